This design comes from an exercise in tuning for small area, a short achievable clock period and few clock cycles on the open sky130 flow, not from production work. In this exercise RTL edits were held to simulation tests only and were not proved equivalent to the original. Order is by start time. A run may have started before the one above it ended, and the first run may already hold edits. Some runs may be left out. An edit can pass the tests and still lose a function that they never use. Power and IR drop assume default switching activity.

==> flow/config.mk <==
export PLATFORM = sky130hd
export DESIGN_NAME = CPU
export DESIGN_NICKNAME = CPU
export VERILOG_FILES = /design/flow/design.v
export SDC_FILE = /design/flow/constraint.sdc
export NUM_CORES = 4
export LEC_CHECK = 0
export CAP_MARGIN = 20
export CORE_MARGIN = 2
export CORE_UTILIZATION = 40
export SLEW_MARGIN = 20
==> flow/constraint.sdc <==
create_clock -name core_clock -period 10.0 [get_ports {clk}]
set_input_delay 2.0000 -clock core_clock [delete_from_list [all_inputs] [get_ports {clk}]]
set_output_delay 2.0000 -clock core_clock [all_outputs]
set_load 0.01 [all_outputs]
==> flow/design.v <==
module ALU(A, B, op, zero, out);
	input signed[31:0] A, B;
	input[2:0] op;
	output zero;
	output[31:0] out;
	assign out = (op==3'b000) ? A + B:
			(op==3'b001) ? A - B:
			(op==3'b010) ? A & B:
			(op==3'b011) ? A | B:
			(op==3'b100) ? A ^ B:
			(op==3'b101) ? ((A < B)? 1 : 0) : 0;
	assign zero = ~|out;
endmodule
module adder32bit(A, B, out);
	input[31:0] A, B;
	output[31:0] out;
	assign out = A + B;
endmodule
module controller(op, func3, func7, regWrite, resultSrc, memWrite, jal, branch, jalr, ALUControl, ALUSrc, immSrc);
	input[6:0] op, func7;
	input[2:0] func3;
	output reg[2:0] ALUControl, immSrc;
	output reg[1:0] resultSrc;
	output reg memWrite, jal, branch, jalr, ALUSrc, regWrite;
	parameter[6:0] RTYPE = 7'b0110011, ITYPE = 7'b0010011, STYPE = 7'b0100011, JTYPE = 7'b1101111,
		 BTYPE = 7'b1100011, UTYPE = 7'b0110111, LWTYPE = 7'b0000011, JALRTYPE = 7'b1100111;
	parameter[9:0] ADD = 10'b0000000000, SUB = 10'b0100000000, AND = 10'b0000000111, OR = 10'b0000000110, SLT = 10'b0000000010;
	parameter[2:0] LW = 3'b010, ADDI = 3'b000, XORI = 3'b100, ORI = 3'b110, SLTI = 3'b010, JALR = 3'b000, 
			SW = 3'b010,
			BEQ = 3'b000, BNE = 3'b001, BLT = 3'b100, BGE = 3'b101; 
	always@(op, func3, func7)
	begin
		{regWrite, resultSrc, memWrite, jal, branch, jalr, ALUControl, ALUSrc, immSrc} = 14'b0;
		case(op)
			RTYPE:
			begin
				{regWrite, resultSrc, memWrite, jal, branch, jalr, ALUSrc} = 8'b1000_0000;
				case({func7, func3})
					ADD: ALUControl = 3'b000;
					SUB: ALUControl = 3'b001;
					AND: ALUControl = 3'b010;
					OR: ALUControl = 3'b011;
					SLT: ALUControl = 3'b101;
				endcase
			end
			ITYPE:
			begin
				{regWrite, resultSrc, memWrite, jal, branch, jalr, ALUSrc, immSrc} = 11'b1000_0001_000;
				case(func3)
					ADDI: ALUControl = 3'b000;
					XORI: ALUControl = 3'b100;
					ORI: ALUControl = 3'b011;
					SLTI: ALUControl = 3'b101;
				endcase
			end
			STYPE: {regWrite, memWrite, jal, branch, jalr, ALUControl, ALUSrc, immSrc} = 12'b0100_0000_1001;
			JTYPE: {regWrite, resultSrc, memWrite, jal, branch, jalr, immSrc} = 10'b1100_1000_10;
			BTYPE: 
			begin
				{regWrite, memWrite, jal, branch, jalr, ALUSrc, immSrc} = 9'b0001_0001_1;
				case(func3)
					BEQ:
					begin
						ALUControl <= 3'b001;
					end
					BNE:
					begin
						ALUControl <= 3'b001;
					end
					BLT:
					begin
						ALUControl <= 3'b101;
					end
					BGE:
					begin
						ALUControl <= 3'b101;
					end
				endcase
			end
			UTYPE: {regWrite, resultSrc, memWrite, jal, branch, jalr, immSrc} = 10'b1110_0001_00;
			LWTYPE: {regWrite, resultSrc, memWrite, jal, branch, jalr, ALUControl, ALUSrc, immSrc} = 14'b1010_0000_0010_00;
			JALRTYPE: {regWrite, resultSrc, memWrite, jal, branch, jalr, ALUControl, ALUSrc, immSrc} = 14'b1100_0010_0010_00;
		endcase
	end
endmodule
module decoder(jalr, jal, branch, zero, LSB, func3, PCSrc);
	input jalr, jal, branch, zero, LSB;
	input[2:0] func3;
	output reg[1:0] PCSrc;
	parameter[2:0] BEQ = 3'b000, BNE = 3'b001, BLT = 3'b100, BGE = 3'b101;
	always@(jalr, jal, branch, zero, LSB, func3)
	begin
		if(jal)
			PCSrc = 2'b01;
		else if(jalr)
			PCSrc = 2'b10;
		else if(branch)
		begin
			case(func3)
				BEQ: PCSrc = zero ? 2'b01 : 2'b00;
				BNE: PCSrc = zero ? 2'b00 : 2'b01;
				BLT: PCSrc = LSB ? 2'b01 : 2'b00;
				BGE: PCSrc = LSB ? 2'b00 : 2'b01;
				default: PCSrc = 2'b00;
			endcase
		end
		else
			PCSrc = 2'b00;
	end
endmodule
module FDReg(clk, en, clr, instRF, PCF, PCPlus4F, instRD, PCD, PCPlus4D);
	input clk, en, clr;
	input[31:0] instRF, PCF, PCPlus4F;
	output reg[31:0] instRD, PCD, PCPlus4D;
	always@(posedge clk)
	begin
		if(clr)
			{instRD, PCD, PCPlus4D} <= 96'b0;
		else if(~en) 
			{instRD, PCD, PCPlus4D} <= {instRF, PCF, PCPlus4F};
		else
			{instRD, PCD, PCPlus4D} <= {instRD, PCD, PCPlus4D};
	end
endmodule
module DEReg(clk, clr, regWriteD, resultSrcD, memWriteD, jalD, branchD, jalrD, ALUControlD, ALUSrcD,func3D ,RD1D, RD2D, PCD, RS1D, RS2D, RDD,
		immExtD, PCPlus4D, regWriteE, resultSrcE, memWriteE, jalE, branchE, jalrE, ALUControlE, ALUSrcE, func3E, RD1E, RD2E, PCE, RS1E,
		RS2E, RDE, immExtE, PCPlus4E);
	input clk, clr;
	input regWriteD;
	input[1:0] resultSrcD;
	input memWriteD, jalD, branchD, jalrD;
	input[2:0] ALUControlD;
	input ALUSrcD;
	input[2:0] func3D;
	input[31:0] RD1D, RD2D, PCD;
	input[4:0] RS1D, RS2D, RDD;
	input[31:0] immExtD, PCPlus4D;
	output reg regWriteE;
	output reg[1:0] resultSrcE;
	output reg memWriteE, jalE, branchE, jalrE;
	output reg[2:0] ALUControlE;
	output reg ALUSrcE;
	output reg[2:0] func3E;
	output reg[31:0] RD1E, RD2E, PCE;
	output reg[4:0] RS1E, RS2E, RDE;
	output reg[31:0] immExtE, PCPlus4E;
	always@(posedge clk)
	begin
		if(clr)
			{regWriteE, resultSrcE, memWriteE, jalE, branchE, jalrE, ALUControlE, ALUSrcE, func3E, RD1E, RD2E, PCE, RS1E, RS2E,
			RDE, immExtE, PCPlus4E} <= 0;
		else
			{regWriteE, resultSrcE, memWriteE, jalE, branchE, jalrE, ALUControlE, ALUSrcE, func3E, RD1E, RD2E, PCE, RS1E, RS2E, RDE,
			immExtE, PCPlus4E} <= {regWriteD, resultSrcD, memWriteD, jalD, branchD, jalrD, ALUControlD, ALUSrcD, func3D, RD1D, RD2D,
			PCD, RS1D, RS2D, RDD, immExtD, PCPlus4D};
	end
endmodule
module EMReg(clk, rst, regWriteE, resultSrcE, memWriteE, ALUResultE, writeDataE, RDE, immExtE, PCPlus4E, regWriteM, resultSrcM, memWriteM,
		ALUResultM, writeDataM, RDM, immExtM, PCPlus4M);
	input clk, rst;
	input regWriteE;
	input[1:0] resultSrcE;
	input memWriteE;
	input[31:0] ALUResultE, writeDataE;
	input[4:0] RDE;
	input[31:0] immExtE, PCPlus4E;
	output reg regWriteM;
	output reg[1:0] resultSrcM;
	output reg memWriteM;
	output reg[31:0] ALUResultM, writeDataM;
	output reg[4:0] RDM;
	output reg[31:0] immExtM, PCPlus4M;
	always@(posedge clk)
	begin
		if(rst)
			{regWriteM, resultSrcM, memWriteM} <= 0;
		else
		{regWriteM, resultSrcM, memWriteM, ALUResultM, writeDataM, RDM, immExtM, PCPlus4M} <= {regWriteE, resultSrcE, memWriteE,
		ALUResultE, writeDataE, RDE, immExtE, PCPlus4E};
	end
endmodule
module MWReg(clk, rst, regWriteM, resultSrcM, ALUResultM, readDataM, RDM, immExtM, PCPlus4M, regWriteW, resultSrcW, ALUResultW, readDataW, RDW,
		immExtW, PCPlus4W);
	input clk, rst;
	input regWriteM;
	input[1:0] resultSrcM;
	input[31:0] ALUResultM, readDataM;
	input[4:0] RDM;
	input[31:0] immExtM, PCPlus4M;
	output reg regWriteW;
	output reg[1:0] resultSrcW;
	output reg[31:0] ALUResultW, readDataW;
	output reg[4:0] RDW;
	output reg[31:0] immExtW, PCPlus4W;
	always@(posedge clk)
	begin
		if(rst)
			{regWriteW, resultSrcW} <= 0;
		else
		{regWriteW, resultSrcW, ALUResultW, readDataW, RDW, immExtW, PCPlus4W} <= {regWriteM, resultSrcM, ALUResultM, readDataM, RDM,
		immExtM, PCPlus4M};
	end
endmodule
module hazardUnit(RS1D, RS2D, RS1E, RS2E, RDE, PCSrcE, resultSrcE, RDM, regWriteM, RDW, regWriteW, resultSrcM, resultSrcW, stallF, stallD, flushD, flushE, forwardAE,
		forwardBE);
	input[4:0] RS1D, RS2D, RS1E, RS2E, RDE;
	input[1:0] PCSrcE, resultSrcE;
	input[4:0] RDM;
	input regWriteM;
	input[4:0] RDW;
	input regWriteW;
	input[1:0] resultSrcM, resultSrcW;
	output reg stallF, stallD, flushD, flushE;
	output reg[1:0] forwardAE, forwardBE;
	reg lwStall;
	always@(RS1D, RS2D, RS1E, RS2E, RDE, PCSrcE, resultSrcE, RDM, regWriteM, RDW, regWriteW, resultSrcM, resultSrcW)
	begin
		{stallF, stallD, flushD, flushE, forwardAE, forwardBE} = 0; 
		if(RS1E == RDM && resultSrcM==2'b11 && RS1E!=0)
			forwardAE = 2'b11;
		else if (((RS1E == RDM) && regWriteM) && RS1E!=0)
			forwardAE = 2'b10;
		else if ((RS1E == RDW && regWriteW && RS1E!=0) || (RS1E == RDW && resultSrcW==2'b11 && RS1E!=0))
			forwardAE = 2'b01;
		else
			forwardAE = 2'b00;
		if(RS2E == RDM && resultSrcM==2'b11 && RS2E!=0)
			forwardBE = 2'b11;
		else if (((RS2E == RDM) && regWriteM) && RS2E!=0)
			forwardBE = 2'b10;
		else if ((RS2E == RDW && regWriteW && RS2E!=0) || (RS2E == RDW && resultSrcW==2'b11 && RS2E!=0))
			forwardBE = 2'b01;
		else
			forwardBE = 2'b00;
		if(((RS1D == RDE) || (RS2D == RDE)) && (resultSrcE == 2'b01))
			lwStall = 1'b1;
		else
			lwStall = 1'b0;
		{stallF, stallD} = {lwStall, lwStall};
		if(PCSrcE != 2'b00)
			flushD = 1'b1;
		else
			flushD = 1'b0;
		if(PCSrcE != 2'b00 || lwStall == 1)
			flushE = 1'b1;
		else
			flushE = 1'b0;
	end
endmodule
module immExtend(in, immSrc, out);
	input[31:7] in;
	input[2:0] immSrc;
	output[31:0] out;
	assign out = (immSrc == 3'b000) ? {{20{in[31]}}, in[31:20]}:
		(immSrc == 3'b001) ? {{20{in[31]}}, in[31:25], in[11:7]}:
		(immSrc == 3'b010) ? {{12{in[31]}}, in[31], in[19:12], in[20], in[30:21], 1'b0}:
		(immSrc == 3'b011) ? {{19{in[31]}}, in[31], in[7], in[30:25], in[11:8], 1'b0}:
		(immSrc == 3'b100) ? {in[31:12], 12'b0}:
		32'b0;
endmodule
module mux2to1(i0, i1, sel, out);
	input[31:0] i0, i1;
	input sel;
	output[31:0] out;
	assign out = (sel==1'b0) ? i0:
			(sel==1'b1) ? i1 : 0;
endmodule
module mux3to1(i0, i1, i2, sel, out);
	input[31:0] i0, i1, i2;
	input[1:0] sel;
	output[31:0] out;
	assign out = (sel==2'b00) ? i0:
			(sel==2'b01) ? i1:
			(sel==2'b10) ? i2: 0;
endmodule
module mux4to1(i0, i1, i2, i3, sel, out);
	input[31:0] i0, i1, i2, i3;
	input[1:0] sel;
	output[31:0] out;
	assign out = (sel==2'b00) ? i0:
			(sel==2'b01) ? i1:
			(sel==2'b10) ? i2:
			(sel==2'b11) ? i3: 0;
endmodule
module reg32bit(in, clk, rst, en, out);
	input[31:0] in;
	input clk, rst, en;
	output reg[31:0] out;
	always@(posedge clk)
	begin
		if(rst)
			out <= 32'b0;
		else if(~en)
			out <= in;
		else
			out <= out;
	end
endmodule
module regFile(A1, A2, A3, WD, regWrite, clk, RD1, RD2);
	input[4:0] A1, A2, A3;
	input[31:0] WD;
	input regWrite, clk;
	output[31:0] RD1, RD2;
	reg[31:0] mem[0:31];
	assign RD1 = (A1 == 5'b0) ? 32'b0 : mem[A1];
	assign RD2 = (A2 == 5'b0) ? 32'b0 : mem[A2];
	always@(negedge clk) 
	begin
		if(regWrite && A3!=32'b0)
			mem[A3] <= WD;
		else
			mem[A3] <= mem[A3];
	end
endmodule
module dataPath(clk, rst, instRF, readDataM, PCFOut, ALUResultMOut, writeDataMOut, memWriteMOut, regWriteD, resultSrcD, memWriteD, jalD, branchD, jalrD, ALUControlD, ALUSrcD, immSrcD, stallF, stallD, flushD, 
		flushE, forwardAE, forwardBE, op, func3, func7, RS1DOut, RS2DOut, RS1EOut, RS2EOut, RDEOut, PCSrcEOut, resultSrcEOut,
		RDMOut, regWriteMOut, RDWOut, regWriteWOut, resultSrcMOut, resultSrcWOut);
	input clk, rst;
	input[31:0] instRF, readDataM;
	output[31:0] PCFOut, ALUResultMOut, writeDataMOut;
	output memWriteMOut;
	input regWriteD;
	input[1:0] resultSrcD;
	input memWriteD, jalD, branchD, jalrD;
	input[2:0] ALUControlD;
	input ALUSrcD;
	input[2:0] immSrcD;
	input stallF, stallD, flushD, flushE;
	input[1:0] forwardAE, forwardBE;
	output[6:0] op;
	output[2:0] func3;
	output[6:0] func7;
	output[4:0] RS1DOut, RS2DOut;
	output[4:0] RS1EOut, RS2EOut, RDEOut;
	output[1:0] PCSrcEOut, resultSrcEOut;
	output[4:0] RDMOut;
	output regWriteMOut;
	output[4:0] RDWOut;
	output regWriteWOut;
	output[1:0] resultSrcMOut, resultSrcWOut;
	wire[31:0] PCFNext, PCF, PCPlus4F;
	wire[31:0] instRD;
	wire[2:0] func3D; 
	wire[31:0] RD1D, RD2D, PCD;
	wire[4:0] RS1D, RS2D, RDD; 
	wire[31:0] immExtD, PCPlus4D;
	wire regWriteE;
	wire[1:0] resultSrcE;
	wire memWriteE, jalE, branchE, jalrE;
	wire[2:0] ALUControlE;
	wire ALUSrcE;
	wire[2:0] func3E;
	wire[31:0] RD1E, RD2E, PCE;
	wire[4:0] RS1E, RS2E, RDE;
	wire[31:0] immExtE, PCPlus4E;
	wire[31:0] srcAE, srcBE, writeDataE, ALUResultE, PCTargetE;
	wire zeroE;
	wire regWriteM;
	wire[1:0] resultSrcM;
	wire memWriteM;
	wire[31:0] ALUResultM, writeDataM;
	wire[4:0] RDM;
	wire[31:0] immExtM, PCPlus4M;
	wire regWriteW;
	wire[1:0] resultSrcW;
	wire[31:0] ALUResultW, readDataW;
	wire[4:0] RDW;
	wire[31:0] immExtW, PCPlus4W, resultW;
	wire[1:0] PCSrcE;
	mux3to1 PCMux(PCPlus4F, PCTargetE, ALUResultE, PCSrcE, PCFNext);
	reg32bit PCReg(PCFNext, clk, rst, stallF, PCF);
	adder32bit addWith4(PCF, 4, PCPlus4F);
	FDReg myFDReg(clk, stallD, flushD | rst, instRF, PCF, PCPlus4F, instRD, PCD, PCPlus4D);
	regFile myRegFile(instRD[19:15], instRD[24:20], RDW, resultW, regWriteW, clk, RD1D, RD2D);
	immExtend myImmExt(instRD[31:7], immSrcD, immExtD);
	DEReg myDEReg(clk, flushE | rst, regWriteD, resultSrcD, memWriteD, jalD, branchD, jalrD, ALUControlD, ALUSrcD, func3D, RD1D, RD2D, PCD, RS1D,
			RS2D, RDD, immExtD, PCPlus4D, regWriteE, resultSrcE, memWriteE, jalE, branchE, jalrE, ALUControlE, ALUSrcE, func3E,
			RD1E, RD2E, PCE, RS1E, RS2E, RDE, immExtE, PCPlus4E);
	mux4to1 forwardAMux(RD1E, resultW, ALUResultM, immExtM, forwardAE, srcAE);
	mux4to1 forwardBMux(RD2E, resultW, ALUResultM, immExtM,forwardBE, writeDataE);
	mux2to1 srcBEMux(writeDataE, immExtE, ALUSrcE, srcBE);
	adder32bit addWithImm(PCE, immExtE, PCTargetE);
	ALU myALU(srcAE, srcBE, ALUControlE, zeroE, ALUResultE);
	EMReg myEMReg(clk, rst, regWriteE, resultSrcE, memWriteE, ALUResultE, writeDataE, RDE, immExtE, PCPlus4E, regWriteM, resultSrcM, memWriteM,
		ALUResultM, writeDataM, RDM, immExtM, PCPlus4M);
	MWReg myMWReg(clk, rst, regWriteM, resultSrcM, ALUResultM, readDataM, RDM, immExtM, PCPlus4M, regWriteW, resultSrcW, ALUResultW, readDataW,
			RDW, immExtW, PCPlus4W);
	mux4to1 resultMux(ALUResultW, readDataW, PCPlus4W, immExtW, resultSrcW, resultW);
	decoder DCD(jalrE, jalE, branchE, zeroE, ALUResultE[0], func3E, PCSrcE);
	assign func3D = instRD[14:12];
	assign RS1D = instRD[19:15];
	assign RS2D = instRD[24:20];
	assign RDD = instRD[11:7];
	assign op = instRD[6:0];
	assign func3 = instRD[14:12];
	assign func7 = instRD[31:25];
	assign PCFOut = PCF;
	assign ALUResultMOut = ALUResultM;
	assign writeDataMOut = writeDataM;
	assign memWriteMOut = memWriteM;
	assign RS1DOut = RS1D;
	assign RS2DOut = RS2D;
	assign RS1EOut = RS1E;
	assign RS2EOut = RS2E;
	assign RDEOut = RDE;
	assign PCSrcEOut = PCSrcE;
	assign resultSrcEOut = resultSrcE;
	assign RDMOut = RDM;
	assign regWriteMOut = regWriteM;
	assign RDWOut = RDW;
	assign regWriteWOut = regWriteW;
	assign resultSrcMOut = resultSrcM;
	assign resultSrcWOut = resultSrcW;
endmodule
module CPU(clk, rst, imem_addr, imem_rdata, dmem_addr, dmem_wdata, dmem_we, dmem_rdata);
	input clk, rst;
	output[31:0] imem_addr;
	input[31:0] imem_rdata;
	output[31:0] dmem_addr, dmem_wdata;
	output dmem_we;
	input[31:0] dmem_rdata;
	wire[4:0] RS1D, RS2D, RS1E, RS2E, RDE;
	wire[1:0] PCSrcE, resultSrcE;
	wire[4:0] RDM;
	wire regWriteM;
	wire[4:0] RDW;
	wire regWriteW, stallF, stallD, flushD, flushE;
	wire[1:0] forwardAE, forwardBE;
	wire[1:0] resultSrcM, resultSrcW;
	wire[6:0] op;
	wire[2:0] func3;
	wire[6:0] func7;
	wire regWrite;
	wire[1:0] resultSrc;
	wire memWrite, jal, branch, jalr;
	wire[2:0] ALUControl;
	wire ALUSrc;
	wire[2:0] immSrc;
	hazardUnit HU(RS1D, RS2D, RS1E, RS2E, RDE, PCSrcE, resultSrcE, RDM, regWriteM, RDW, regWriteW, resultSrcM, resultSrcW, stallF,
			stallD, flushD, flushE, forwardAE, forwardBE);
	dataPath DP(clk, rst, imem_rdata, dmem_rdata, imem_addr, dmem_addr, dmem_wdata, dmem_we, regWrite, resultSrc, memWrite, jal, branch, jalr, ALUControl, ALUSrc, immSrc, stallF, stallD, flushD, 
		flushE, forwardAE, forwardBE, op, func3, func7, RS1D, RS2D, RS1E, RS2E, RDE, PCSrcE, resultSrcE,
		RDM, regWriteM, RDW, regWriteW, resultSrcM, resultSrcW);
	controller CU(op, func3, func7, regWrite, resultSrc, memWrite, jal, branch, jalr, ALUControl, ALUSrc, immSrc);
endmodule
==> flow/run.sh <==
#!/bin/bash
# synth_recipe.tcl (not shown) runs the flow's synth.tcl, then flattens the netlist and writes it again
# the make line also repeats each setting of config.mk as NAME=value (left out here)
make -C /OpenROAD-flow-scripts/flow DESIGN_CONFIG=/design/flow/config.mk WORK_HOME=/design/flow/orfs CLKGATE_MAP_FILE= SYNTH_SCRIPT=/design/flow/synth_recipe.tcl finish
==> impl_metrics.toml, run 1 <==
[yosys]
synth_simple_gate_area_share_pct = 6.71
postSynthCellCount = 4971
synth_top_family_by_area = "multiplexers"
yosysWarnings = 9
synthMuxAreaShare_pct = 21.1
ys_types = 92
synth_edf_count = 1290
synth_flop_cell = "edfxtp_1"
synth_area_per_cell_um2 = 15.3
yosys.area_share.adder_pct = 2.19
ys_seq_area_share_pct = 59.4
yosys_register_bits = 1610
async_reset_ff_share_pct = 0
synthXorXnorAreaFrac_pct = 1.20
synth_compound_area_share_pct = 6.88
netlist_area_um2 = 76000

[timing]
period_minus_slack_ns = 9.50
whs_ns = 0.404
relSlewSlack_pct = 18.2
hold_violations = 0
timing.final.crit_share_pct = 95.0
slew_violations = 0
setup_viol = 0
rsz0062_at_grt = "no"
tightestPinTransition_ns = 1.22
max_freq_mhz = 105
fin_skew_ns = 0.107
fin_setup_tns_ns = 0

[floorplanning]
chipHeight_um = 440
initial_core_util_pct = 40.1
dieArea_um2 = 194000
top_level_ports = 163
die_x_um = 440
core_area_um2 = 190000
rows = 160

[drt]
drt_iter0_drc = 6013
routed_wl_um = 256000
drtPass1Iterations = 9
wl_per_cell_um = 29.1
drc = 0
vias_per_cell = 5.89
postRouteAntennaNets = 0
num_vias = 51900

[run_status]
status = "finished clean"

[worst_hold_path]
whs_path_depth = 0
hold_class = "reg2reg"

[clock_network]
h-tree-depth = 4
insertion_delay_ns = 0.88
cts_buffer_depth = 3
ctsHoldBuffers = 0
clk_pin_slew_ns = 0.06
clock_sinks = 1610
root_buffer = "clkbuf_16"
cts_buffers = 175
cts_tree = "built"

[finish]
syn_to_final_growth_pct = 19.4
layout-drive-gt1-share_pct = 18.8
utilization_pct = 47.9
nets = 6341

[power]
ir_drop_mv = 0.150
powerDensity_nw_per_um2 = 194
p_leak_nw = 34.5

[placement]
io_buffers = 162
place_congestion = 0.980
dp_hpwl_um = 164000

[critical_path]
end_kind = "register"
critPathLaunchType = "register"
reg2reg_slack_ns = 0.50
path_max_fanout = 32
cp.arrival_ns = 10.18
cp.required_ns = 10.68
worst_r2r_path_depth = 27
critPathKind = "reg2reg"

[global_route]
grt_pass1_vias = 53600
grt_pass1_wl_um = 364000
grt_use_total_pct = 26.3
grt_max_degree = 161
antenna_found_initial = 6
grt-ovfl-total = 0

[job]
maxCapViolations = 0
-- kinds of logic after synthesis --
group,after synthesis
fa+ha+maj,131
simple gates,1091
compound gates,767
buf+inv,505
xor+xnor,104
flops,1610
mux,762
other cells,1
-- layout make-up --
class / instances / area (µm²)
fill: 16500 / 98800
multi-input combinational: 2887 / 29400
clock inverter: 1144 / 5210
timing repair buffer: 294 / 2750
clock buffer: 198 / 4570
inverter: 152 / 578
tap: 2511 / 3140
antenna: 3 / 7.51
sequential: 1610 / 45200
-- registers in the layout, summed over array words and instances (netlist names), 30 cells and up --
name,flops
DP.myDEReg.PCE,32
DP.myDEReg.PCPlus4E,30
DP.myFDReg.PCPlus4D,30
DP.PCReg.out,32
DP.myFDReg.instRD,32
DP.myDEReg.RD2E,32
DP.myEMReg.ALUResultM,32
DP.myEMReg.immExtM,32
DP.myMWReg.ALUResultW,32
DP.myDEReg.immExtE,32
DP.myFDReg.PCD,32
DP.myDEReg.RD1E,32
DP.myEMReg.writeDataM,32
DP.myMWReg.immExtW,32
DP.myMWReg.PCPlus4W,32
DP.myMWReg.readDataW,32
DP.myEMReg.PCPlus4M,32
DP.myRegFile.mem,1024
-- cells in the mapped netlist, types with 11 or more instances --
master    number  area (µm²)
o21a_1        46         345
xnor2_1       67         587
a22oi_1       32         240
buf_1         64         240
o211ai_1      14         105
o211a_1       11         110
a22o_1        14         123
or4_1         15         113
nand3_1       65         325
xor2_1        37         324
a21oi_1      216        1080
nor4_1        22         138
or3_1         20         125
clkbuf_1     262         983
a311oi_1      13         114
a222oi_1      32         320
a21o_1        38         285
mux4_2       673       15200
nand2b_1      23         144
o21ai_0      119         596
edfxtp_1    1290       38700
and3_1        26         163
inv_1        150         563
and2_1        92         576
o21bai_1      14         105
a31oi_1       27         169
dfxtp_1      320        6410
mux2i_1       86         861
a221oi_1      11        96.3
a211oi_1      53         398
a221o_1       16         160
ha_1         128        1600
nor3_1        60         300
buf_2         23         115
nand2_1      349        1310
a31o_2        14         123
nor2_1       322        1210
nor2b_1       41         257
-- layout by cell type (no fill, tap or decap), types with 15 or more instances in the layout --
cell and count:
clkbuf_16 176, inv_1 1197, a222oi_1 32, o21ai_0 119
clkinvlp_2 24, o21a_1 46, nor4_1 22, mux4_2 673
dfxtp_1 306, nand2b_1 23, mux2i_1 86, xnor2_1 67
buf_4 121, a21oi_1 216, nor2_1 301, and2_1 92
nor2b_1 39, xor2_1 37, clkdlybuf4s50_1 161, edfxtp_1 1290
nor3_1 50, nor2_4 21, or3_1 20, a221o_1 16
ha_1 128, nand2_1 347, or4_1 15, a22oi_1 32
a211oi_1 51, conb_1 32, nand3_1 65, and3_1 24
a31oi_1 27, a21o_1 38
-- metrics by stage --
stage / area [µm²] / total power [mW] / setup slack (ns) / instances
final: 90800 / 17.6 / 0.500 / 8799
after global routing: 90800 / 18.5 / 0.0289 / 8796
after CTS: 90800 / 17.8 / 0.645 / 8796
after detailed placement: 81000 / 10.1 / 0.700 / 7455
after global placement: 81000 / 10.1 / 0.817 / 7454
after floorplan: 76200 / 9.34 / 1.08 / 5002
-- path summary, 6_finish.rpt --
check	to	start
setup / recovery	DP.myDEReg.immExtE[27]$_SDFF_PP0_	DP.myEMReg.RDM[0]$_DFFE_PN_
hold / removal	DP.myEMReg.PCPlus4M[11]$_DFFE_PN_	DP.myDEReg.PCPlus4E[11]$_SDFF_PP0_
setup reg to reg	DP.myDEReg.immExtE[27]$_SDFF_PP0_	DP.myEMReg.RDM[0]$_DFFE_PN_
hold reg to reg	DP.myEMReg.PCPlus4M[11]$_DFFE_PN_	DP.myDEReg.PCPlus4E[11]$_SDFF_PP0_
-- power breakdown --
group / switching, mW / internal [mW] / leakage (nW)
clock network: 3.96 / 4.29 / 8.39
registers: 0.184 / 7.51 / 14.6
logic: 1.05 / 0.655 / 11.6
-- worst max-delay path: stages (launching register included) --
cell and delay (ns):
edfxtp_1 0.44, xnor2_1 0.19, nand3_1 0.10, nor3_1 0.41, a21boi_0 0.43, and3_4 0.52
a21oi_1 0.09, nand2_2 0.49, buf_12 0.26, o21ai_0 0.15, o21a_1 0.25, ha_1 0.38
inv_1 0.15, o2111ai_1 0.28, a2111oi_4 0.70, o21ai_1 0.27, a2111oi_0 0.69, mux2i_1 0.28
a211oi_1 0.10, or4_1 0.51, nor4_1 0.54, and4_1 0.40, mux2i_4 0.34, buf_4 0.31
nor4_4 0.07, buf_4 0.26, o21ai_1 0.53, a21oi_1 0.11
-- layer usage --
metal  up-vias  routed length (µm)  track usage [%]
met3       450               21100             5.64
met2      2628              124000             42.0
met4         0               11300             13.0
met1     26800              100000             34.0
li1      22000                   -                -
met5         -                   0                0
-- what timing repair did --
| action | CTS | global route |
|---|---|---|
| endpoints found under the setup margin | 0 | 14 |
| gates resized for setup | 0 | 1 |
| buffers inserted | 0 | 0 |
Testbench counts, summed over its fixed seeds: cycles 338,225.
==> run 2, diff against run 1 <==
==> flow/design.v (replaced) <==
module adder32bit(a, b, cin, s);
	parameter N = 32;
	input[N-1:0] a, b;
	input cin;
	output[N-1:0] s;
	wire[N-1:0] g[0:5];
	wire[N-1:0] p[0:5];
	wire[N-1:0] p0 = a ^ b;
	assign g[0] = (a & b) | {{(N-1){1'b0}}, p0[0] & cin};
	assign p[0] = p0;
	genvar l, i;
	generate
		for (l = 0; l < 5; l = l + 1) begin : lvl
			for (i = 0; i < N; i = i + 1) begin : bitl
				if (i >= (1 << l)) begin : node
					assign g[l+1][i] = g[l][i] | (p[l][i] & g[l][i-(1<<l)]);
					assign p[l+1][i] = p[l][i] & p[l][i-(1<<l)];
				end else begin : pass
					assign g[l+1][i] = g[l][i];
					assign p[l+1][i] = p[l][i];
				end
			end
		end
	endgenerate
	assign s = p0 ^ {g[5][N-2:0], cin};
endmodule
module CPU(clk, rst, imem_addr, imem_rdata, dmem_addr, dmem_wdata, dmem_we, dmem_rdata);
	input clk, rst;
	output[31:0] imem_addr;
	input[31:0] imem_rdata;
	output[31:0] dmem_addr, dmem_wdata;
	output dmem_we;
	input[31:0] dmem_rdata;
	reg[31:0] eA, eB, eC;	 
	reg[4:0] eRd;
	reg eWe, eSt, eLd, eFwdLd, eBr, eJalr, ePred, eBrLt, eBrInv, eCin;
	reg eSelSum, eSelAnd, eSelOr, eSelXor, eSelSlt;
	reg[31:0] mRes, mData;
	reg[4:0] mRd;
	reg mWe, mSt, mLd;
	wire[31:0] sum;
	adder32bit aluAdd(eA, eB, eCin, sum);
	wire[31:0] andv = eA & eB;
	wire[31:0] orv = eA | eB;
	wire[31:0] xorv = eA ^ eB;
	wire lt = (eA[31] == eB[31]) ? eA[31] : sum[31];
	wire eq = &xorv;
	wire selC = ~(eSelSum | eSelAnd | eSelOr | eSelXor | eSelSlt);
	wire[31:0] eRes = ({32{eSelSum}} & sum) | ({32{eSelAnd}} & andv) | ({32{eSelOr}} & orv) |
			({32{eSelXor}} & xorv) | {31'b0, eSelSlt & lt} | ({32{selC}} & eC);
	wire taken = (eBrLt ? lt : eq) ^ eBrInv;
	wire redirect = eJalr | (eBr & (taken ^ ePred));
	wire[31:0] redirPC = eJalr ? sum : eC;
	assign dmem_addr = mRes;
	assign dmem_wdata = mData;
	assign dmem_we = mSt;
	wire[31:0] mWb = mLd ? dmem_rdata : mRes;
	reg[31:0] rf[1:31];
	always @(posedge clk)
		if (mWe)
			rf[mRd] <= mWb;
	reg[31:0] pc;
	assign imem_addr = pc;
	wire[31:0] inst = imem_rdata;
	wire[4:0] op = inst[6:2];
	wire[4:0] rd = inst[11:7];
	wire[2:0] f3 = inst[14:12];
	wire[4:0] rs1 = inst[19:15];
	wire[4:0] rs2 = inst[24:20];
	wire isR = op == 5'b01100;
	wire isI = op == 5'b00100;
	wire isLW = op == 5'b00000;
	wire isSW = op == 5'b01000;
	wire isBR = op == 5'b11000;
	wire isJAL = op == 5'b11011;
	wire isJALR = op == 5'b11001;
	wire isLUI = op == 5'b01101;
	wire isALU = isR | isI;
	wire use1 = isALU | isLW | isSW | isBR | isJALR;
	wire use2 = isR | isSW | isBR;
	reg[31:0] rf1, rf2;
	integer i;
	always @* begin
		rf1 = 32'd0;
		rf2 = 32'd0;
		for (i = 1; i < 32; i = i + 1) begin
			rf1 = rf1 | ({32{rs1 == i}} & rf[i]);
			rf2 = rf2 | ({32{rs2 == i}} & rf[i]);
		end
	end
	wire e1 = eWe & (eRd == rs1);
	wire e2 = eWe & (eRd == rs2);
	wire m1 = mWe & (mRd == rs1);
	wire m2 = mWe & (mRd == rs2);
	wire[31:0] rv1 = e1 ? eRes : m1 ? mWb : rf1;
	wire[31:0] rv2 = e2 ? eRes : m2 ? mWb : rf2;
	wire stall = eLd & ((e1 & use1) | (e2 & use2 & ~isSW));
	wire fwdLd = eLd & e2;
	wire[31:0] immI = {{20{inst[31]}}, inst[31:20]};
	wire[31:0] immS = {{20{inst[31]}}, inst[31:25], inst[11:7]};
	wire[31:0] immB = {{19{inst[31]}}, inst[31], inst[7], inst[30:25], inst[11:8], 1'b0};
	wire[31:0] immJ = {{11{inst[31]}}, inst[31], inst[19:12], inst[20], inst[30:21], 1'b0};
	wire[31:0] immU = {inst[31:12], 12'b0};
	wire inv = (isR & inst[30] & (f3 == 3'b000)) | (isALU & (f3 == 3'b010)) | isBR;
	wire useImm = isI | isLW | isSW | isJALR;
	wire[31:0] bval = (useImm ? (isSW ? immS : immI) : rv2) ^ {32{inv}};
	wire pred = isJAL | (isBR & (inst[31] | (f3 == 3'b001)));
	wire[31:0] pc4 = pc + 32'd4;
	wire[31:0] target;
	adder32bit tgtAdd(pc, inst[2] ? immJ : immB, 1'b0, target);
	wire[31:0] altPC = pred ? pc4 : target;
	wire[31:0] cval = isSW ? rv2 : isLUI ? immU : (isJAL | isJALR) ? pc4 : altPC;
	always @(posedge clk) begin
		if (rst)
			pc <= 32'd0;
		else if (redirect)
			pc <= redirPC;
		else if (!stall)
			pc <= pred ? target : pc4;
		eA <= rv1;
		eB <= bval;
		eC <= cval;
		eRd <= rd;
		ePred <= pred;
		eBrLt <= f3[2];
		eBrInv <= f3[0];
		eCin <= inv;
		eSelSum <= (isALU & (f3 == 3'b000)) | isLW | isSW;
		eSelAnd <= isALU & (f3 == 3'b111);
		eSelOr <= isALU & (f3 == 3'b110);
		eSelXor <= isALU & (f3 == 3'b100);
		eSelSlt <= isALU & (f3 == 3'b010);
		eLd <= isLW;
		eFwdLd <= fwdLd;
		if (rst | redirect | stall) begin
			eWe <= 1'b0;
			eSt <= 1'b0;
			eBr <= 1'b0;
			eJalr <= 1'b0;
		end else begin
			eWe <= ~(isSW | isBR) & (rd != 5'd0);
			eSt <= isSW;
			eBr <= isBR;
			eJalr <= isJALR;
		end
		mRes <= eRes;
		mData <= eFwdLd ? dmem_rdata : eC;
		mRd <= eRd;
		mLd <= eLd;
		if (rst) begin
			mWe <= 1'b0;
			mSt <= 1'b0;
		end else begin
			mWe <= eWe;
			mSt <= eSt;
		end
	end
endmodule
--- a/flow/config.mk
+++ b/flow/config.mk
@@ -6,6 +6,7 @@
 export NUM_CORES = 4
 export LEC_CHECK = 0
 export CAP_MARGIN = 20
-export CORE_MARGIN = 2
-export CORE_UTILIZATION = 40
+export CORE_AREA = 2.3 2.72 361.9 361.48
+export DIE_AREA = 0 0 364.2 364.2
+export SETUP_SLACK_MARGIN = 5
 export SLEW_MARGIN = 20
==> impl_metrics.toml, run 2 <==
[drt]
wl_per_cell_um = 42.5
postRouteAntennaNets = 0
drt_iter0_drc = 12000
routed_wl_um = 296000
drc = 0
num_vias = 52100
drtPass1Iterations = 12
vias_per_cell = 7.50

[yosys]
ys_seq_area_share_pct = 59.6
synth_compound_area_share_pct = 19.2
synth_area_per_cell_um2 = 11.7
synthXorXnorAreaFrac_pct = 1.97
synthMuxAreaShare_pct = 1.91
postSynthCellCount = 4918
async_reset_ff_share_pct = 0
yosys.area_share.adder_pct = 2.21
yosys_register_bits = 1212
synth_flop_cell = "edfxtp_1"
synth.top_cell.area_share_pct = 52.0
synth_edf_count = 992
synth_top_area_cell = "edfxtp_1"
netlist_area_um2 = 57300
yosysWarnings = 2
ys_types = 97
synth_top_family_by_area = "compound AO/OA/AOI/OAI gates"
netlist_top_cells_area = "edfxtp_1 (52%), a22oi_1 (10%), dfxtp_1 (7.7%), nand2_1 (3.2%), ha_1 (2.1%)"
synth_simple_gate_area_share_pct = 11.7
synth_most_common_cell = "edfxtp_1"
synth_common_cells = "edfxtp_1 (992), a22oi_1 (780), nand2_1 (488), nor2_1 (309), dfxtp_1 (220)"

[floorplanning]
chipHeight_um = 364
rows = 131
initial_core_util_pct = 44.8
core_area_um2 = 128000
dieArea_um2 = 133000
top_level_ports = 163
die_x_um = 364

[power]
p_leak_nw = 23.8
ir_drop_mv = 0.129
power.total_mw = 13.2
powerDensity_nw_per_um2 = 197

[critical_path]
end_kind = "register"
cp.arrival_ns = 5.87
critPathKind = "in2reg"
crit_slowest_cell = "a2111oi_1"
slowest_delay_ns = 0.61
crit_family = "simple AND/OR/NAND/NOR gates"
crit_cells = 11
cp.required_ns = 10.62
path_max_fanout = 20
crit_buf_inv = 2
crit_chain = "clkdlybuf4s15_2 -> and3b_1 -> buf_4 -> and2_4 -> a2111oi_1 -> nand3_1 -> nor4_1 -> a31oi_2 -> mux2i_2 -> a21oi_1 -> xor2_1"
critPathLaunchType = "input port"
worst_r2r_path_depth = 18

[placement]
dp_hpwl_um = 170000
place_congestion = 0.997
io_buffers = 160

[timing]
fin_setup_tns_ns = 0
whs_ns = 0.395
slew_violations = 0
rsz0062_at_grt = "yes"
fin_skew_ns = 0.0415
hold_violations = 0
max_freq_mhz = 190
period_minus_slack_ns = 5.26
setup_viol = 0
timing.final.crit_share_pct = 52.6
relSlewSlack_pct = 20.1
tightestPinTransition_ns = 1.20

[global_route]
grt_max_degree = 60
grt_pass1_vias = 47800
grt-ovfl-total = 0
grt_pass1_wl_um = 392000
antenna_found_initial = 22
grt_use_total_pct = 43.2

[clock_network]
h-tree-depth = 4
insertion_delay_ns = 0.77
cts_tree = "built"
clock_sinks = 1212
clk_pin_slew_ns = 0.05
ctsHoldBuffers = 0
cts_buffer_depth = 3
root_buffer = "clkbuf_16"
cts_buffers = 131

[finish]
layout_commonest_cell = "edfxtp_1"
nets = 5263
largest_reg_flops = 992
largest_register = "rf"
layout-drive-gt1-share_pct = 14.4
mostFrequentLayoutCells = "edfxtp_1 (992), a22oi_1 (778), nand2_1 (485), nor2_1 (240), dfxtp_1 (218)"
syn_to_final_growth_pct = 17.0

[run_status]
status = "finished clean"

[worst_hold_path]
hold_class = "reg2reg"
whs_path_depth = 0

[job]
maxCapViolations = 0
## run 2: cell types whose count changed in the layout (fill, tap and decap cells not counted), sizes merged, moves of 100 or more
cell    previous run  this run
a22oi             32       780
buf              133       234
dfxtp            320       220
edfxtp          1290       992
inv             1212       124
mux4             673         0
nand2            349       488
## run 2: repair_timing
action,4_1_cts,5_1_grt
buffers inserted,48,25
gates cloned,4,2
pin swaps,28,16
gates resized for setup,119,90
endpoints found under the hold margin,0,0
endpoints found under the setup margin,125,94
## run 2: per-layer routing
metal | GRT usage [%] | up-vias | wire length (µm)
met5 | 0.145 | - | 127
met4 | 35.6 | 12 | 32200
met3 | 20.3 | 1880 | 51200
met2 | 61.3 | 5860 | 119000
met1 | 49.6 | 24700 | 93400
li1 | - | 19700 | -
## run 2: area by class of cell
class | count | area [µm²]
fillers | 11000 | 60900
clock inverters | 67 | 631
multi-input cells | 3242 | 22500
flip-flops and latches | 1212 | 34200
clock buffers | 166 | 3520
well taps | 1729 | 2160
inverters | 118 | 443
diodes | 24 | 60.1
repair buffers | 393 | 3600
## run 2: path summary, 6_finish.rpt
path                       start                 end  slack [ns]
setup reg to reg   eB[0]$_DFF_P_  pc[8]$_SDFFE_PP0P_        5.07
setup / recovery  imem_rdata[22]       eB[4]$_DFF_P_        4.74
hold reg to reg   eRd[3]$_DFF_P_      mRd[3]$_DFF_P_        0.39
hold / removal    eRd[3]$_DFF_P_      mRd[3]$_DFF_P_        0.39
## run 2: report_power, final
part,switching [mW],leakage [nW],total [mW],internal [mW]
Sequential,0.173,10.8,6.05,5.87
Clock,2.11,2.02,4.84,2.74
Combinational,1.64,11.0,2.33,0.686
## run 2: cell families after synthesis
group,after synthesis
simple gates,1402
mux,100
fa+ha+maj,99
buf+inv,469
flops,1212
xor+xnor,129
compound gates,1507
## run 2: stage by stage
stage | cell area, µm² | instances | utilization [%] | setup WS [ns]
floorplan | 57300 | 4918 | - | 5.04
global placement | 61400 | 6615 | 48.0 | 2.61
detailed placement | 61400 | 6615 | 48.0 | 2.74
CTS | 66400 | 6900 | 51.9 | 4.90
global route | 67000 | 6929 | 52.4 | 4.80
finish | 67100 | 6951 | 52.4 | 4.74
Testbench counts for the RTL of run 2, summed over its fixed seeds: cycles 280,847.
==> run 3, diff against run 2 <==
--- a/flow/design.v
+++ b/flow/design.v
@@ -1,3 +1,34 @@
+module ALU(a, b, lt, eq);
+	input[31:0] a, b;
+	output lt, eq;
+	wire[31:0] l0 = {a[31] & ~b[31], ~a[30:0] & b[30:0]};
+	wire[31:0] e0 = ~(a ^ b);
+	wire[15:0] l1, e1;
+	wire[7:0] l2, e2;
+	wire[3:0] l3, e3;
+	wire[1:0] l4, e4;
+	genvar i;
+	generate
+		for (i = 0; i < 16; i = i + 1) begin : g1
+			assign l1[i] = l0[2*i+1] | (e0[2*i+1] & l0[2*i]);
+			assign e1[i] = e0[2*i+1] & e0[2*i];
+		end
+		for (i = 0; i < 8; i = i + 1) begin : g2
+			assign l2[i] = l1[2*i+1] | (e1[2*i+1] & l1[2*i]);
+			assign e2[i] = e1[2*i+1] & e1[2*i];
+		end
+		for (i = 0; i < 4; i = i + 1) begin : g3
+			assign l3[i] = l2[2*i+1] | (e2[2*i+1] & l2[2*i]);
+			assign e3[i] = e2[2*i+1] & e2[2*i];
+		end
+		for (i = 0; i < 2; i = i + 1) begin : g4
+			assign l4[i] = l3[2*i+1] | (e3[2*i+1] & l3[2*i]);
+			assign e4[i] = e3[2*i+1] & e3[2*i];
+		end
+	endgenerate
+	assign lt = l4[1] | (e4[1] & l4[0]);
+	assign eq = e4[1] & e4[0];
+endmodule
 module adder32bit(a, b, cin, s);
 	parameter N = 32;
 	input[N-1:0] a, b;
@@ -39,12 +70,12 @@
 	reg[4:0] mRd;
 	reg mWe, mSt, mLd;
 	wire[31:0] sum;
-	adder32bit aluAdd(eA, eB, eCin, sum);
+	adder32bit aluAdd(eA, eB ^ {32{eCin}}, eCin, sum);
 	wire[31:0] andv = eA & eB;
 	wire[31:0] orv = eA | eB;
 	wire[31:0] xorv = eA ^ eB;
-	wire lt = (eA[31] == eB[31]) ? eA[31] : sum[31];
-	wire eq = &xorv;
+	wire lt, eq;
+	ALU cmp(eA, eB, lt, eq);
 	wire selC = ~(eSelSum | eSelAnd | eSelOr | eSelXor | eSelSlt);
 	wire[31:0] eRes = ({32{eSelSum}} & sum) | ({32{eSelAnd}} & andv) | ({32{eSelOr}} & orv) |
 			({32{eSelXor}} & xorv) | {31'b0, eSelSlt & lt} | ({32{selC}} & eC);
@@ -101,13 +132,15 @@
 	wire[31:0] immB = {{19{inst[31]}}, inst[31], inst[7], inst[30:25], inst[11:8], 1'b0};
 	wire[31:0] immJ = {{11{inst[31]}}, inst[31], inst[19:12], inst[20], inst[30:21], 1'b0};
 	wire[31:0] immU = {inst[31:12], 12'b0};
-	wire inv = (isR & inst[30] & (f3 == 3'b000)) | (isALU & (f3 == 3'b010)) | isBR;
+	wire inv = isR & inst[30] & (f3 == 3'b000);
 	wire useImm = isI | isLW | isSW | isJALR;
-	wire[31:0] bval = (useImm ? (isSW ? immS : immI) : rv2) ^ {32{inv}};
+	wire[31:0] bval = useImm ? (isSW ? immS : immI) : rv2;
 	wire pred = isJAL | (isBR & (inst[31] | (f3 == 3'b001)));
 	wire[31:0] pc4 = pc + 32'd4;
-	wire[31:0] target;
-	adder32bit tgtAdd(pc, inst[2] ? immJ : immB, 1'b0, target);
+	wire[31:0] targetJ, targetB;
+	adder32bit tgtAddJ(pc, immJ, 1'b0, targetJ);
+	adder32bit tgtAddB(pc, immB, 1'b0, targetB);
+	wire[31:0] target = inst[2] ? targetJ : targetB;
 	wire[31:0] altPC = pred ? pc4 : target;
 	wire[31:0] cval = isSW ? rv2 : isLUI ? immU : (isJAL | isJALR) ? pc4 : altPC;
 	always @(posedge clk) begin
==> flow/flow/run.sh (new file) <==
#!/bin/bash
# Layout flow: the standard ORFS flow (standard.sh, standard synthesis and
# all steps unchanged) with two settings changed:
#  - the port buffers are plain buf_4 cells instead of delay buffers.
# make's full output goes to standard.log here; ORFS's own step logs are in orfs/logs.
set -euo pipefail
cd "$(dirname "$0")/.."
bash standard.sh SETUP_SLACK_MARGIN=5.8 "BUFFER_PORTS_ARGS=-buffer_cell sky130_fd_sc_hd__buf_4" finish > standard.log 2>&1
==> flow/standard.sh (new file) <==
#!/bin/bash
# synth_recipe.tcl (not shown) runs the flow's synth.tcl, then flattens the netlist and writes it again
# the make line also repeats each setting of config.mk as NAME=value (left out here)
make -C /OpenROAD-flow-scripts/flow DESIGN_CONFIG=/design/flow/config.mk WORK_HOME=/design/flow/orfs CLKGATE_MAP_FILE= SYNTH_SCRIPT=/design/flow/synth_recipe.tcl "${@:-finish}"
--- a/flow/config.mk
+++ b/flow/config.mk
@@ -8,5 +8,4 @@
 export CAP_MARGIN = 20
 export CORE_AREA = 2.3 2.72 361.9 361.48
 export DIE_AREA = 0 0 364.2 364.2
-export SETUP_SLACK_MARGIN = 5
 export SLEW_MARGIN = 20
removed: flow/run.sh
==> impl_metrics.toml, run 3 <==
[finish]
stdcell_area_um2 = 68200
fill_cells = 10900
layout_commonest_cell = "edfxtp_1"
syn_to_final_growth_pct = 17.5
largest_reg_flops = 992
layout-drive-gt1-share_pct = 18.4
register_area_um2 = 34200
nets = 5280
multiInputGateArea_um2 = 23700
utilization_pct = 53.2
mostFrequentLayoutCells = "edfxtp_1 (992), a22oi_1 (649), buf_4 (341), nand2_1 (336), dfxtp_1 (216)"
largest_register = "rf"

[floorplanning]
chipHeight_um = 364
top_level_ports = 163
die_x_um = 364
initial_core_util_pct = 45.3
dieArea_um2 = 133000
core_area_um2 = 128000
rows = 131

[drt]
wl_per_cell_um = 42.9
drt_iter0_drc = 12300
vias_per_cell = 7.58
postRouteAntennaNets = 0
drc = 0
num_vias = 52200
routed_wl_um = 295000
drtPass1Iterations = 11

[power]
p_leak_nw = 24.1
ir_drop_mv = 0.169
powerDensity_nw_per_um2 = 195

[global_route]
grt_max_degree = 60
grt_use_total_pct = 43.3
antenna_found_initial = 20
grt_pass1_vias = 48100
grt-ovfl-total = 0
grt_pass1_wl_um = 395000

[clock_network]
cts_tree = "built"
h-tree-depth = 3
ctsHoldBuffers = 0
root_buffer = "clkbuf_16"
cts_buffers = 121
clock_sinks = 1212
insertion_delay_ns = 0.79
cts_buffer_depth = 3
clk_pin_slew_ns = 0.07

[critical_path]
path_max_fanout = 20
cp.required_ns = 10.64
critPathLaunchType = "input port"
end_kind = "register"
cp.arrival_ns = 5.02
critPathKind = "in2reg"

[yosys]
synth_common_cells = "edfxtp_1 (992), a22oi_1 (649), nand2_1 (348), nor2_1 (308), clkbuf_1 (229)"
netlist_top_cells_area = "edfxtp_1 (51%), a22oi_1 (8.4%), dfxtp_1 (7.6%), ha_1 (3.7%), nand2_1 (2.3%)"
synth.top_cell.area_share_pct = 51.4
synth_area_per_cell_um2 = 12.0
postSynthCellCount = 4847
ys_types = 94
netlist_area_um2 = 58000
yosysWarnings = 2
synth_edf_count = 992
yosys_register_bits = 1212
synth_most_common_cell = "edfxtp_1"
synth_top_area_cell = "edfxtp_1"
ys_seq_area_share_pct = 59.0
async_reset_ff_share_pct = 0
synth_flop_cell = "edfxtp_1"

[worst_hold_path]
hold_class = "reg2reg"

[timing]
period_minus_slack_ns = 4.38
max_freq_mhz = 228
tightestPinTransition_ns = 1.15
timing.final.crit_share_pct = 43.8
setup_viol = 0
fin_setup_tns_ns = 0
hold_violations = 0
slew_violations = 0
fin_ws_ns = 5.62
fin_skew_ns = 0.0271
relSlewSlack_pct = 23.4
rsz0062_at_grt = "yes"

[placement]
place_area_um2 = 62000
post-place-ws_ns = 3.94
io_buffers = 160
dp_hpwl_um = 167000
place_congestion = 1.00

[job]
maxCapViolations = 0

[run_status]
status = "finished clean"
run 3: power by group:
group	total (mW)	switching, mW	internal [mW]
Clock	4.86	2.11	2.75
Combinational	2.39	1.68	0.711
Sequential	6.05	0.196	5.85
run 3: worst paths after layout:
check / start / slack (ns) / cells after the start / endpoint
max: imem_rdata[17] / 5.62 / 12 / eA[27]$_DFF_P_
min: eRd[3]$_DFF_P_ / 0.40 / 0 / mRd[3]$_DFF_P_
max reg2reg: eCin$_DFF_P_ / 5.88 / 11 / eA[23]$_DFF_P_
min reg2reg: eRd[3]$_DFF_P_ / 0.40 / 0 / mRd[3]$_DFF_P_
run 3: per-layer routing:
layer | part of all wire [%] | track usage (%) | up-vias
li1 | - | - | 19800
met1 | 32 | 51.0 | 25000
met2 | 40 | 61.4 | 5691
met3 | 17 | 19.8 | 1670
met4 | 10 | 33.0 | 28
met5 | 0.25 | 1.82 | -
run 3: cells by family after synthesis:
family / Yosys count / share of synthesized area (%)
AOI/OAI and AO/OA: 1619 / 20.9
xor gates and xnor gates: 138 / 2.08
adders and majority gates: 173 / 3.77
buffers and inverters: 458 / 3.13
DFF: 1212 / 59.0
muxes: 92 / 1.75
and+or+nand+nor: 1155 / 9.41
run 3: area by class of cell:
type                       instances  area share, %
clock inverter                    86           1.40
antenna                            9         0.0330
inverter                         128          0.710
sequential                      1212           50.2
timing repair buffer             399           5.04
tap                             1729           3.17
clock buffer                     141           4.69
multi-input combinational       3178           34.8
timing repair inverter             1        0.00734
run 3: what timing repair did:
item                       CTS  global route
cloned                       1             2
gates resized for setup    132           120
buffers inserted            66            22
setup endpoints to repair  130            94
pin swaps                   34            43
run 3: worst max-delay path, stage by stage:
cell	delay, ns
buf_4	0.19
or3_1	0.55
nor2_4	0.12
buf_4	0.39
buf_8	0.39
a22o_1	0.20
a221oi_1	0.05
nand3_1	0.09
nor3_1	0.10
a21oi_4	0.40
nor2_1	0.13
a21oi_1	0.36
run 3: through the flow:
step	instances	power [mW]	hold slack, ns
5_1_grt	6874	13.5	0.416
2_1_floorplan	4847	7.22	0.358
3_5_place_dp	6556	8.27	0.378
3_3_place_gp	6556	8.25	0.376
4_1_cts	6850	13.1	0.400
6_report	6883	13.3	0.400
Testbench counts for the RTL of run 3, summed over its fixed seeds: cycles 280,847.
==> run 4, diff against run 3 <==
--- a/flow/design.v
+++ b/flow/design.v
@@ -92,7 +92,9 @@
 			rf[mRd] <= mWb;
 	reg[31:0] pc;
 	assign imem_addr = pc;
-	wire[31:0] inst = imem_rdata;
+	reg[31:0] dInst, dPC;
+	reg dValid;
+	wire[31:0] inst = dInst;
 	wire[4:0] op = inst[6:2];
 	wire[4:0] rd = inst[11:7];
 	wire[2:0] f3 = inst[14:12];
@@ -125,7 +127,7 @@
 	wire m2 = mWe & (mRd == rs2);
 	wire[31:0] rv1 = e1 ? eRes : m1 ? mWb : rf1;
 	wire[31:0] rv2 = e2 ? eRes : m2 ? mWb : rf2;
-	wire stall = eLd & ((e1 & use1) | (e2 & use2 & ~isSW));
+	wire stall = dValid & eLd & ((e1 & use1) | (e2 & use2 & ~isSW));
 	wire fwdLd = eLd & e2;
 	wire[31:0] immI = {{20{inst[31]}}, inst[31:20]};
 	wire[31:0] immS = {{20{inst[31]}}, inst[31:25], inst[11:7]};
@@ -135,14 +137,12 @@
 	wire inv = isR & inst[30] & (f3 == 3'b000);
 	wire useImm = isI | isLW | isSW | isJALR;
 	wire[31:0] bval = useImm ? (isSW ? immS : immI) : rv2;
-	wire pred = isJAL | (isBR & (inst[31] | (f3 == 3'b001)));
+	wire pred = dValid & (isJAL | (isBR & (inst[31] | (f3 == 3'b001))));
+	wire[31:0] target;
+	adder32bit tgtAdd(dPC, inst[2] ? immJ : immB, 1'b0, target);
+	wire[31:0] altPC = pred ? pc : target;
+	wire[31:0] cval = isSW ? rv2 : isLUI ? immU : (isJAL | isJALR) ? pc : altPC;
 	wire[31:0] pc4 = pc + 32'd4;
-	wire[31:0] targetJ, targetB;
-	adder32bit tgtAddJ(pc, immJ, 1'b0, targetJ);
-	adder32bit tgtAddB(pc, immB, 1'b0, targetB);
-	wire[31:0] target = inst[2] ? targetJ : targetB;
-	wire[31:0] altPC = pred ? pc4 : target;
-	wire[31:0] cval = isSW ? rv2 : isLUI ? immU : (isJAL | isJALR) ? pc4 : altPC;
 	always @(posedge clk) begin
 		if (rst)
 			pc <= 32'd0;
@@ -150,6 +150,14 @@
 			pc <= redirPC;
 		else if (!stall)
 			pc <= pred ? target : pc4;
+		if (rst | redirect | (pred & !stall))
+			dValid <= 1'b0;
+		else if (!stall)
+			dValid <= 1'b1;
+		if (!stall) begin
+			dInst <= imem_rdata;
+			dPC <= pc;
+		end
 		eA <= rv1;
 		eB <= bval;
 		eC <= cval;
@@ -165,7 +173,7 @@
 		eSelSlt <= isALU & (f3 == 3'b010);
 		eLd <= isLW;
 		eFwdLd <= fwdLd;
-		if (rst | redirect | stall) begin
+		if (rst | redirect | stall | !dValid) begin
 			eWe <= 1'b0;
 			eSt <= 1'b0;
 			eBr <= 1'b0;
--- a/flow/flow/run.sh
+++ b/flow/flow/run.sh
@@ -5,4 +5,4 @@
 # make's full output goes to standard.log here; ORFS's own step logs are in orfs/logs.
 set -euo pipefail
 cd "$(dirname "$0")/.."
-bash standard.sh SETUP_SLACK_MARGIN=5.8 "BUFFER_PORTS_ARGS=-buffer_cell sky130_fd_sc_hd__buf_4" finish > standard.log 2>&1
+bash standard.sh SETUP_SLACK_MARGIN=6.5 "BUFFER_PORTS_ARGS=-buffer_cell sky130_fd_sc_hd__buf_4" finish > standard.log 2>&1
--- a/flow/config.mk
+++ b/flow/config.mk
@@ -7,5 +7,7 @@
 export LEC_CHECK = 0
 export CAP_MARGIN = 20
 export CORE_AREA = 2.3 2.72 361.9 361.48
+export CTS_CLUSTER_DIAMETER = 60
+export CTS_CLUSTER_SIZE = 20
 export DIE_AREA = 0 0 364.2 364.2
 export SLEW_MARGIN = 20
==> impl_metrics.toml, run 4 <==
[run_status]
status = "finished clean"

[drt]
vias_per_cell = 7.49
num_vias = 52400
wl_per_cell_um = 42.4
routed_wl_um = 296000
drc = 0
postRouteAntennaNets = 0
drtPass1Iterations = 12
drt_iter0_drc = 11500

[clock_network]
root_buffer = "clkbuf_16"
cts_tree = "built"
insertion_delay_ns = 0.77
clock_sinks = 1275
clk_pin_slew_ns = 0.08
h-tree-depth = 3
cts_buffers = 109
cts_buffer_depth = 3

[placement]
io_buffers = 160
dp_hpwl_um = 167000
place_congestion = 0.969
post-place-ws_ns = 4.74

[worst_hold_path]
hold_class = "reg2reg"

[yosys]
ys_types = 84
synth_top_area_cell = "edfxtp_1"
ys_seq_area_share_pct = 61.0
synth_area_per_cell_um2 = 12.2
postSynthCellCount = 4846
synth_most_common_cell = "edfxtp_1"
synth_flop_cell = "edfxtp_1"
netlist_area_um2 = 59100
synth_common_cells = "edfxtp_1 (1054), a22oi_1 (679), nand2_1 (390), nor2_1 (306), clkbuf_1 (281)"
netlist_top_cells_area = "edfxtp_1 (54%), a22oi_1 (8.6%), dfxtp_1 (7.5%), ha_1 (3.3%), nand2_1 (2.5%)"
async_reset_ff_share_pct = 0
yosysWarnings = 2
synth.top_cell.area_share_pct = 53.6
synth_edf_count = 1054
yosys_register_bits = 1275

[power]
power.total_mw = 13.6
p_leak_nw = 25.2
powerDensity_nw_per_um2 = 191
ir_drop_mv = 0.180

[floorplanning]
die_x_um = 364
core_area_um2 = 128000
initial_core_util_pct = 46.2
rows = 131
chipHeight_um = 364
top_level_ports = 163
dieArea_um2 = 133000

[timing]
max_freq_mhz = 270
fin_ws_ns = 6.29
period_minus_slack_ns = 3.71
timing.final.crit_share_pct = 37.1
fin_skew_ns = 0.0484
rsz0062_at_grt = "yes"
hold_violations = 0
fin_setup_tns_ns = 0
setup_viol = 0
relSlewSlack_pct = 15.9
slew_violations = 0
tightestPinTransition_ns = 1.26

[finish]
largest_register = "rf"
layout_commonest_cell = "edfxtp_1"
syn_to_final_growth_pct = 20.6
mostFrequentLayoutCells = "edfxtp_1 (1054), a22oi_1 (679), buf_4 (453), nand2_1 (383), nor2_1 (202)"
largest_reg_flops = 992
layout-drive-gt1-share_pct = 23.7
nets = 5381

[global_route]
grt-ovfl-total = 0
grt_max_degree = 53
grt_pass1_wl_um = 391000
grt_use_total_pct = 42.9
antenna_found_initial = 15
grt_pass1_vias = 48000

[critical_path]
critPathLaunchType = "register"
critPathKind = "reg2reg"
end_kind = "register"
cp.required_ns = 10.58
path_max_fanout = 25
cp.arrival_ns = 4.29

[job]
maxCapViolations = 0
==> run 4: cell types whose count changed after synthesis, sizes merged, moves of 25 or more <==
| cell | delta |
|---|---|
| o21ai | -25 |
| a22oi | +30 |
| buf | -56 |
| edfxtp | +62 |
| nand2 | +42 |
| clkbuf | +52 |
==> run 4: what timing repair did <==
item | CTS | global route
setup endpoints to repair | 164 | 160
gates cloned | 3 | 4
pin swaps | 61 | 110
hold buffers | 0 | 0
setup buffers | 95 | 109
resized for setup | 229 | 283
==> run 4: layer usage <==
metal | global-route usage, % | wire length (µm) | vias to the layer above
li1 | - | - | 19900
met4 | 34.0 | 31200 | 20
met2 | 61.7 | 121000 | 5510
met1 | 50.5 | 94900 | 25200
met3 | 17.8 | 48800 | 1697
met5 | 1.20 | 414 | -
==> run 4: critical path, cell delays in order, from the launching register on <==
cell	delay [ns]
edfxtp_1	0.56
buf_4	0.21
nand2_1	0.28
nor2_4	0.20
buf_4	0.36
a22oi_1	0.29
nand3_1	0.10
nor2_1	0.12
nand4_1	0.14
o22ai_1	1.00
o21ai_0	0.17
==> run 4: logic make-up (layout without fill, tap and decap cells) <==
kind of cell	Yosys count	count (layout)	share of synthesized area, %
other	0	7	0
adder cells (fa/ha/maj)	159	159	3.39
buffers and inverters	456	859	2.95
flip-flops	1275	1275	61.0
multiplexers	103	103	1.89
XOR/XNOR	135	135	2.00
AND/OR/NAND/NOR	1156	1158	9.08
AO/OA/AOI/OAI	1562	1562	19.6
==> run 4: metrics by stage <==
step	hold slack (ns)	cell area [µm²]	util [%]	std cells
5_1_grt	0.401	71300	55.7	6980
3_5_place_dp	0.370	63100	49.3	6563
6_report	0.379	71300	55.7	6987
3_3_place_gp	0.372	63100	49.3	6562
4_1_cts	0.381	69100	53.9	6867
2_1_floorplan	0.344	59100	-	4846
==> run 4: final cells by class <==
| class | instances | area [µm²] |
|---|---|---|
| inverters | 130 | 490 |
| multi-input cells | 3117 | 24100 |
| fillers | 10500 | 56700 |
| repair buffers | 523 | 4430 |
| diodes | 7 | 17.5 |
| well taps | 1729 | 2160 |
| flip-flops and latches | 1275 | 36200 |
| clock inverters | 88 | 1130 |
| clock buffers | 118 | 2820 |
==> run 4: power breakdown <==
group          switching [mW]  internal, mW  leakage (nW)  total, mW
Clock                    2.34          2.41          1.92       4.75
Sequential              0.199          6.09          11.5       6.29
Combinational            1.67         0.889          11.8       2.56
Total                    4.21          9.39          25.2       13.6
==> run 4: worst paths after layout <==
path | start | to | slack (ns) | cells after the start
max reg2reg | dInst[16]$_DFFE_PN_ | eA[27]$_DFF_P_ | 6.29 | 10
min reg2reg | eLd$_DFF_P_ | mLd$_DFF_P_ | 0.38 | 0
max | dInst[16]$_DFFE_PN_ | eA[27]$_DFF_P_ | 6.29 | 10
min | eLd$_DFF_P_ | mLd$_DFF_P_ | 0.38 | 0
Testbench counts for the RTL of run 4, summed over its fixed seeds: cycles 311,396.
==> run 5, diff against run 4 <==
--- a/flow/flow/run.sh
+++ b/flow/flow/run.sh
@@ -5,4 +5,4 @@
 # make's full output goes to standard.log here; ORFS's own step logs are in orfs/logs.
 set -euo pipefail
 cd "$(dirname "$0")/.."
-bash standard.sh SETUP_SLACK_MARGIN=6.5 "BUFFER_PORTS_ARGS=-buffer_cell sky130_fd_sc_hd__buf_4" finish > standard.log 2>&1
+bash standard.sh SETUP_SLACK_MARGIN=6.7 "BUFFER_PORTS_ARGS=-buffer_cell sky130_fd_sc_hd__buf_4" finish > standard.log 2>&1
==> impl_metrics.toml, run 5 <==
[run_status]
status = "finished clean"

[power]
p_leak_nw = 25.5
powerDensity_nw_per_um2 = 187
ir_drop_mv = 0.159

[global_route]
grt_pass1_wl_um = 394000
grt_use_total_pct = 43.2
grt_pass1_vias = 48600
grt_max_degree = 56
antenna_found_initial = 13
grt-ovfl-total = 0

[critical_path]
path_max_fanout = 17
end_kind = "register"
crit_chain = "buf_6 -> buf_4 -> or3b_2 -> nor2_4 -> buf_4 -> buf_8 -> a222oi_1 -> nand3_1 -> nor2_1 -> a31oi_1 -> mux2_4 -> o2bb2ai_2"
regToRegStartpoint = "dInst[21]$_DFFE_PN_"
crit_family = "buffers and inverters"
reg2reg_slack_ns = 6.26
worst_r2r_path_depth = 12
cp.required_ns = 10.69
cp.arrival_ns = 4.44
crit_slowest_cell = "a31oi_1"
crit_end = "eC[30]$_DFF_P_"
cpMostUsedCell = "buf_4"
slowest_delay_ns = 0.61
critPathLaunchType = "register"
setup.worst_path.start = "dInst[21]$_DFFE_PN_"
crit_cells = 12
reg2reg_to = "eC[30]$_DFF_P_"
critPathKind = "reg2reg"
crit_buf_inv = 4

[yosys]
synth_edf_count = 1054
yosysWarnings = 2
synth_common_cells = "edfxtp_1 (1054), a22oi_1 (679), nand2_1 (390), nor2_1 (306), clkbuf_1 (281)"
netlist_area_um2 = 59100
synth_most_common_cell = "edfxtp_1"
synth_flop_cell = "edfxtp_1"
async_reset_ff_share_pct = 0
netlist_top_cells_area = "edfxtp_1 (54%), a22oi_1 (8.6%), dfxtp_1 (7.5%), ha_1 (3.3%), nand2_1 (2.5%)"
synth_top_area_cell = "edfxtp_1"
synth.top_cell.area_share_pct = 53.6
ys_seq_area_share_pct = 61.0
ys_types = 84
synth_area_per_cell_um2 = 12.2
postSynthCellCount = 4846
yosys_register_bits = 1275

[finish]
register_area_um2 = 36300
mostFrequentLayoutCells = "edfxtp_1 (1054), a22oi_1 (678), buf_4 (477), nand2_1 (377), nor2_1 (200)"
layout-drive-gt1-share_pct = 25.8
multiInputGateArea_um2 = 24500
syn_to_final_growth_pct = 21.9
largest_reg_flops = 992
largest_register = "rf"
fill_cells = 10300
layout_commonest_cell = "edfxtp_1"
nets = 5420

[timing]
whs_ns = 0.380
timing.final.crit_share_pct = 37.4
slew_violations = 0
rsz0062_at_grt = "yes"
max_freq_mhz = 267
period_minus_slack_ns = 3.74
fin_skew_ns = 0.0389
fin_setup_tns_ns = 0
hold_violations = 0
setup_viol = 0
relSlewSlack_pct = 17.4
tightestPinTransition_ns = 1.23

[floorplanning]
top_level_ports = 163
chipHeight_um = 364
dieArea_um2 = 133000
core_area_um2 = 128000
initial_core_util_pct = 46.2
rows = 131
die_x_um = 364

[clock_network]
root_buffer = "clkbuf_16"
clock_sinks = 1275
cts_buffers = 107
cts_tree = "built"
cts_buffer_depth = 3
clk_pin_slew_ns = 0.08
insertion_delay_ns = 0.77
ctsHoldBuffers = 0
h-tree-depth = 3

[placement]
dp_hpwl_um = 162000
place_congestion = 1.01
io_buffers = 160

[drt]
postRouteAntennaNets = 0
num_vias = 52700
drt_iter0_drc = 11900
vias_per_cell = 7.52
wl_per_cell_um = 41.9
drtPass1Iterations = 11
drc = 0
routed_wl_um = 294000

[job]
maxCapViolations = 0

[worst_hold_path]
hold_class = "reg2reg"
-- run 5: cell counts after synthesis --
No cell type changed its count.
-- run 5: worst reg2reg max path, cell delays in order, from the launching register on --
cell and delay, ns:
edfxtp_1 0.38, buf_6 0.15, buf_4 0.14, or3b_2 0.58, nor2_4 0.12, buf_4 0.42, buf_8 0.38, a222oi_1 0.24
nand3_1 0.13, nor2_1 0.04, a31oi_1 0.61, mux2_4 0.38, o2bb2ai_2 0.13
-- run 5: kinds of logic (layout without fill, tap and decap cells) --
logic type                 after synthesis  count (layout)  share of synthesized area (%)
adders and majority gates              159             159                           3.39
buffers and inverters                  456             888                           2.95
xor gates and xnor gates               135             135                           2.00
and+or+nand+nor                       1156            1157                           9.08
AOI/OAI and AO/OA                     1562            1562                           19.6
muxes                                  103             103                           1.89
DFF                                   1275            1275                           61.0
other                                    0              10                              0
-- run 5: stage by stage --
step | area [µm²] | total power, mW | util [%] | instances | setup slack (ns)
after floorplan | 59100 | 7.34 | - | 4846 | 6.72
after global placement | 63200 | 8.25 | 49.4 | 6567 | 4.97
after detailed placement | 63200 | 8.27 | 49.4 | 6567 | 4.92
after CTS | 70300 | 13.1 | 54.9 | 6931 | 6.40
after global routing | 72000 | 13.7 | 56.3 | 7010 | 6.32
final | 72100 | 13.5 | 56.3 | 7018 | 6.26
-- run 5: metal layers --
metal | vias to the layer above | share of wire, % | global-route usage, %
li1 | 19900 | - | -
met1 | 25600 | 32 | 51.9
met2 | 5550 | 41 | 61.6
met3 | 1661 | 17 | 17.7
met4 | 18 | 10 | 32.7
met5 | - | 0.074 | 0.254
-- run 5: power by group --
| part | switching [mW] | leakage (nW) | internal, mW |
|---|---|---|---|
| registers | 0.187 | 11.5 | 6.09 |
| clock network | 2.29 | 1.79 | 2.22 |
| logic | 1.70 | 12.2 | 1.00 |
-- run 5: layout make-up --
class | count | area share, %
Antenna cell | 10 | 0.0347
Clock buffer | 111 | 3.83
Clock inverter | 82 | 1.30
Inverter | 130 | 0.684
Multi-Input combinational cell | 3116 | 34.0
Sequential cell | 1275 | 50.3
Tap cell | 1729 | 3.00
Timing Repair Buffer | 565 | 6.85
-- run 5: repair_timing --
item                                    in CTS  in global routing
cloned                                       5                  2
endpoints found under the setup margin     202                152
resized for setup                          447                232
pin swaps                                  125                108
setup buffers                              166                 75
-- run 5: how the worst min path moves through the flow --
| stage | endpoint | start | cells past startpoint |
|---|---|---|---|
| 6_report | mLd$_DFF_P_ | eLd$_DFF_P_ | 0 |
| 5_1_grt | mLd$_DFF_P_ | eLd$_DFF_P_ | 0 |
| 4_1_cts | mLd$_DFF_P_ | eLd$_DFF_P_ | 0 |
| 3_5_place_dp | mLd$_DFF_P_ | eLd$_DFF_P_ | 0 |
| 3_3_place_gp | mLd$_DFF_P_ | eLd$_DFF_P_ | 0 |
| 2_1_floorplan | mLd$_DFF_P_ | eLd$_DFF_P_ | 0 |
==> run 6, diff against run 5 <==
--- a/flow/flow/run.sh
+++ b/flow/flow/run.sh
@@ -5,4 +5,4 @@
 # make's full output goes to standard.log here; ORFS's own step logs are in orfs/logs.
 set -euo pipefail
 cd "$(dirname "$0")/.."
-bash standard.sh SETUP_SLACK_MARGIN=6.7 "BUFFER_PORTS_ARGS=-buffer_cell sky130_fd_sc_hd__buf_4" finish > standard.log 2>&1
+bash standard.sh SETUP_SLACK_MARGIN=6.3 "BUFFER_PORTS_ARGS=-buffer_cell sky130_fd_sc_hd__buf_4" finish > standard.log 2>&1
==> impl_metrics.toml, run 6 <==
[power]
power.total_mw = 13.2
power_frac_clock_pct = 34.6
power.internal_mw = 9.11
pwr-share-comb_pct = 17.7
swShare_pct = 30.7
seqPwrFrac_pct = 47.7
switchingPower_mw = 4.04
ir_drop_mv = 0.140
powerDensity_nw_per_um2 = 190
p_leak_nw = 24.4

[placement]
numPlacedInstances = 6547
io_buffers = 160
place_congestion = 0.993
dp_hpwl_um = 167000

[critical_path]
reg2reg_slack_ns = 6.18
critPathLaunchType = "register"
reg2reg_to = "eC[15]$_DFF_P_"
cp.required_ns = 10.65
cp.arrival_ns = 4.47
critPathKind = "reg2reg"
setup.worst_path.start = "dInst[22]$_DFFE_PN_"
worst_r2r_path_depth = 12
path_max_fanout = 26
regToRegStartpoint = "dInst[22]$_DFFE_PN_"
end_kind = "register"

[clock_network]
insertion_delay_ns = 0.77
h-tree-depth = 3
root_buffer = "clkbuf_16"
cts_tree = "built"
cts_buffer_depth = 3
clock_sinks = 1275
cts_buffers = 106
clk_pin_slew_ns = 0.08
ctsHoldBuffers = 0

[yosys]
yosys.area_share.adder_pct = 3.39
netlist_top_cells_area = "edfxtp_1 (54%), a22oi_1 (8.6%), dfxtp_1 (7.5%), ha_1 (3.3%), nand2_1 (2.5%)"
synth_area_per_cell_um2 = 12.2
synth_flop_cell = "edfxtp_1"
postSynthCellCount = 4846
synthXorXnorAreaFrac_pct = 2.00
netlist_area_um2 = 59100
synth_simple_gate_area_share_pct = 9.08
synth_top_area_cell = "edfxtp_1"
yosysWarnings = 2
synth_compound_area_share_pct = 19.6
synth_common_cells = "edfxtp_1 (1054), a22oi_1 (679), nand2_1 (390), nor2_1 (306), clkbuf_1 (281)"
synth_edf_count = 1054
yosys_register_bits = 1275
synth.top_cell.area_share_pct = 53.6
synth_top_family_by_area = "compound AO/OA/AOI/OAI gates"
synthMuxAreaShare_pct = 1.89
ys_types = 84
async_reset_ff_share_pct = 0
synth_most_common_cell = "edfxtp_1"
ys_seq_area_share_pct = 61.0

[floorplanning]
chipHeight_um = 364
top_level_ports = 163
core_area_um2 = 128000
rows = 131
initial_core_util_pct = 46.2
die_x_um = 364
dieArea_um2 = 133000

[run_status]
status = "finished clean"

[drt]
routed_wl_um = 289000
drt_iter0_drc = 11400
num_vias = 51400
drc = 0
postRouteAntennaNets = 0
wl_per_cell_um = 42.0
drtPass1Iterations = 16
vias_per_cell = 7.48

[global_route]
grt-ovfl-total = 0
grt_pass1_vias = 47200
grt_use_total_pct = 42.2
grt_pass1_wl_um = 385000
antenna_found_initial = 11
grt_max_degree = 52

[timing]
tightestPinTransition_ns = 1.20
timing.final.crit_share_pct = 38.2
fin_skew_ns = 0.0392
period_minus_slack_ns = 3.82
whs_ns = 0.379
rsz0062_at_grt = "yes"
setup_viol = 0
slew_violations = 0
fin_setup_tns_ns = 0
relSlewSlack_pct = 19.3
hold_violations = 0
max_freq_mhz = 262

[worst_hold_path]
hold_class = "reg2reg"
hp-start = "eLd$_DFF_P_"
hold-path-endpoint = "mLd$_DFF_P_"
whs_path_depth = 0

[finish]
syn_to_final_growth_pct = 17.1
largest_register = "rf"
mostFrequentLayoutCells = "edfxtp_1 (1054), a22oi_1 (678), nand2_1 (386), buf_4 (378), dfxtp_1 (215)"
final_cells = 6876
layout_commonest_cell = "edfxtp_1"
layout-drive-gt1-share_pct = 19.4
nets = 5278
largest_reg_flops = 992

[job]
maxCapViolations = 0
## run 6: cell counts after synthesis
Identical to the previous run, type by type.
## run 6: worst max-delay path by stage
stage,end,slack [ns],cells after the start
floorplan,pc[30]$_SDFFE_PP0P_,6.33,13
finish,eC[15]$_DFF_P_,6.18,12
global route,eB[30]$_DFF_P_,6.20,14
global placement,eB[28]$_DFF_P_,4.48,13
detailed placement,eB[28]$_DFF_P_,4.48,13
CTS,eB[30]$_DFF_P_,6.17,13
## run 6: cell families after synthesis
group	count (synthesis)
adder cells (fa/ha/maj)	159
AND/OR/NAND/NOR	1156
buffers and inverters	456
AO/OA/AOI/OAI	1562
XOR/XNOR	135
multiplexers	103
flip-flops	1275
## run 6: layout make-up
type	instances	area (µm²)
clock buffers	113	2770
fillers	10700	58800
multi-input cells	3120	23200
repair buffers	420	3450
inverters	130	490
clock inverters	80	956
well taps	1729	2160
flip-flops and latches	1275	36100
diodes	9	22.5
## run 6: power by group through the flow
stage / Combinational (mW) / Clock [mW] / Sequential, mW
after global routing: 2.40 / 4.74 / 6.28
after detailed placement: 1.90 / 0 / 6.39
after floorplan: 1.03 / 0 / 6.31
final: 2.33 / 4.55 / 6.27
after global placement: 1.89 / 0 / 6.39
after CTS: 2.10 / 4.55 / 6.26
## run 6: metal layers
layer	share of wire (%)	up-vias	routed length [µm]	GRT usage, %
met3	16	1579	47300	16.6
met5	0.057	-	164	0.908
met2	41	5258	118000	60.3
met1	33	24900	94600	51.1
met4	10	12	28900	31.9
li1	-	19700	-	-
## run 6: stage by stage
step           cell area (µm²)  setup slack [ns]  utilization [%]
2_1_floorplan            59100              6.33                -
4_1_cts                  68100              6.17             53.2
6_report                 69200              6.18             54.0
5_1_grt                  69200              6.20             54.0
3_5_place_dp             63000              4.48             49.2
3_3_place_gp             63000              4.48             49.2
## run 6: repair_timing
item | 4_1_cts | 5_1_grt
gates cloned | 3 | 3
setup endpoints to repair | 157 | 118
resized for setup | 147 | 128
pin swaps | 39 | 40
buffers inserted | 73 | 48
## run 6: worst max-delay path, stage by stage (launching register included)
cell and delay [ns]:
edfxtp_1 0.47, clkbuf_2 0.21, or3b_2 0.59, nor2_4 0.42, clkbuf_8 0.56, a22oi_1 0.17
nand2_1 0.11, nor4_1 0.08, a31oi_2 0.49, nor2_1 0.11, a21oi_2 0.29, nand2_1 0.09
o21ai_0 0.08
==> run 7, diff against run 6 <==
--- a/flow/flow/run.sh
+++ b/flow/flow/run.sh
@@ -5,4 +5,4 @@
 # make's full output goes to standard.log here; ORFS's own step logs are in orfs/logs.
 set -euo pipefail
 cd "$(dirname "$0")/.."
-bash standard.sh SETUP_SLACK_MARGIN=6.3 "BUFFER_PORTS_ARGS=-buffer_cell sky130_fd_sc_hd__buf_4" finish > standard.log 2>&1
+bash standard.sh SETUP_SLACK_MARGIN=6.5 "BUFFER_PORTS_ARGS=-buffer_cell sky130_fd_sc_hd__buf_4" finish > standard.log 2>&1
--- a/flow/config.mk
+++ b/flow/config.mk
@@ -10,4 +10,5 @@
 export CTS_CLUSTER_DIAMETER = 60
 export CTS_CLUSTER_SIZE = 20
 export DIE_AREA = 0 0 364.2 364.2
+export PLACE_DENSITY = 0.7
 export SLEW_MARGIN = 20
==> impl_metrics.toml, run 7 <==
[run_status]
status = "finished clean"

[yosys]
postSynthCellCount = 4846
synth_edf_count = 1054
synth_simple_gate_area_share_pct = 9.08
netlist_area_um2 = 59100
synth_area_per_cell_um2 = 12.2
yosys_register_bits = 1275
yosysWarnings = 2
synth_common_cells = "edfxtp_1 (1054), a22oi_1 (679), nand2_1 (390), nor2_1 (306), clkbuf_1 (281)"
netlist_top_cells_area = "edfxtp_1 (54%), a22oi_1 (8.6%), dfxtp_1 (7.5%), ha_1 (3.3%), nand2_1 (2.5%)"
ys_types = 84
synth_compound_area_share_pct = 19.6
yosys.area_share.adder_pct = 3.39
ys_seq_area_share_pct = 61.0
async_reset_ff_share_pct = 0
synthXorXnorAreaFrac_pct = 2.00
synthMuxAreaShare_pct = 1.89
synth_most_common_cell = "edfxtp_1"
synth_top_family_by_area = "compound AO/OA/AOI/OAI gates"
synth_flop_cell = "edfxtp_1"
synth.top_cell.area_share_pct = 53.6
synth_top_area_cell = "edfxtp_1"

[global_route]
grt_max_degree = 53
grt_use_total_pct = 40.4
grt_pass1_wl_um = 374000
grt-ovfl-total = 0
antenna_found_initial = 16
grt_pass1_vias = 48400

[drt]
drtPass1Iterations = 13
vias_per_cell = 7.63
postRouteAntennaNets = 0
routed_wl_um = 277000
num_vias = 52600
wl_per_cell_um = 40.2
drt_iter0_drc = 13000
drc = 0

[timing]
max_freq_mhz = 268
setup_viol = 0
hold_violations = 0
fin_setup_tns_ns = 0
whs_ns = 0.373
timing.final.crit_share_pct = 37.3
slew_violations = 0
relSlewSlack_pct = 23.1
tightestPinTransition_ns = 1.15
rsz0062_at_grt = "yes"
fin_ws_ns = 6.27
fin_skew_ns = 0.0550
period_minus_slack_ns = 3.73

[clock_network]
clock_sinks = 1275
clk_pin_slew_ns = 0.08
ctsHoldBuffers = 0
root_buffer = "clkbuf_16"
cts_buffers = 99
cts_tree = "built"
h-tree-depth = 3
insertion_delay_ns = 0.76
cts_buffer_depth = 3

[power]
swShare_pct = 30.7
powerDensity_nw_per_um2 = 186
power.total_mw = 13.0
seqPwrFrac_pct = 48.5
power_frac_clock_pct = 32.9
p_leak_nw = 24.5
pwr-share-comb_pct = 18.6
switchingPower_mw = 3.98
power.internal_mw = 8.99
ir_drop_mv = 0.145

[finish]
largest_register = "rf"
layout_commonest_cell = "edfxtp_1"
layout-drive-gt1-share_pct = 21.6
largest_reg_flops = 992
nets = 5305
mostFrequentLayoutCells = "edfxtp_1 (1054), a22oi_1 (678), buf_4 (415), nand2_1 (384), nor2_1 (206)"
syn_to_final_growth_pct = 17.9
fill_cells = 10400

[floorplanning]
core_area_um2 = 128000
die_x_um = 364
rows = 131
chipHeight_um = 364
dieArea_um2 = 133000
initial_core_util_pct = 46.2
top_level_ports = 163

[critical_path]
critPathLaunchType = "register"
crit_family = "compound AO/OA/AOI/OAI gates"
slowest_delay_ns = 0.79
crit_chain = "buf_12 -> or3b_2 -> nor2_4 -> buf_4 -> buf_8 -> a22oi_1 -> nand2_1 -> nor3_1 -> a31oi_1 -> mux2i_2 -> a21oi_1"
crit_buf_inv = 3
cp.required_ns = 10.67
end_kind = "register"
path_max_fanout = 19
cp.arrival_ns = 4.40
critPathKind = "reg2reg"
crit_slowest_cell = "a31oi_1"

[placement]
place_congestion = 0.997
io_buffers = 160
dp_hpwl_um = 156000
post-place-ws_ns = 5.23

[job]
maxCapViolations = 0

[worst_hold_path]
hold_class = "reg2reg"
-- run 7: per-stage QoR --
stage	util, %	area (µm²)	cells
after floorplan	-	59100	4846
after global placement	49.2	63000	6545
after detailed placement	49.2	63000	6545
after CTS	53.3	68200	6834
after global routing	54.4	69600	6887
final	54.4	69700	6899
-- run 7: final timing paths --
check	start	depth (start not counted)	slack [ns]	endpoint
worst max-delay path	dInst[23]$_DFFE_PN_	11	6.27	eB[24]$_DFF_P_
worst min-delay path	eLd$_DFF_P_	0	0.37	mLd$_DFF_P_
worst max register to register	dInst[23]$_DFFE_PN_	11	6.27	eB[24]$_DFF_P_
worst min register to register	eLd$_DFF_P_	0	0.37	mLd$_DFF_P_
-- run 7: cell type report --
cell class / count / area, µm² / area share, %
clock buffer: 104 / 2550 / 3.66
sequential: 1275 / 36100 / 51.9
antenna: 14 / 35.0 / 0.0503
tap: 1729 / 2160 / 3.11
timing repair buffer: 457 / 3720 / 5.34
inverter: 130 / 493 / 0.708
multi-input combinational: 3117 / 23700 / 34.0
clock inverter: 73 / 861 / 1.24
-- run 7: power groups by stage --
stage | combinational (mW) | clock [mW] | sequential [mW]
after floorplan | 1.03 | 0 | 6.31
after global placement | 1.83 | 0 | 6.40
after global routing | 2.48 | 4.45 | 6.29
final | 2.41 | 4.27 | 6.29
after detailed placement | 1.84 | 0 | 6.40
after CTS | 2.08 | 4.23 | 6.27
-- run 7: logic make-up after synthesis --
group / Yosys count
xor+xnor: 135
fa+ha+maj: 159
mux: 103
simple gates: 1156
compound gates: 1562
buf+inv: 456
flops: 1275
-- run 7: worst reg2reg max path: stages (launching register included) --
cell and delay [ns]:
edfxtp_1 0.42, buf_12 0.17, or3b_2 0.60, nor2_4 0.14, buf_4 0.45, buf_8 0.39
a22oi_1 0.13, nand2_1 0.09, nor3_1 0.06, a31oi_1 0.79, mux2i_2 0.22, a21oi_1 0.19
-- run 7: routing by layer --
| metal | vias up | GRT usage, % | routed length (µm) | share of wire [%] |
|---|---|---|---|---|
| met1 | 24900 | 46.2 | 84900 | 31 |
| met5 | - | 2.83 | 751 | 0.27 |
| li1 | 19700 | - | - | - |
| met2 | 5942 | 57.1 | 111000 | 40 |
| met4 | 30 | 31.3 | 29800 | 11 |
| met3 | 2037 | 20.4 | 50700 | 18 |
-- run 7: timing repair --
action	4_1_cts	5_1_grt
pin swaps	69	73
endpoints found under the setup margin	157	156
gates cloned	4	0
resized for setup	202	215
setup buffers	108	51
==> run 8, diff against run 7 <==
--- a/flow/flow/run.sh
+++ b/flow/flow/run.sh
@@ -5,4 +5,4 @@
 # make's full output goes to standard.log here; ORFS's own step logs are in orfs/logs.
 set -euo pipefail
 cd "$(dirname "$0")/.."
-bash standard.sh SETUP_SLACK_MARGIN=6.5 "BUFFER_PORTS_ARGS=-buffer_cell sky130_fd_sc_hd__buf_4" finish > standard.log 2>&1
+bash standard.sh SETUP_SLACK_MARGIN=6.6 "BUFFER_PORTS_ARGS=-buffer_cell sky130_fd_sc_hd__buf_4" finish > standard.log 2>&1
==> impl_metrics.toml, run 8 <==
[run_status]
status = "finished clean"

[yosys]
postSynthCellCount = 4846
netlist_area_um2 = 59100
async_reset_ff_share_pct = 0
synth.top_cell.area_share_pct = 53.6
synth_top_area_cell = "edfxtp_1"
synth_most_common_cell = "edfxtp_1"
ys_seq_area_share_pct = 61.0
synth_common_cells = "edfxtp_1 (1054), a22oi_1 (679), nand2_1 (390), nor2_1 (306), clkbuf_1 (281)"
synth_edf_count = 1054
synth_flop_cell = "edfxtp_1"
synth_area_per_cell_um2 = 12.2
ys_types = 84
yosysWarnings = 2
yosys_register_bits = 1275
netlist_top_cells_area = "edfxtp_1 (54%), a22oi_1 (8.6%), dfxtp_1 (7.5%), ha_1 (3.3%), nand2_1 (2.5%)"

[floorplanning]
rows = 131
core_area_um2 = 128000
dieArea_um2 = 133000
top_level_ports = 163
die_x_um = 364
chipHeight_um = 364
initial_core_util_pct = 46.2

[drt]
wl_met1_um = 87600
vias_per_cell = 7.57
num_vias = 52900
drt_iter0_drc = 13000
drtPass1Iterations = 17
wl_met2_um = 112000
drc = 0
met3WireLength_um = 50800
routed_wl_um = 282000
highest_layer = "met5"
postRouteAntennaNets = 0
wl_per_cell_um = 40.3

[worst_hold_path]
hold_class = "reg2reg"

[finish]
largest_register = "rf"
final_cells = 6993
fill_cells = 10200
layout_commonest_cell = "edfxtp_1"
nets = 5389
register_area_um2 = 36200
layout-drive-gt1-share_pct = 25.0
multiInputGateArea_um2 = 24600
largest_reg_flops = 992
mostFrequentLayoutCells = "edfxtp_1 (1054), a22oi_1 (678), buf_4 (452), nand2_1 (380), nor2_1 (203)"
syn_to_final_growth_pct = 21.5
utilization_pct = 56.1

[timing]
timing.final.crit_share_pct = 35.8
max_freq_mhz = 280
relSlewSlack_pct = 25.2
tightestPinTransition_ns = 1.12
fin_skew_ns = 0.0568
setup_viol = 0
fin_setup_tns_ns = 0
rsz0062_at_grt = "yes"
slew_violations = 0
hold_violations = 0
period_minus_slack_ns = 3.58

[global_route]
antenna_found_initial = 15
grt-ovfl-total = 0
grt_pass1_wl_um = 378000
grt_use_total_pct = 40.9
grt_max_degree = 53
grt_pass1_vias = 48300

[clock_network]
cts_tree = "built"
root_buffer = "clkbuf_16"
cts_buffers = 102
insertion_delay_ns = 0.77
h-tree-depth = 3
clock_sinks = 1275
clk_pin_slew_ns = 0.07
cts_buffer_depth = 3

[critical_path]
crit_slowest_cell = "edfxtp_1"
cp.required_ns = 10.61
crit_end = "eC[19]$_DFF_P_"
end_kind = "register"
crit_chain = "buf_6 -> mux2_4 -> ha_4 -> fa_2 -> a211oi_4 -> o21ai_2 -> nand3b_1 -> a21boi_2 -> o221ai_4 -> buf_6 -> xor2_4 -> o21ai_2 -> o211ai_1 -> o21ai_1"
reg2reg_to = "eC[19]$_DFF_P_"
cp.arrival_ns = 4.18
reg2reg_slack_ns = 6.42
path_max_fanout = 4
regToRegStartpoint = "dInst[2]$_DFFE_PN_"
slowest_delay_ns = 0.53
critPathLaunchType = "register"
setup.worst_path.start = "dInst[2]$_DFFE_PN_"
critPathKind = "reg2reg"
worst_r2r_path_depth = 14

[placement]
dp_hpwl_um = 157000
place_congestion = 0.991
numPlacedInstances = 6558
io_buffers = 160

[power]
p_leak_nw = 25.3
powerDensity_nw_per_um2 = 186
ir_drop_mv = 0.145

[job]
maxCapViolations = 0
-- run 8: cell counts after synthesis --
No cell type changed its count.
-- run 8: layout make-up --
cell class	instances	share of cell area [%]
flip-flops and latches	1275	50.4
multi-input cells	3116	34.2
repair buffers	539	6.54
clock buffers	112	3.72
well taps	1729	3.01
clock inverters	78	1.42
inverters	130	0.690
diodes	14	0.0488
-- run 8: through the flow --
step | setup WS (ns) | hold slack (ns) | area (µm²) | power, mW
after floorplan | 6.61 | 0.344 | 59100 | 7.34
after global routing | 6.33 | 0.400 | 71800 | 13.6
final | 6.42 | 0.381 | 71800 | 13.4
after detailed placement | 5.16 | 0.371 | 63100 | 8.25
after global placement | 5.16 | 0.365 | 63100 | 8.23
after CTS | 6.47 | 0.381 | 69400 | 12.9
-- run 8: cell families (layout without fill, tap and decap cells) --
kind of cell	Yosys count	in the layout	synth area share (%)
and+or+nand+nor	1156	1157	9.08
buffers and inverters	456	859	2.95
AOI/OAI and AO/OA	1562	1562	19.6
adders and majority gates	159	159	3.39
muxes	103	103	1.89
xor gates and xnor gates	135	135	2.00
other	0	14	0
DFF	1275	1275	61.0
-- run 8: worst max-delay path: cells and delay by family, from the launching register on --
kind | cells | cell delay [ns]
AOI/OAI and AO/OA | 7 | 1.33
buffers and inverters | 2 | 0.33
adders and majority gates | 2 | 0.56
DFF | 1 | 0.53
and+or+nand+nor | 1 | 0.19
xor gates and xnor gates | 1 | 0.20
muxes | 1 | 0.30
-- run 8: where the power goes --
part | switching (mW) | total (mW) | internal [mW]
combinational | 1.63 | 2.55 | 0.918
clock | 2.23 | 4.51 | 2.28
sequential | 0.198 | 6.29 | 6.09
total | 4.06 | 13.4 | 9.29
-- run 8: worst min path at each step --
| stage | from | end | slack (ns) | depth (start not counted) |
|---|---|---|---|---|
| after global placement | eLd$_DFF_P_ | mLd$_DFF_P_ | 0.37 | 0 |
| after detailed placement | eLd$_DFF_P_ | mLd$_DFF_P_ | 0.37 | 0 |
| final | eLd$_DFF_P_ | mLd$_DFF_P_ | 0.38 | 0 |
| after CTS | eLd$_DFF_P_ | mLd$_DFF_P_ | 0.38 | 0 |
| after global routing | eLd$_DFF_P_ | mLd$_DFF_P_ | 0.40 | 0 |
| after floorplan | eLd$_DFF_P_ | mLd$_DFF_P_ | 0.34 | 0 |
-- run 8: routing by layer --
layer / track usage (%) / up-vias
met1: 48.7 / 25100
met3: 18.6 / 2051
li1: - / 19900
met4: 32.0 / 21
met2: 57.0 / 5834
met5: 0.980 / -
-- run 8: timing repair --
item,in CTS,in global routing
pin swaps,95,127
setup endpoints to repair,183,133
gates resized for setup,325,318
hold buffers,0,0
buffers inserted,129,92
gates cloned,6,4
==> run 9, diff against run 8 <==
--- a/flow/flow/run.sh
+++ b/flow/flow/run.sh
@@ -5,4 +5,4 @@
 # make's full output goes to standard.log here; ORFS's own step logs are in orfs/logs.
 set -euo pipefail
 cd "$(dirname "$0")/.."
-bash standard.sh SETUP_SLACK_MARGIN=6.6 "BUFFER_PORTS_ARGS=-buffer_cell sky130_fd_sc_hd__buf_4" finish > standard.log 2>&1
+bash standard.sh SETUP_SLACK_MARGIN=6.8 "BUFFER_PORTS_ARGS=-buffer_cell sky130_fd_sc_hd__buf_4" finish > standard.log 2>&1
--- a/flow/config.mk
+++ b/flow/config.mk
@@ -8,7 +8,7 @@
 export CAP_MARGIN = 20
 export CORE_AREA = 2.3 2.72 361.9 361.48
 export CTS_CLUSTER_DIAMETER = 60
-export CTS_CLUSTER_SIZE = 20
+export CTS_CLUSTER_SIZE = 30
 export DIE_AREA = 0 0 364.2 364.2
 export PLACE_DENSITY = 0.7
 export SLEW_MARGIN = 20
==> impl_metrics.toml, run 9 <==
[run_status]
status = "finished clean"

[power]
powerDensity_nw_per_um2 = 183
ir_drop_mv = 0.135
seqPwrFrac_pct = 46.4
power_frac_clock_pct = 32.6
power.internal_mw = 9.28
swShare_pct = 31.6
pwr-share-comb_pct = 21.0
switchingPower_mw = 4.29
p_leak_nw = 26.2

[timing]
hold_violations = 0
fin_ws_ns = 6.43
fin_skew_ns = 0.0598
max_freq_mhz = 280
timing.final.crit_share_pct = 35.7
whs_ns = 0.371
fin_setup_tns_ns = 0
slew_violations = 0
period_minus_slack_ns = 3.57
tightestPinTransition_ns = 1.15
relSlewSlack_pct = 23.6
rsz0062_at_grt = "yes"
setup_viol = 0

[clock_network]
root_buffer = "clkbuf_16"
ctsHoldBuffers = 0
h-tree-depth = 3
clk_pin_slew_ns = 0.08
clock_sinks = 1275
cts_buffers = 100
cts_tree = "built"
cts_buffer_depth = 3
insertion_delay_ns = 0.76

[critical_path]
crit_family = "compound AO/OA/AOI/OAI gates"
crit_slowest_cell = "dfxtp_4"
crit_buf_inv = 3
cp.arrival_ns = 4.13
path_max_fanout = 8
critPathLaunchType = "register"
crit_chain = "buf_12 -> xor2_2 -> inv_1 -> fa_2 -> nor2b_4 -> o31a_1 -> o211ai_1 -> buf_4 -> a21boi_4 -> nor3_2 -> nor3_2 -> xor2_2 -> a221o_1 -> mux2i_2 -> a21oi_1"
critPathKind = "reg2reg"
end_kind = "register"
cp.required_ns = 10.56
slowest_delay_ns = 0.44

[yosys]
netlist_top_cells_area = "edfxtp_1 (54%), a22oi_1 (8.6%), dfxtp_1 (7.5%), ha_1 (3.3%), nand2_1 (2.5%)"
yosys_register_bits = 1275
synth_top_area_cell = "edfxtp_1"
synth_common_cells = "edfxtp_1 (1054), a22oi_1 (679), nand2_1 (390), nor2_1 (306), clkbuf_1 (281)"
async_reset_ff_share_pct = 0
synth_edf_count = 1054
synth.top_cell.area_share_pct = 53.6
yosysWarnings = 2
synth_flop_cell = "edfxtp_1"
postSynthCellCount = 4846
ys_seq_area_share_pct = 61.0
ys_types = 84
synth_area_per_cell_um2 = 12.2
netlist_area_um2 = 59100
synth_most_common_cell = "edfxtp_1"

[floorplanning]
dieArea_um2 = 133000
initial_core_util_pct = 46.2
chipHeight_um = 364
core_area_um2 = 128000
die_x_um = 364
rows = 131
top_level_ports = 163

[placement]
dp_hpwl_um = 159000
post-place-ws_ns = 5.33
place_congestion = 1.03
io_buffers = 160

[worst_hold_path]
hold_class = "reg2reg"

[finish]
multiInputGateArea_um2 = 25300
layout_commonest_cell = "edfxtp_1"
register_area_um2 = 36400
fill_cells = 9761
nets = 5493
largest_reg_flops = 992
utilization_pct = 57.9
largest_register = "rf"
syn_to_final_growth_pct = 25.4
mostFrequentLayoutCells = "edfxtp_1 (1054), a22oi_1 (675), buf_4 (453), nand2_1 (372), nor2_1 (200)"
layout-drive-gt1-share_pct = 28.9

[global_route]
grt_max_degree = 53
grt_pass1_vias = 49600
grt_use_total_pct = 41.3
antenna_found_initial = 20
grt-ovfl-total = 0
grt_pass1_wl_um = 383000

[drt]
postRouteAntennaNets = 0
num_vias = 54400
drtPass1Iterations = 17
wl_per_cell_um = 40.6
routed_wl_um = 288000
drc = 0
drt_iter0_drc = 13600
vias_per_cell = 7.67

[job]
maxCapViolations = 0
==> run 9: cell counts after synthesis <==
Identical to the previous run, type by type.
==> run 9: kinds of logic (layout without fill, tap and decap cells) <==
| kind of cell | after synthesis | in the layout | share of synthesized area, % |
|---|---|---|---|
| AOI/OAI and AO/OA | 1562 | 1562 | 19.6 |
| DFF | 1275 | 1275 | 61.0 |
| and+or+nand+nor | 1156 | 1159 | 9.08 |
| buffers and inverters | 456 | 960 | 2.95 |
| adders and majority gates | 159 | 159 | 3.39 |
| xor gates and xnor gates | 135 | 135 | 2.00 |
| muxes | 103 | 103 | 1.89 |
| other | 0 | 10 | 0 |
==> run 9: per-layer routing <==
metal	share of wire [%]	up-vias	GRT usage, %
li1	-	20100	-
met1	30	25200	47.1
met2	39	6643	56.8
met3	19	2373	21.5
met4	12	30	35.1
met5	0.13	-	0
==> run 9: final cells by class <==
class	instances	area share [%]
multi-input cells	3118	34.2
flip-flops and latches	1275	49.1
clock buffers	107	3.50
diodes	10	0.0338
clock inverters	80	1.43
repair buffers	643	8.17
well taps	1729	2.92
inverters	130	0.675
==> run 9: stage by stage <==
stage	area (µm²)	std cells	power (mW)
5_1_grt	74100	7082	13.8
3_3_place_gp	63100	6556	8.22
6_report	74100	7092	13.6
3_5_place_dp	63100	6556	8.24
4_1_cts	71300	6939	13.0
2_1_floorplan	59200	4846	7.34
==> run 9: power groups by stage <==
stage	Combinational (mW)	Clock (mW)	Sequential [mW]
CTS	2.36	4.38	6.28
detailed placement	1.84	0	6.40
finish	2.85	4.42	6.30
global route	2.90	4.59	6.31
global placement	1.82	0	6.39
floorplan	1.03	0	6.31
==> run 9: timing repair <==
item	in CTS	in global routing
pin swaps	134	151
setup endpoints to repair	224	348
buffers inserted	187	139
gates resized for setup	673	306
cloned	9	4
==> run 9: final timing paths <==
| path | start | to | slack [ns] | depth (start not counted) |
|---|---|---|---|---|
| hold reg to reg | eLd$_DFF_P_ | mLd$_DFF_P_ | 0.37 | 0 |
| hold / removal | eLd$_DFF_P_ | mLd$_DFF_P_ | 0.37 | 0 |
| setup / recovery | eCin$_DFF_P_ | eB[24]$_DFF_P_ | 6.43 | 15 |
| setup reg to reg | eCin$_DFF_P_ | eB[24]$_DFF_P_ | 6.43 | 15 |
==> run 10, diff against run 9 <==
--- a/flow/flow/run.sh
+++ b/flow/flow/run.sh
@@ -5,4 +5,4 @@
 # make's full output goes to standard.log here; ORFS's own step logs are in orfs/logs.
 set -euo pipefail
 cd "$(dirname "$0")/.."
-bash standard.sh SETUP_SLACK_MARGIN=6.8 "BUFFER_PORTS_ARGS=-buffer_cell sky130_fd_sc_hd__buf_4" finish > standard.log 2>&1
+bash standard.sh SETUP_SLACK_MARGIN=6.6 "BUFFER_PORTS_ARGS=-buffer_cell sky130_fd_sc_hd__buf_4" finish > standard.log 2>&1
--- a/flow/config.mk
+++ b/flow/config.mk
@@ -8,7 +8,7 @@
 export CAP_MARGIN = 20
 export CORE_AREA = 2.3 2.72 361.9 361.48
 export CTS_CLUSTER_DIAMETER = 60
-export CTS_CLUSTER_SIZE = 30
+export CTS_CLUSTER_SIZE = 25
 export DIE_AREA = 0 0 364.2 364.2
 export PLACE_DENSITY = 0.7
 export SLEW_MARGIN = 20
==> impl_metrics.toml, run 10 <==
[drt]
drt_iter0_drc = 12500
vias_per_cell = 7.55
wl_per_cell_um = 40.5
drtPass1Iterations = 14
postRouteAntennaNets = 0
drc = 0
num_vias = 52400
routed_wl_um = 281000

[clock_network]
h-tree-depth = 3
clk_pin_slew_ns = 0.10
cts_buffer_depth = 3
root_buffer = "clkbuf_16"
cts_tree = "built"
clock_sinks = 1275
insertion_delay_ns = 0.77
cts_buffers = 99

[critical_path]
end_kind = "register"
critPathLaunchType = "register"
reg2reg_to = "eB[30]$_DFF_P_"
critPathKind = "reg2reg"
cp.arrival_ns = 4.21
reg2reg_slack_ns = 6.42
regToRegStartpoint = "eCin$_DFF_P_"
cp.required_ns = 10.63
path_max_fanout = 6
setup.worst_path.start = "eCin$_DFF_P_"
worst_r2r_path_depth = 14

[global_route]
antenna_found_initial = 19
grt_pass1_wl_um = 377000
grt-ovfl-total = 0
grt_max_degree = 53
grt_use_total_pct = 40.8
grt_pass1_vias = 48100

[job]
maxCapViolations = 0

[run_status]
status = "finished clean"

[timing]
fin_skew_ns = 0.0453
slew_violations = 0
period_minus_slack_ns = 3.58
rsz0062_at_grt = "yes"
timing.final.crit_share_pct = 35.8
tightestPinTransition_ns = 1.16
fin_setup_tns_ns = 0
max_freq_mhz = 279
relSlewSlack_pct = 22.7
setup_viol = 0
hold_violations = 0
whs_ns = 0.386

[yosys]
yosysWarnings = 2
synth_most_common_cell = "edfxtp_1"
synth_top_area_cell = "edfxtp_1"
synth_edf_count = 1054
synth.top_cell.area_share_pct = 53.6
yosys_register_bits = 1275
postSynthCellCount = 4846
ys_types = 84
netlist_area_um2 = 59100
synth_area_per_cell_um2 = 12.2
netlist_top_cells_area = "edfxtp_1 (54%), a22oi_1 (8.6%), dfxtp_1 (7.5%), ha_1 (3.3%), nand2_1 (2.5%)"
ys_seq_area_share_pct = 61.0
synth_flop_cell = "edfxtp_1"
synth_common_cells = "edfxtp_1 (1054), a22oi_1 (679), nand2_1 (390), nor2_1 (306), clkbuf_1 (281)"
async_reset_ff_share_pct = 0

[finish]
utilization_pct = 55.5
largest_register = "rf"
nets = 5343
layout_commonest_cell = "edfxtp_1"
layout-drive-gt1-share_pct = 24.1
stdcell_area_um2 = 71100
largest_reg_flops = 992
syn_to_final_growth_pct = 20.3
mostFrequentLayoutCells = "edfxtp_1 (1054), a22oi_1 (678), buf_4 (419), nand2_1 (381), nor2_1 (207)"

[floorplanning]
initial_core_util_pct = 46.2
die_x_um = 364
dieArea_um2 = 133000
chipHeight_um = 364
core_area_um2 = 128000
top_level_ports = 163
rows = 131

[worst_hold_path]
whs_path_depth = 0
hold-path-endpoint = "mLd$_DFF_P_"
hold_class = "reg2reg"
hp-start = "eLd$_DFF_P_"

[placement]
place_congestion = 0.991
place_area_um2 = 63100
dp_hpwl_um = 157000
io_buffers = 160

[power]
power.total_mw = 13.1
ir_drop_mv = 0.147
p_leak_nw = 25.0
powerDensity_nw_per_um2 = 185
## run 10: cell types whose count changed in the layout (fill, tap and decap cells not counted), sizes merged
| cell | delta |
|---|---|
| clkbuf | -3 |
| buf | -147 |
| inv | +8 |
| clkinvlp | -5 |
| bufinv | -1 |
| clkinv | +1 |
| nand3 | -2 |
| diode | -6 |
## run 10: worst max path at each step
stage	endpoint	slack [ns]	depth (start not counted)
after global routing	pc[23]$_SDFFE_PP0P_	6.37	11
after global placement	eB[28]$_DFF_P_	5.16	13
after detailed placement	eB[28]$_DFF_P_	5.16	13
after CTS	eB[30]$_DFF_P_	6.46	14
after floorplan	eC[31]$_DFF_P_	6.61	14
final	eB[30]$_DFF_P_	6.42	14
## run 10: final cells by class
| type | instances | area (µm²) |
|---|---|---|
| Multi-Input combinational cell | 3116 | 24400 |
| Sequential cell | 1275 | 36200 |
| Antenna cell | 4 | 10.0 |
| Clock buffer | 104 | 2500 |
| Inverter | 130 | 493 |
| Tap cell | 1729 | 2160 |
| Timing Repair Buffer | 496 | 4350 |
| Fill cell | 10300 | 56900 |
| Clock inverter | 83 | 1040 |
## run 10: metal layers
layer | track usage [%] | wire length, µm
met5 | 1.45 | 565
met4 | 31.6 | 30500
met3 | 19.3 | 51900
met2 | 56.9 | 112000
met1 | 48.2 | 86800
## run 10: cell families after synthesis
group / count (synthesis) / share of synthesized area [%]
AO/OA/AOI/OAI: 1562 / 19.6
XOR/XNOR: 135 / 2.00
adder cells (fa/ha/maj): 159 / 3.39
buffers and inverters: 456 / 2.95
flip-flops: 1275 / 61.0
multiplexers: 103 / 1.89
AND/OR/NAND/NOR: 1156 / 9.08
## run 10: what timing repair did
item                       4_1_cts  5_1_grt
buffers inserted               108       71
pin swaps                       78      111
cloned                           6        3
hold buffers                     0        0
gates resized for setup        291      311
setup endpoints to repair      182      152
## run 10: power breakdown
part	switching, mW	leakage (nW)	internal [mW]	total, mW
registers	0.196	11.5	6.09	6.29
clock network	2.33	1.72	2.02	4.35
logic	1.61	11.7	0.883	2.50
total	4.14	25.0	9.00	13.1
## run 10: through the flow
step,worst slack (ns),instances
2_1_floorplan,6.61,4846
3_3_place_gp,5.16,6558
3_5_place_dp,5.16,6558
4_1_cts,6.46,6859
5_1_grt,6.37,6933
6_report,6.42,6937
## run 10: critical path, cell delays in order (launching register included)
cell and delay, ns:
dfxtp_4 0.39, buf_12 0.15, buf_16 0.14, xor2_1 0.14, ha_1 0.31, a21o_1 0.19, a21o_1 0.16, a311o_1 0.37
nor2b_4 0.16, o21ai_2 0.20, and4b_2 0.30, nor3_4 0.06, a221o_1 0.34, mux2_4 0.34, o21a_1 0.19

afterwards: timing with drivers on the ports:
In the flow no input, the clock included, has a driving cell. The finished layouts below were timed again as built, in two steps.
Step 1 sets driving cells, clkbuf_16 on the clock port and buf_2 on the other inputs (assumed; they add their load-dependent delay and slew).
Step 2, shift: input delay + t, output delay - t, t = (earliest + latest rising clock arrival at the registers) / 2. This alone moves slack from input paths to output paths.
Slacks: ideal ports / drivers / drivers and shift; pairs: ideal ports / drivers.
run | t, ns | setup WS [ns] | hold slack, ns
run 2 | 0.827 | 4.740 / 4.790 / 3.963 | 0.395 / 0.395 / 0.395
run 3 | 0.851 | 5.621 / 5.668 / 4.818 | 0.400 / 0.400 / 0.400
run 4 | 0.824 | 6.291 / 6.291 / 5.860 | 0.379 / 0.379 / 0.379
run 5 | 0.830 | 6.257 / 6.257 / 5.964 | 0.380 / 0.380 / 0.380
run 6 | 0.822 | 6.181 / 6.181 / 5.939 | 0.379 / 0.379 / 0.379
run 7 | 0.807 | 6.267 / 6.268 / 5.883 | 0.373 / 0.373 / 0.373
run 8 | 0.817 | 6.424 / 6.424 / 5.911 | 0.381 / 0.381 / 0.381
run 9 | 0.799 | 6.434 / 6.434 / 5.976 | 0.371 / 0.371 / 0.371
run 10 | 0.822 | 6.418 / 6.418 / 5.851 | 0.386 / 0.386 / 0.386
After both steps setup and hold are still met in every run listed. For run 3, which loses most, drivers alone change the setup slack by +0.047 ns; drivers and shift together by -0.803 ns.
